Context: an optimization exercise on an open-source flow, tuned for small area, a short achievable clock period and few clock cycles per item. The choices shown serve that exercise and are no tape-out recipe. At most, simulation tests tie the RTL to the original design; equivalence was not proved. Runs are listed by start time; runs that overlapped did not see each other's results, and the first one shown may already differ from the original design. The series may have gaps, and a smaller design here may also do less where the tests do not look. For run 2, only the layout was checked, not whether the RTL still works.

==> design/flow/design.v <==
package defs_div_sqrt_mvp;
   localparam C_RM                  = 3;
   localparam C_RM_NEAREST          = 3'h0;
   localparam C_RM_TRUNC            = 3'h1;
   localparam C_RM_PLUSINF          = 3'h2;
   localparam C_RM_MINUSINF         = 3'h3;
   localparam C_RM_M                = 3'h4;
   localparam C_PC                  = 6;  
   localparam C_FS                  = 2;  
   localparam C_IUNC                = 2;  
   localparam Iteration_unit_num_S  = 2'b10;
   localparam C_OP_FP64             = 64;
   localparam C_MANT_FP64           = 52;
   localparam C_EXP_FP64            = 11;
   localparam C_BIAS_FP64           = 1023;
   localparam C_BIAS_AONE_FP64      = 11'h400;
   localparam C_HALF_BIAS_FP64      = 511;
   localparam C_EXP_ZERO_FP64       = 11'h000;
   localparam C_EXP_ONE_FP64        = 13'h001;  
   localparam C_EXP_INF_FP64        = 11'h7FF;
   localparam C_MANT_ZERO_FP64      = 52'h0;
   localparam C_MANT_NAN_FP64       = 52'h8_0000_0000_0000;
   localparam C_PZERO_FP64          = 64'h0000_0000_0000_0000;
   localparam C_MZERO_FP64          = 64'h8000_0000_0000_0000;
   localparam C_QNAN_FP64           = 64'h7FF8_0000_0000_0000;
   localparam C_OP_FP32             = 32;
   localparam C_MANT_FP32           = 23;
   localparam C_EXP_FP32            = 8;
   localparam C_BIAS_FP32           = 127;
   localparam C_BIAS_AONE_FP32      = 8'h80;
   localparam C_HALF_BIAS_FP32      = 63;
   localparam C_EXP_ZERO_FP32       = 8'h00;
   localparam C_EXP_INF_FP32        = 8'hFF;
   localparam C_MANT_ZERO_FP32      = 23'h0;
   localparam C_PZERO_FP32          = 32'h0000_0000;
   localparam C_MZERO_FP32          = 32'h8000_0000;
   localparam C_QNAN_FP32           = 32'h7FC0_0000;
   localparam C_OP_FP16             = 16;
   localparam C_MANT_FP16           = 10;
   localparam C_EXP_FP16            = 5;
   localparam C_BIAS_FP16           = 15;
   localparam C_BIAS_AONE_FP16      = 5'h10;
   localparam C_HALF_BIAS_FP16      = 7;
   localparam C_EXP_ZERO_FP16       = 5'h00;
   localparam C_EXP_INF_FP16        = 5'h1F;
   localparam C_MANT_ZERO_FP16      = 10'h0;
   localparam C_PZERO_FP16          = 16'h0000;
   localparam C_MZERO_FP16          = 16'h8000;
   localparam C_QNAN_FP16           = 16'h7E00;
   localparam C_OP_FP16ALT           = 16;
   localparam C_MANT_FP16ALT         = 7;
   localparam C_EXP_FP16ALT          = 8;
   localparam C_BIAS_FP16ALT         = 127;
   localparam C_BIAS_AONE_FP16ALT    = 8'h80;
   localparam C_HALF_BIAS_FP16ALT    = 63;
   localparam C_EXP_ZERO_FP16ALT     = 8'h00;
   localparam C_EXP_INF_FP16ALT      = 8'hFF;
   localparam C_MANT_ZERO_FP16ALT    = 7'h0;
   localparam C_QNAN_FP16ALT         = 16'h7FC0;
endpackage : defs_div_sqrt_mvp
import defs_div_sqrt_mvp::*;
module div_sqrt_top_mvp
  ( 
   input logic                            Clk_CI,
   input logic                            Rst_RBI,
   input logic                            Div_start_SI,
   input logic                            Sqrt_start_SI,
   input logic [C_OP_FP64-1:0]            Operand_a_DI,
   input logic [C_OP_FP64-1:0]            Operand_b_DI,
   input logic [C_RM-1:0]                 RM_SI,     
   input logic [C_FS-1:0]                 Format_sel_SI,   
   input logic                            Kill_SI,
   output logic [C_OP_FP64-1:0]           Result_DO,
   output logic [4:0]                     Fflags_SO,
   output logic                           Ready_SO,
   output logic                           Done_SO
 );
  localparam logic [3:0] S_IDLE = 4'd0,
                         S_PREP = 4'd1,
                         S_NORM = 4'd2,
                         S_ITER = 4'd3,
                         S_DENS = 4'd4,
                         S_N1   = 4'd5,
                         S_N2   = 4'd6,
                         S_DONE = 4'd7;
  localparam int RW = 60;    
  logic [3:0]    State_SP, State_SN;
  logic          Ready_SP, Done_SP;
  logic [RW-1:0] Rem_DP, Rem_DN;       
  logic [53:0]   Div_DP, Div_DN;       
  logic [56:0]   Quo_DP, Quo_DN;       
  logic [11:0]   Exp_a_DP, Exp_a_DN;
  logic [11:0]   Exp_b_DP, Exp_b_DN;
  logic [12:0]   Exp_z_DP, Exp_z_DN;
  logic [5:0]    Cnt_SP, Cnt_SN;
  logic          Div_SP;               
  logic [1:0]    Fmt_SP;
  logic [2:0]    RM_SP;
  logic          Sign_z_DP, Sign_z_DN;
  logic          Nan_SP, Nan_SN;       
  logic          Den_SP, Den_SN;       
  logic          Neg_SP, Neg_SN;       
  logic          Of_SP, Of_SN;
  logic          Lower1_SP, Lower1_SN, Lower0_SP, Lower0_SN, Sticky_SP, Sticky_SN;
  logic [4:0]    Flags_DP, Flags_DN;
  logic          Start_S;
  assign Start_S = (Div_start_SI | Sqrt_start_SI) & Ready_SP;
  logic [51:0]   Frac_a_D, Frac_b_D;
  logic [10:0]   Ex_a_D, Ex_b_D;
  logic          Sg_a_D, Sg_b_D;
  always_comb begin
    case (Format_sel_SI)
      2'b00: begin
        Sg_a_D = Operand_a_DI[31]; Sg_b_D = Operand_b_DI[31];
        Ex_a_D = {3'h0, Operand_a_DI[30:23]}; Ex_b_D = {3'h0, Operand_b_DI[30:23]};
        Frac_a_D = {Operand_a_DI[22:0], 29'h0}; Frac_b_D = {Operand_b_DI[22:0], 29'h0};
      end
      2'b01: begin
        Sg_a_D = Operand_a_DI[63]; Sg_b_D = Operand_b_DI[63];
        Ex_a_D = Operand_a_DI[62:52]; Ex_b_D = Operand_b_DI[62:52];
        Frac_a_D = Operand_a_DI[51:0]; Frac_b_D = Operand_b_DI[51:0];
      end
      2'b10: begin
        Sg_a_D = Operand_a_DI[15]; Sg_b_D = Operand_b_DI[15];
        Ex_a_D = {6'h0, Operand_a_DI[14:10]}; Ex_b_D = {6'h0, Operand_b_DI[14:10]};
        Frac_a_D = {Operand_a_DI[9:0], 42'h0}; Frac_b_D = {Operand_b_DI[9:0], 42'h0};
      end
      default: begin
        Sg_a_D = Operand_a_DI[15]; Sg_b_D = Operand_b_DI[15];
        Ex_a_D = {3'h0, Operand_a_DI[14:7]}; Ex_b_D = {3'h0, Operand_b_DI[14:7]};
        Frac_a_D = {Operand_a_DI[6:0], 45'h0}; Frac_b_D = {Operand_b_DI[6:0], 45'h0};
      end
    endcase
  end
  logic        FP32_S, FP64_S, FP16_S, FP16ALT_S;
  assign FP32_S    = (Fmt_SP == 2'b00);
  assign FP64_S    = (Fmt_SP == 2'b01);
  assign FP16_S    = (Fmt_SP == 2'b10);
  assign FP16ALT_S = (Fmt_SP == 2'b11);
  logic [5:0]  Kbits_S;       
  logic [59:0] Lsb_S;         
  logic [53:0] Rpos_S;        
  logic [12:0] Bias_S, Half_bias_S;
  always_comb begin
    case (Fmt_SP)
      2'b00:   begin Kbits_S = 6'd27; Lsb_S = 60'd1 << 30; Rpos_S = 54'd1 << 29; Bias_S = 13'd127;  Half_bias_S = 13'd63;  end
      2'b01:   begin Kbits_S = 6'd57; Lsb_S = 60'd1;       Rpos_S = 54'd1; Bias_S = 13'd1023; Half_bias_S = 13'd511; end
      2'b10:   begin Kbits_S = 6'd15; Lsb_S = 60'd1 << 42; Rpos_S = 54'd1 << 42; Bias_S = 13'd15;   Half_bias_S = 13'd7;   end
      default: begin Kbits_S = 6'd12; Lsb_S = 60'd1 << 45; Rpos_S = 54'd1 << 45; Bias_S = 13'd127;  Half_bias_S = 13'd63;  end
    endcase
  end
  logic Ea_zero_S, Eb_zero_S, Ea_ones_S, Eb_ones_S, Fa_zero_S, Fb_zero_S;
  assign Ea_zero_S = (Exp_a_DP[10:0] == 11'd0);
  assign Eb_zero_S = (Exp_b_DP[10:0] == 11'd0);
  always_comb begin
    case (Fmt_SP)
      2'b00:   begin Ea_ones_S = &Exp_a_DP[7:0];  Eb_ones_S = &Exp_b_DP[7:0];  end
      2'b01:   begin Ea_ones_S = &Exp_a_DP[10:0]; Eb_ones_S = &Exp_b_DP[10:0]; end
      2'b10:   begin Ea_ones_S = &Exp_a_DP[4:0];  Eb_ones_S = &Exp_b_DP[4:0];  end
      default: begin Ea_ones_S = &Exp_a_DP[7:0];  Eb_ones_S = &Exp_b_DP[7:0];  end
    endcase
  end
  assign Fa_zero_S = (Rem_DP[51:0] == 52'd0);
  assign Fb_zero_S = (Div_DP[52:1] == 52'd0);
  logic Zero_a_S, Zero_b_S, Inf_a_S, Inf_b_S, NaN_a_S, NaN_b_S, SNaN_S;
  assign Zero_a_S = Ea_zero_S & Fa_zero_S;
  assign Zero_b_S = Eb_zero_S & Fb_zero_S;
  assign Inf_a_S  = Ea_ones_S & Fa_zero_S;
  assign Inf_b_S  = Eb_ones_S & Fb_zero_S;
  assign NaN_a_S  = Ea_ones_S & ~Fa_zero_S;
  assign NaN_b_S  = Eb_ones_S & ~Fb_zero_S;
  assign SNaN_S   = (NaN_a_S & ~Rem_DP[51]) | (NaN_b_S & ~Div_DP[52]);
  logic Sp_nan_S, Sp_inf_S, Sp_zero_S, Sp_nv_S, Sp_dz_S, Special_S;
  always_comb begin
    Sp_nan_S = 1'b0; Sp_inf_S = 1'b0; Sp_zero_S = 1'b0; Sp_nv_S = 1'b0; Sp_dz_S = 1'b0;
    if (NaN_a_S | NaN_b_S) begin
      Sp_nan_S = 1'b1; Sp_nv_S = SNaN_S;
    end else if (Inf_a_S) begin
      if ((Div_SP & Inf_b_S) | (~Div_SP & Sign_z_DP)) begin Sp_nan_S = 1'b1; Sp_nv_S = 1'b1; end
      else Sp_inf_S = 1'b1;
    end else if (Div_SP & Inf_b_S) begin
      Sp_zero_S = 1'b1;
    end else if (Zero_a_S) begin
      if (Div_SP & Zero_b_S) begin Sp_nan_S = 1'b1; Sp_nv_S = 1'b1; end
      else Sp_zero_S = 1'b1;
    end else if (Div_SP & Zero_b_S) begin
      Sp_inf_S = 1'b1; Sp_dz_S = 1'b1;
    end else if (~Div_SP & Sign_z_DP) begin
      Sp_nan_S = 1'b1; Sp_nv_S = 1'b1;
    end
  end
  assign Special_S = Sp_nan_S | Sp_inf_S | Sp_zero_S;
  logic          Sub_S;            
  logic [RW-1:0] Add_a_D, Add_b_D, Sum_D;
  logic          Qbit_S;
  assign Sub_S = ~Rem_DP[RW-1];
  always_comb begin
    if (Div_SP) begin
      Add_a_D = {Rem_DP[RW-2:0], 1'b0};
      Add_b_D = {{(RW-54){1'b0}}, Div_DP};
    end else begin
      Add_a_D = {Rem_DP[RW-3:0], 2'b00} | (Div_DP[53] ? (Lsb_S << 1) : '0) | (Div_DP[52] ? Lsb_S : '0);
      Add_b_D = {Quo_DP, 2'b00} | (Sub_S ? Lsb_S : (Lsb_S | (Lsb_S << 1)));
    end
  end
  assign Sum_D  = Add_a_D + (Add_b_D ^ {RW{Sub_S}}) + {{(RW-1){1'b0}}, Sub_S};
  assign Qbit_S = ~Sum_D[RW-1];
  logic [12:0] Exp_calc_D;
  assign Exp_calc_D = Div_SP ? ({Exp_a_DP[11], Exp_a_DP} - {Exp_b_DP[11], Exp_b_DP} + Bias_S)
                             : ({Exp_a_DP[11], Exp_a_DP[11], Exp_a_DP[11:1]} + {12'd0, Exp_a_DP[0]} + Half_bias_S);
  logic Exp_lt1_S, Exp_deep_S;
  assign Exp_lt1_S  = Exp_z_DP[12] | (Exp_z_DP == 13'd0);
  assign Exp_deep_S = Exp_z_DP[12] & (Exp_z_DP[11:0] <= 12'hF92);    
  logic        Ovf_S, Ones_S;
  always_comb begin
    case (Fmt_SP)
      2'b00:   begin Ovf_S = Exp_z_DP[8];  Ones_S = &Exp_z_DP[7:0];  end
      2'b01:   begin Ovf_S = Exp_z_DP[11]; Ones_S = &Exp_z_DP[10:0]; end
      2'b10:   begin Ovf_S = Exp_z_DP[5];  Ones_S = &Exp_z_DP[4:0];  end
      default: begin Ovf_S = Exp_z_DP[8];  Ones_S = &Exp_z_DP[7:0];  end
    endcase
  end
  logic [52:0] Mnorm_D;
  logic [10:0] Enorm_D;
  logic        N_of_S, N_uf_S, N_l1_S, N_l0_S, N_st_S;
  logic [10:0] Exp_m1_D;
  assign Exp_m1_D = Exp_z_DP[10:0] - 11'd1;
  always_comb begin
    N_of_S = 1'b0; N_uf_S = 1'b0;
    if (Den_SP | ((Exp_z_DP == 13'd1) & ~Quo_DP[56])) begin
      Mnorm_D = Quo_DP[56:4]; Enorm_D = 11'd0;
      N_l1_S = Quo_DP[3]; N_l0_S = Quo_DP[2];
      N_st_S = (|Quo_DP[2:0]) | (Den_SP & (|Rem_DP[52:0]));
      N_uf_S = Den_SP & Neg_SP & (Quo_DP[56:33] == 24'd0);
    end else if (Ovf_S) begin
      Mnorm_D = '1; Enorm_D = 11'h7FE; N_of_S = 1'b1;
      N_l1_S = 1'b0; N_l0_S = 1'b0; N_st_S = 1'b0;
    end else if (Ones_S & Quo_DP[56]) begin
      Mnorm_D = '0; Enorm_D = 11'h7FF; N_of_S = 1'b1;
      N_l1_S = 1'b0; N_l0_S = 1'b0; N_st_S = 1'b0;
    end else if (Quo_DP[56]) begin
      Mnorm_D = Quo_DP[56:4]; Enorm_D = Exp_z_DP[10:0];
      N_l1_S = Quo_DP[3]; N_l0_S = Quo_DP[2]; N_st_S = |Quo_DP[2:0];
    end else begin
      Mnorm_D = Quo_DP[55:3]; Enorm_D = Exp_m1_D;
      N_l1_S = Quo_DP[2]; N_l0_S = Quo_DP[1]; N_st_S = |Quo_DP[1:0];
    end
  end
  logic [52:0] Mup_D;
  logic [1:0]  Mlow_D;
  logic        Mst_S, Ulsb_S, Rounded_S, RoundUp_S;
  logic [53:0] Mrnd_D;
  always_comb begin
    case (Fmt_SP)
      2'b00: begin
        Mup_D  = {Quo_DP[52:29], 29'd0};
        Mlow_D = Quo_DP[28:27];
        Mst_S  = |Quo_DP[26:0];
        Ulsb_S = Quo_DP[29];
      end
      2'b01: begin
        Mup_D  = Quo_DP[52:0];
        Mlow_D = {Lower1_SP, Lower0_SP};
        Mst_S  = Sticky_SP;
        Ulsb_S = Quo_DP[0];
      end
      2'b10: begin
        Mup_D  = {Quo_DP[52:42], 42'd0};
        Mlow_D = Quo_DP[41:40];
        Mst_S  = |Quo_DP[39:30];
        Ulsb_S = Quo_DP[42];
      end
      default: begin
        Mup_D  = {Quo_DP[52:45], 45'd0};
        Mlow_D = Quo_DP[44:43];
        Mst_S  = |Quo_DP[42:30];
        Ulsb_S = Quo_DP[45];
      end
    endcase
  end
  assign Rounded_S = (|Mlow_D) | Mst_S;
  always_comb begin
    case (RM_SP)
      C_RM_NEAREST:  RoundUp_S = Mlow_D[1] & (Mlow_D[0] | Mst_S | Ulsb_S);
      C_RM_TRUNC:    RoundUp_S = 1'b0;
      C_RM_PLUSINF:  RoundUp_S = Rounded_S & ~Sign_z_DP;
      C_RM_MINUSINF: RoundUp_S = Rounded_S & Sign_z_DP;
      C_RM_M:        RoundUp_S = Ulsb_S;
      default:       RoundUp_S = 1'b0;
    endcase
  end
  logic RoundUp_en_S;
  assign RoundUp_en_S = RoundUp_S & ~(FP32_S & Of_SP);
  assign Mrnd_D = {1'b0, Mup_D} + (Rpos_S & {54{RoundUp_en_S}});
  logic Div_norm_S;    
  assign Div_norm_S = Rem_DP[52] & Div_DP[53];
  always_comb begin
    State_SN  = State_SP;
    Rem_DN    = Rem_DP;
    Div_DN    = Div_DP;
    Quo_DN    = Quo_DP;
    Exp_a_DN  = Exp_a_DP;
    Exp_b_DN  = Exp_b_DP;
    Exp_z_DN  = Exp_z_DP;
    Cnt_SN    = Cnt_SP;
    Sign_z_DN = Sign_z_DP;
    Nan_SN    = Nan_SP;
    Den_SN    = Den_SP;
    Neg_SN    = Neg_SP;
    Of_SN     = Of_SP;
    Lower1_SN = Lower1_SP;
    Lower0_SN = Lower0_SP;
    Sticky_SN = Sticky_SP;
    Flags_DN  = Flags_DP;
    case (State_SP)
      S_PREP, S_NORM: begin
        Exp_z_DN = Exp_calc_D;
        if ((State_SP == S_PREP) && Special_S) begin
          Quo_DN    = '0;
          Nan_SN    = Sp_nan_S;
          Sign_z_DN = Sign_z_DP & ~Sp_nan_S;
          Exp_z_DN  = (Sp_nan_S | Sp_inf_S) ? 13'h7FF : 13'h0;
          Flags_DN  = {Sp_nv_S, Sp_dz_S, 3'b000};
          State_SN  = S_DONE;
        end else if (Div_SP) begin
          if ((State_SP == S_PREP) ? (~Ea_zero_S & ~Eb_zero_S) : Div_norm_S) begin
            Rem_DN   = Sum_D;
            Quo_DN   = (Quo_DP << 1) | (Qbit_S ? Lsb_S[56:0] : '0);
            Cnt_SN   = Kbits_S - 6'd1;
            State_SN = S_ITER;
          end else begin
            if ((State_SP == S_PREP) ? Ea_zero_S : ~Rem_DP[52]) begin
              Rem_DN[52:0] = {Rem_DP[51:0], 1'b0};
              if (State_SP == S_NORM) Exp_a_DN = Exp_a_DP - 12'd1;
            end
            if ((State_SP == S_PREP) ? Eb_zero_S : ~Div_DP[53]) begin
              Div_DN = {Div_DP[52:0], 1'b0};
              if (State_SP == S_NORM) Exp_b_DN = Exp_b_DP - 12'd1;
            end
            State_SN = S_NORM;
          end
        end else begin
          if ((State_SP == S_PREP) ? ~Ea_zero_S : Rem_DP[52]) begin
            Div_DN   = Exp_a_DP[0] ? {1'b0, Rem_DP[52:0]} : {Rem_DP[52:0], 1'b0};
            Rem_DN   = '0;
            Cnt_SN   = Kbits_S;
            State_SN = S_ITER;
          end else begin
            Rem_DN[52:0] = {Rem_DP[51:0], 1'b0};
            if (State_SP == S_NORM) Exp_a_DN = Exp_a_DP - 12'd1;
            State_SN = S_NORM;
          end
        end
      end
      S_ITER: begin
        Exp_z_DN = Exp_calc_D;
        Rem_DN   = Sum_D;
        Quo_DN   = (Quo_DP << 1) | (Qbit_S ? Lsb_S[56:0] : '0);
        Div_DN   = Div_SP ? Div_DP : {Div_DP[51:0], 2'b00};
        Cnt_SN   = Cnt_SP - 6'd1;
        if (Cnt_SP == 6'd1) begin
          if (Exp_lt1_S) begin
            Rem_DN   = '0;
            Den_SN   = 1'b1;
            Neg_SN   = Exp_z_DP[12];
            State_SN = S_DENS;
          end else begin
            State_SN = S_N1;
          end
        end
      end
      S_DENS: begin
        if (Exp_deep_S) begin
          Quo_DN   = '0;
          Rem_DN   = '0;
          Exp_z_DN = 13'd1;
          State_SN = S_N1;
        end else begin
          Quo_DN       = {1'b0, Quo_DP[56:1]};
          Rem_DN[52:0] = {Quo_DP[0], Rem_DP[52:1]};
          Exp_z_DN     = Exp_z_DP + 13'd1;
          if (Exp_z_DP == 13'd0) State_SN = S_N1;
        end
      end
      S_N1: begin
        Quo_DN    = {4'd0, Mnorm_D};
        Exp_z_DN  = {2'b00, Enorm_D};
        Of_SN     = N_of_S;
        Lower1_SN = N_l1_S;
        Lower0_SN = N_l0_S;
        Sticky_SN = N_st_S;
        Flags_DN  = {2'b00, N_of_S, N_uf_S, 1'b0};
        State_SN  = S_N2;
      end
      S_N2: begin
        Quo_DN      = {5'd0, Mrnd_D[51:0]};
        Exp_z_DN    = {2'b00, Exp_z_DP[10:0] + {10'd0, Mrnd_D[53]}};
        Flags_DN[0] = Rounded_S;
        State_SN    = S_DONE;
      end
      default: ;   
    endcase
    if (Start_S) begin
      Rem_DN    = {{(RW-53){1'b0}}, 1'b1, Frac_a_D};
      Div_DN    = {1'b1, Frac_b_D, 1'b0};
      Quo_DN    = '0;
      Exp_a_DN  = {1'b0, Ex_a_D};
      Exp_b_DN  = {1'b0, Ex_b_D};
      Sign_z_DN = Div_start_SI ? (Sg_a_D ^ Sg_b_D) : Sg_a_D;
      Nan_SN    = 1'b0;
      Den_SN    = 1'b0;
      Neg_SN    = 1'b0;
      State_SN  = S_PREP;
    end else if (State_SP == S_DONE) begin
      State_SN  = S_IDLE;
    end
    if (Kill_SI) State_SN = S_IDLE;
  end
  always_ff @(posedge Clk_CI, negedge Rst_RBI) begin
    if (~Rst_RBI) begin
      State_SP <= S_IDLE;
      Ready_SP <= 1'b1;
      Done_SP  <= 1'b0;
    end else begin
      State_SP <= State_SN;
      Ready_SP <= (State_SN == S_IDLE) | (State_SN == S_DONE);
      Done_SP  <= (State_SN == S_DONE);
    end
  end
  always_ff @(posedge Clk_CI) begin
    Rem_DP    <= Rem_DN;
    Div_DP    <= Div_DN;
    Quo_DP    <= Quo_DN;
    Exp_a_DP  <= Exp_a_DN;
    Exp_b_DP  <= Exp_b_DN;
    Exp_z_DP  <= Exp_z_DN;
    Cnt_SP    <= Cnt_SN;
    Sign_z_DP <= Sign_z_DN;
    Nan_SP    <= Nan_SN;
    Den_SP    <= Den_SN;
    Neg_SP    <= Neg_SN;
    Of_SP     <= Of_SN;
    Lower1_SP <= Lower1_SN;
    Lower0_SP <= Lower0_SN;
    Sticky_SP <= Sticky_SN;
    Flags_DP  <= Flags_DN;
    if (Start_S) begin
      Div_SP <= Div_start_SI;
      Fmt_SP <= Format_sel_SI;
      RM_SP  <= RM_SI;
    end
  end
  logic [51:0] Mout_D;
  assign Mout_D = {Quo_DP[51] | Nan_SP, Quo_DP[50:0]};
  always_comb begin
    case (Fmt_SP)
      2'b00:   Result_DO = {32'hffff_ffff, Sign_z_DP, Exp_z_DP[7:0], Mout_D[51:29]};
      2'b01:   Result_DO = {Sign_z_DP, Exp_z_DP[10:0], Mout_D};
      2'b10:   Result_DO = {48'hffff_ffff_ffff, Sign_z_DP, Exp_z_DP[4:0], Mout_D[51:42]};
      default: Result_DO = {48'hffff_ffff_ffff, Sign_z_DP, Exp_z_DP[7:0], Mout_D[51:45]};
    endcase
  end
  assign Fflags_SO = Flags_DP;
  assign Ready_SO  = Ready_SP;
  assign Done_SO   = Done_SP;
endmodule
==> design/flow/run.sh <==
#!/bin/bash
# synth_recipe.tcl (not shown) runs the flow's synth.tcl, then flattens the netlist and writes it again
# the make line also repeats each setting of config.mk as NAME=value (left out here)
make -C /OpenROAD-flow-scripts/flow DESIGN_CONFIG=/design/flow/config.mk WORK_HOME=/design/flow/orfs CLKGATE_MAP_FILE= SYNTH_SCRIPT=/design/flow/synth_recipe.tcl finish
==> design/flow/config.mk <==
export PLATFORM = sky130hd
export DESIGN_NAME = div_sqrt_top_mvp
export DESIGN_NICKNAME = div_sqrt_top_mvp
export VERILOG_FILES = /design/flow/design.v
export SDC_FILE = /design/flow/constraint.sdc
export NUM_CORES = 4
export LEC_CHECK = 0
export ABC_CLOCK_PERIOD_IN_PS = 4000
export CAP_MARGIN = 20
export CORE_MARGIN = 2
export CORE_UTILIZATION = 30
export SETUP_SLACK_MARGIN = 5
export SLEW_MARGIN = 20
==> design/flow/constraint.sdc <==
create_clock -name core_clock -period 15.0 [get_ports {Clk_CI}]
set_input_delay 3.0000 -clock core_clock [delete_from_list [all_inputs] [get_ports {Clk_CI}]]
set_output_delay 3.0000 -clock core_clock [all_outputs]
set_load 0.01 [all_outputs]
==> results of run 1 <==
[sequential cells by signal (all words and copies together), names as in the netlist]
signal     cells
Div_SP         1
Lower0_SP      1
Flags_DP       5
Exp_b_DP      12
Ready_SP       1
Lower1_SP      1
Exp_a_DP      12
Den_SP         1
Div_DP        54
Sign_z_DP      1
Nan_SP         1
Exp_z_DP      13
Neg_SP         1
Quo_DP        57
Cnt_SP         6
Sticky_SP      1
Done_SP        1
Rem_DP        60
Fmt_SP         2
RM_SP          3
Of_SP          1
State_SP       4
[metrics by stage]
step	cells	setup WS (ps)	area [µm²]	utilization (%)	hold WS (ps)
floorplan	3425	9290	26400	-	425
finish	4590	7200	30300	34.8	476
detailed placement	4527	7500	29200	33.6	456
CTS	4588	7440	30200	34.8	482
global placement	4527	7610	29200	33.6	442
global route	4588	6650	30200	34.8	498
[synthesized netlist by cell type, types with 52 or more instances]
cell type  count  area, µm²
inv_1         84        315
xnor2_1       92        806
mux2_2        55        619
edfxtp_1     161       4830
ha_1         115       1440
o21ai_0      273       1370
dfxtp_1       72       1440
nand3_1       79        395
a221oi_1      58        508
clkbuf_1     257        965
a21oi_1      406       2030
nor3_1        52        260
a222oi_1      60        601
mux2i_1      147       1470
nor2_1       291       1090
nand2_1      399       1500
xor2_1       113        990
[logic make-up (layout without fill, tap and decap cells)]
kind of cell               Yosys count  count (layout)  synth area share (%)
adders and majority gates          124             124                  6.13
other                                0               2                     0
muxes                              226             226                  9.96
AOI/OAI and AO/OA                 1160            1160                  28.2
xor gates and xnor gates           206             206                  6.86
DFF                                239             239                  24.3
and+or+nand+nor                   1059            1059                  18.4
buffers and inverters              411             419                  6.09
[worst max-delay path, delay by kind of cell (launching register included)]
kind	cells	cell delay [ps]
AND/OR/NAND/NOR	14	3150
AO/OA/AOI/OAI	10	2480
adder cells (fa/ha/maj)	4	750
buffers and inverters	2	730
flip-flops	1	410
[worst paths after layout]
check                                    end  slack, ps  depth (start not counted)
min in group asynchronous        State_SP[3]       2660                          1
worst min-delay path              Rem_DP[58]        480                          2
worst max-delay path            Exp_z_DP[10]       7200                         30
max in group asynchronous           Ready_SP      12070                          1
worst min register to register    Rem_DP[58]        480                          2
worst max register to register  Exp_z_DP[10]       7200                         30
[per-layer routing]
layer  vias to the layer above  global-route usage [%]  share of wire [%]
li1                      12700                       -                  -
met1                     13700                    33.2                 39
met2                      1893                    40.5                 44
met3                       388                    4.27                 10
met4                         0                    15.6                7.1
met5                         -                       0                  0
[cell type report]
cell class / instances / area, µm²
Antenna cell: 2 / 5.00
Clock buffer: 44 / 908
Clock inverter: 17 / 128
Sequential cell: 239 / 6430
Fill cell: 9164 / 56800
Inverter: 86 / 325
Multi-Input combinational cell: 2775 / 18400
Tap cell: 1155 / 1450
Timing Repair Buffer: 272 / 2570
==> results.cfg, run 1 <==
[place]
portBuffers = 208
hpwl_um = 88200
gp_congestion = 0.984

[routing]
drt_iter0_drc = 4570
ant_nets = 0
wirelength_um = 122000
vias_per_cell = 6.24
drt_pass1_iterations = 10
via_count = 28600
wl_per_cell_um = 26.5
drc = 0

[sta]
hold_viol = 0
slew_headroom_pct = 21.5
worst_pin_slew_ps = 1180
drv_slew = 0
max_freq_mhz = 128
fin_crit_sh_pct = 52.0
period_needed_ps = 7800
setup_viol = 0
tns_ps = 0
rsz0062_at_grt = no
clock_skew_ps = 22.3

[logic_synthesis]
syn_nets = 3687
synth_edf_count = 161
ys_types = 107
async_flop_share_pct = 2.51
syn_inst = 3425
synth-seq-cells = 239
synth_flop_cell = edfxtp_1
syn_area_mm2 = 0.0264
ys_seq_area_share_pct = 24.3
ys.warnings.count = 1
synth_area_per_cell_um2 = 7.71

[cells_and_area]
drive_above_1_share_pct = 7.34
nets = 3670
area_growth_pct = 14.5
final_common_cell = a21oi_1
final_cell_mix = a21oi_1, nand2_1, nor2_1

[clock_network]
htree_num_levels = 2
insertion_delay_ps = 570
tritoncts = done
clk_pin_slew_ps = 60
post_cts_resized = 0
postCtsSetupBuffers = 0
hold_buffers = 0
clk_path_buf_depth = 3
clock-root-buffer = clkbuf_16
numCtsBuffers = 34
cts.sink_count = 239

[worst_setup_path]
critPathLaunchType = flip-flop
end_kind = flip-flop
worst-path-max-fanout = 23
cp_data_required_time_ps = 15300
crit_start = Fmt_SP[0]
crit_top_cell = nor2_1
slowest_delay_ps = 770
setup.worst_path.class = flip-flop to flip-flop
critPathSlowestCell = nand2_1
critPathArrivalTime_ps = 8100
r2r-start = Fmt_SP[0]

[grt]
grt-ovfl-total = 0
track_usage_pct = 25.8
grt_pass1_wl_um = 178000
antenna_found_initial = 1
grt_pass1_vias = 26100
grt_max_degree = 165

[floorplanning]
die_y_um = 301
rows = 108
start_util_pct = 30.3
coreArea_mm2 = 0.0870
num_io_pins = 209
dieWidth_um = 301
dieArea_mm2 = 0.0904

[status]
outcome = complete, no violations

[run]
max_cap_violations = 0

[hold_path]
hold_class = flip-flop to flip-flop
worstHoldStart = Rem_DP[58]
Testbench counts, summed over its fixed seeds: cycles 1,058,448, ops 32,000.
Power of run 1 is not shown: the default activity estimate is doubtful for this run.
==> inputs of run 2 (changes only) <==
--- a/design/flow/design.v
+++ b/design/flow/design.v
@@ -81,7 +81,6 @@
                          S_ITER = 4'd3,
                          S_DENS = 4'd4,
                          S_N1   = 4'd5,
-                         S_N2   = 4'd6,
                          S_DONE = 4'd7;
   localparam int RW = 60;    
   logic [3:0]    State_SP, State_SN;
@@ -91,17 +90,16 @@
   logic [56:0]   Quo_DP, Quo_DN;       
   logic [11:0]   Exp_a_DP, Exp_a_DN;
   logic [11:0]   Exp_b_DP, Exp_b_DN;
-  logic [12:0]   Exp_z_DP, Exp_z_DN;
+  logic [12:0]   Exp_z_DP, Exp_z_DN;   
   logic [5:0]    Cnt_SP, Cnt_SN;
   logic          Div_SP;               
   logic [1:0]    Fmt_SP;
   logic [2:0]    RM_SP;
   logic          Sign_z_DP, Sign_z_DN;
-  logic          Nan_SP, Nan_SN;       
+  logic          Spc_SP, Spc_SN;       
   logic          Den_SP, Den_SN;       
   logic          Neg_SP, Neg_SN;       
-  logic          Of_SP, Of_SN;
-  logic          Lower1_SP, Lower1_SN, Lower0_SP, Lower0_SN, Sticky_SP, Sticky_SN;
+  logic          Shf_SP, Shf_SN;       
   logic [4:0]    Flags_DP, Flags_DN;
   logic          Start_S;
   assign Start_S = (Div_start_SI | Sqrt_start_SI) & Ready_SP;
@@ -206,7 +204,7 @@
   assign Sum_D  = Add_a_D + (Add_b_D ^ {RW{Sub_S}}) + {{(RW-1){1'b0}}, Sub_S};
   assign Qbit_S = ~Sum_D[RW-1];
   logic [12:0] Exp_calc_D;
-  assign Exp_calc_D = Div_SP ? ({Exp_a_DP[11], Exp_a_DP} - {Exp_b_DP[11], Exp_b_DP} + Bias_S)
+  assign Exp_calc_D = Div_SP ? ({Exp_a_DP[11], Exp_a_DP} - {Exp_b_DP[11], Exp_b_DP} + (Bias_S - {12'd0, Shf_SP}))
                              : ({Exp_a_DP[11], Exp_a_DP[11], Exp_a_DP[11:1]} + {12'd0, Exp_a_DP[0]} + Half_bias_S);
   logic Exp_lt1_S, Exp_deep_S;
   assign Exp_lt1_S  = Exp_z_DP[12] | (Exp_z_DP == 13'd0);
@@ -223,58 +221,52 @@
   logic [52:0] Mnorm_D;
   logic [10:0] Enorm_D;
   logic        N_of_S, N_uf_S, N_l1_S, N_l0_S, N_st_S;
-  logic [10:0] Exp_m1_D;
-  assign Exp_m1_D = Exp_z_DP[10:0] - 11'd1;
   always_comb begin
+    Mnorm_D = Quo_DP[56:4]; Enorm_D = Exp_z_DP[10:0];
     N_of_S = 1'b0; N_uf_S = 1'b0;
-    if (Den_SP | ((Exp_z_DP == 13'd1) & ~Quo_DP[56])) begin
-      Mnorm_D = Quo_DP[56:4]; Enorm_D = 11'd0;
-      N_l1_S = Quo_DP[3]; N_l0_S = Quo_DP[2];
-      N_st_S = (|Quo_DP[2:0]) | (Den_SP & (|Rem_DP[52:0]));
-      N_uf_S = Den_SP & Neg_SP & (Quo_DP[56:33] == 24'd0);
-    end else if (Ovf_S) begin
+    N_l1_S = Quo_DP[3]; N_l0_S = Quo_DP[2];
+    N_st_S = (|Quo_DP[2:0]) | (Den_SP & (|Rem_DP[52:0]));
+    if (Spc_SP) begin
+      N_l1_S = 1'b0; N_l0_S = 1'b0; N_st_S = 1'b0;
+    end else if (Den_SP) begin
+      Enorm_D = 11'd0;
+      N_uf_S  = Neg_SP & (Quo_DP[56:33] == 24'd0);
+    end else if (Ovf_S | (Shf_SP & Ones_S)) begin
       Mnorm_D = '1; Enorm_D = 11'h7FE; N_of_S = 1'b1;
       N_l1_S = 1'b0; N_l0_S = 1'b0; N_st_S = 1'b0;
-    end else if (Ones_S & Quo_DP[56]) begin
+    end else if (Ones_S) begin
       Mnorm_D = '0; Enorm_D = 11'h7FF; N_of_S = 1'b1;
       N_l1_S = 1'b0; N_l0_S = 1'b0; N_st_S = 1'b0;
-    end else if (Quo_DP[56]) begin
-      Mnorm_D = Quo_DP[56:4]; Enorm_D = Exp_z_DP[10:0];
-      N_l1_S = Quo_DP[3]; N_l0_S = Quo_DP[2]; N_st_S = |Quo_DP[2:0];
-    end else begin
-      Mnorm_D = Quo_DP[55:3]; Enorm_D = Exp_m1_D;
-      N_l1_S = Quo_DP[2]; N_l0_S = Quo_DP[1]; N_st_S = |Quo_DP[1:0];
     end
   end
   logic [52:0] Mup_D;
   logic [1:0]  Mlow_D;
   logic        Mst_S, Ulsb_S, Rounded_S, RoundUp_S;
-  logic [53:0] Mrnd_D;
   always_comb begin
     case (Fmt_SP)
       2'b00: begin
-        Mup_D  = {Quo_DP[52:29], 29'd0};
-        Mlow_D = Quo_DP[28:27];
-        Mst_S  = |Quo_DP[26:0];
-        Ulsb_S = Quo_DP[29];
+        Mup_D  = {Mnorm_D[52:29], 29'd0};
+        Mlow_D = Mnorm_D[28:27];
+        Mst_S  = |Mnorm_D[26:0];
+        Ulsb_S = Mnorm_D[29];
       end
       2'b01: begin
-        Mup_D  = Quo_DP[52:0];
-        Mlow_D = {Lower1_SP, Lower0_SP};
-        Mst_S  = Sticky_SP;
-        Ulsb_S = Quo_DP[0];
+        Mup_D  = Mnorm_D[52:0];
+        Mlow_D = {N_l1_S, N_l0_S};
+        Mst_S  = N_st_S;
+        Ulsb_S = Mnorm_D[0];
       end
       2'b10: begin
-        Mup_D  = {Quo_DP[52:42], 42'd0};
-        Mlow_D = Quo_DP[41:40];
-        Mst_S  = |Quo_DP[39:30];
-        Ulsb_S = Quo_DP[42];
+        Mup_D  = {Mnorm_D[52:42], 42'd0};
+        Mlow_D = Mnorm_D[41:40];
+        Mst_S  = |Mnorm_D[39:30];
+        Ulsb_S = Mnorm_D[42];
       end
       default: begin
-        Mup_D  = {Quo_DP[52:45], 45'd0};
-        Mlow_D = Quo_DP[44:43];
-        Mst_S  = |Quo_DP[42:30];
-        Ulsb_S = Quo_DP[45];
+        Mup_D  = {Mnorm_D[52:45], 45'd0};
+        Mlow_D = Mnorm_D[44:43];
+        Mst_S  = |Mnorm_D[42:30];
+        Ulsb_S = Mnorm_D[45];
       end
     endcase
   end
@@ -290,8 +282,29 @@
     endcase
   end
   logic RoundUp_en_S;
-  assign RoundUp_en_S = RoundUp_S & ~(FP32_S & Of_SP);
-  assign Mrnd_D = {1'b0, Mup_D} + (Rpos_S & {54{RoundUp_en_S}});
+  assign RoundUp_en_S = RoundUp_S & ~(FP32_S & N_of_S) & ~Spc_SP;
+  logic [63:0] Pack_D, Expf_D, Res_D;
+  always_comb begin
+    case (Fmt_SP)
+      2'b00: begin
+        Pack_D = {32'hffff_ffff, Sign_z_DP, Enorm_D[7:0], Mnorm_D[51:29]};
+        Expf_D = 64'h0000_0000_7f80_0000;
+      end
+      2'b01: begin
+        Pack_D = {Sign_z_DP, Enorm_D, Mnorm_D[51:0]};
+        Expf_D = 64'h7ff0_0000_0000_0000;
+      end
+      2'b10: begin
+        Pack_D = {48'hffff_ffff_ffff, Sign_z_DP, Enorm_D[4:0], Mnorm_D[51:42]};
+        Expf_D = 64'h0000_0000_0000_7c00;
+      end
+      default: begin
+        Pack_D = {48'hffff_ffff_ffff, Sign_z_DP, Enorm_D[7:0], Mnorm_D[51:45]};
+        Expf_D = 64'h0000_0000_0000_7f80;
+      end
+    endcase
+  end
+  assign Res_D = (Pack_D + {63'd0, RoundUp_en_S}) & ~(Den_SP ? Expf_D : 64'd0);
   logic Div_norm_S;    
   assign Div_norm_S = Rem_DP[52] & Div_DP[53];
   always_comb begin
@@ -304,29 +317,27 @@
     Exp_z_DN  = Exp_z_DP;
     Cnt_SN    = Cnt_SP;
     Sign_z_DN = Sign_z_DP;
-    Nan_SN    = Nan_SP;
+    Spc_SN    = Spc_SP;
     Den_SN    = Den_SP;
     Neg_SN    = Neg_SP;
-    Of_SN     = Of_SP;
-    Lower1_SN = Lower1_SP;
-    Lower0_SN = Lower0_SP;
-    Sticky_SN = Sticky_SP;
+    Shf_SN    = Shf_SP;
     Flags_DN  = Flags_DP;
     case (State_SP)
       S_PREP, S_NORM: begin
         Exp_z_DN = Exp_calc_D;
         if ((State_SP == S_PREP) && Special_S) begin
-          Quo_DN    = '0;
-          Nan_SN    = Sp_nan_S;
+          Quo_DN    = Sp_nan_S ? (57'd1 << 55) : 57'd0;    
+          Spc_SN    = 1'b1;
           Sign_z_DN = Sign_z_DP & ~Sp_nan_S;
           Exp_z_DN  = (Sp_nan_S | Sp_inf_S) ? 13'h7FF : 13'h0;
           Flags_DN  = {Sp_nv_S, Sp_dz_S, 3'b000};
-          State_SN  = S_DONE;
+          State_SN  = S_N1;
         end else if (Div_SP) begin
           if ((State_SP == S_PREP) ? (~Ea_zero_S & ~Eb_zero_S) : Div_norm_S) begin
             Rem_DN   = Sum_D;
-            Quo_DN   = (Quo_DP << 1) | (Qbit_S ? Lsb_S[56:0] : '0);
-            Cnt_SN   = Kbits_S - 6'd1;
+            Quo_DN   = Qbit_S ? Lsb_S[56:0] : '0;
+            Shf_SN   = ~Qbit_S;
+            Cnt_SN   = Qbit_S ? (Kbits_S - 6'd1) : Kbits_S;
             State_SN = S_ITER;
           end else begin
             if ((State_SP == S_PREP) ? Ea_zero_S : ~Rem_DP[52]) begin
@@ -341,9 +352,10 @@
           end
         end else begin
           if ((State_SP == S_PREP) ? ~Ea_zero_S : Rem_DP[52]) begin
-            Div_DN   = Exp_a_DP[0] ? {1'b0, Rem_DP[52:0]} : {Rem_DP[52:0], 1'b0};
-            Rem_DN   = '0;
-            Cnt_SN   = Kbits_S;
+            Div_DN   = Exp_a_DP[0] ? {Rem_DP[51:0], 2'b00} : {Rem_DP[50:0], 3'b000};
+            Rem_DN   = Exp_a_DP[0] ? '0 : (Rem_DP[51] ? (Lsb_S << 1) : Lsb_S);
+            Quo_DN   = Lsb_S[56:0];
+            Cnt_SN   = Kbits_S - 6'd1;
             State_SN = S_ITER;
           end else begin
             Rem_DN[52:0] = {Rem_DP[51:0], 1'b0};
@@ -355,14 +367,14 @@
       S_ITER: begin
         Exp_z_DN = Exp_calc_D;
         Rem_DN   = Sum_D;
-        Quo_DN   = (Quo_DP << 1) | (Qbit_S ? Lsb_S[56:0] : '0);
+        Quo_DN   = (Quo_DP << 1) | ((Qbit_S & ~(Shf_SP & (Cnt_SP == 6'd1))) ? Lsb_S[56:0] : '0);
         Div_DN   = Div_SP ? Div_DP : {Div_DP[51:0], 2'b00};
         Cnt_SN   = Cnt_SP - 6'd1;
         if (Cnt_SP == 6'd1) begin
           if (Exp_lt1_S) begin
             Rem_DN   = '0;
             Den_SN   = 1'b1;
-            Neg_SN   = Exp_z_DP[12];
+            Neg_SN   = Exp_z_DP[12] & ~(Shf_SP & (Exp_z_DP == 13'h1FFF));
             State_SN = S_DENS;
           end else begin
             State_SN = S_N1;
@@ -383,36 +395,25 @@
         end
       end
       S_N1: begin
-        Quo_DN    = {4'd0, Mnorm_D};
-        Exp_z_DN  = {2'b00, Enorm_D};
-        Of_SN     = N_of_S;
-        Lower1_SN = N_l1_S;
-        Lower0_SN = N_l0_S;
-        Sticky_SN = N_st_S;
-        Flags_DN  = {2'b00, N_of_S, N_uf_S, 1'b0};
-        State_SN  = S_N2;
-      end
-      S_N2: begin
-        Quo_DN      = {5'd0, Mrnd_D[51:0]};
-        Exp_z_DN    = {2'b00, Exp_z_DP[10:0] + {10'd0, Mrnd_D[53]}};
-        Flags_DN[0] = Rounded_S;
-        State_SN    = S_DONE;
+        Quo_DN    = {5'd0, Res_D[51:0]};
+        Exp_z_DN  = {1'b0, Res_D[63:52]};
+        if (~Spc_SP) Flags_DN = {2'b00, N_of_S, N_uf_S, Rounded_S};
+        State_SN  = S_DONE;
       end
       default: ;   
     endcase
-    if (Start_S) begin
+    if (Ready_SP) begin
       Rem_DN    = {{(RW-53){1'b0}}, 1'b1, Frac_a_D};
       Div_DN    = {1'b1, Frac_b_D, 1'b0};
       Quo_DN    = '0;
       Exp_a_DN  = {1'b0, Ex_a_D};
       Exp_b_DN  = {1'b0, Ex_b_D};
       Sign_z_DN = Div_start_SI ? (Sg_a_D ^ Sg_b_D) : Sg_a_D;
-      Nan_SN    = 1'b0;
+      Spc_SN    = 1'b0;
       Den_SN    = 1'b0;
       Neg_SN    = 1'b0;
-      State_SN  = S_PREP;
-    end else if (State_SP == S_DONE) begin
-      State_SN  = S_IDLE;
+      Shf_SN    = 1'b0;
+      State_SN  = Start_S ? S_PREP : S_IDLE;
     end
     if (Kill_SI) State_SN = S_IDLE;
   end
@@ -436,30 +437,18 @@
     Exp_z_DP  <= Exp_z_DN;
     Cnt_SP    <= Cnt_SN;
     Sign_z_DP <= Sign_z_DN;
-    Nan_SP    <= Nan_SN;
+    Spc_SP    <= Spc_SN;
     Den_SP    <= Den_SN;
     Neg_SP    <= Neg_SN;
-    Of_SP     <= Of_SN;
-    Lower1_SP <= Lower1_SN;
-    Lower0_SP <= Lower0_SN;
-    Sticky_SP <= Sticky_SN;
+    Shf_SP    <= Shf_SN;
     Flags_DP  <= Flags_DN;
-    if (Start_S) begin
+    if (Ready_SP) begin
       Div_SP <= Div_start_SI;
       Fmt_SP <= Format_sel_SI;
       RM_SP  <= RM_SI;
     end
   end
-  logic [51:0] Mout_D;
-  assign Mout_D = {Quo_DP[51] | Nan_SP, Quo_DP[50:0]};
-  always_comb begin
-    case (Fmt_SP)
-      2'b00:   Result_DO = {32'hffff_ffff, Sign_z_DP, Exp_z_DP[7:0], Mout_D[51:29]};
-      2'b01:   Result_DO = {Sign_z_DP, Exp_z_DP[10:0], Mout_D};
-      2'b10:   Result_DO = {48'hffff_ffff_ffff, Sign_z_DP, Exp_z_DP[4:0], Mout_D[51:42]};
-      default: Result_DO = {48'hffff_ffff_ffff, Sign_z_DP, Exp_z_DP[7:0], Mout_D[51:45]};
-    endcase
-  end
+  assign Result_DO = {Exp_z_DP[11:0], Quo_DP[51:0]};
   assign Fflags_SO = Flags_DP;
   assign Ready_SO  = Ready_SP;
   assign Done_SO   = Done_SP;
==> design/flow/flow/run.sh (new file) <==
#!/bin/bash
# The standard layout (standard.sh, unchanged synthesis), with ORFS's
# timing repair asked for 10.5 ns of setup slack on the 15 ns clock, so that it
# keeps improving paths the 15 ns clock alone would leave as they are.
set -euo pipefail
export SETUP_SLACK_MARGIN=10.5
bash standard.sh > standard.log 2>&1
==> design/flow/standard.sh (new file) <==
#!/bin/bash
# synth_recipe.tcl (not shown) runs the flow's synth.tcl, then flattens the netlist and writes it again
# the make line also repeats each setting of config.mk as NAME=value (left out here)
make -C /OpenROAD-flow-scripts/flow DESIGN_CONFIG=/design/flow/config.mk WORK_HOME=/design/flow/orfs CLKGATE_MAP_FILE= SYNTH_SCRIPT=/design/flow/synth_recipe.tcl "${@:-finish}"
==> design/flow/config.mk (replaced) <==
export PLATFORM = sky130hd
export DESIGN_NAME = div_sqrt_top_mvp
export DESIGN_NICKNAME = div_sqrt_top_mvp
export VERILOG_FILES = /design/flow/design.v
export SDC_FILE = /design/flow/constraint.sdc
export NUM_CORES = 4
export LEC_CHECK = 0
export CAP_MARGIN = 40
export CORE_MARGIN = 2
export CORE_UTILIZATION = 50
export SLEW_MARGIN = 40
removed: design/flow/run.sh
==> results.cfg, run 2 <==
[cells_and_area]
largestRegisters = Rem_DP (60), Quo_DP (57), Div_DP (53)
seq_area_mm2 = 0.00646
final_common_cell = nand2_1
drive_above_1_share_pct = 20.8
fin_cells = 4231
regMostFlops = Rem_DP
nFillCells = 4429
final_cell_mix = nand2_1, a21oi_1, nor2_1
multiInputGateArea_mm2 = 0.0198
area_growth_pct = 26.9
nets = 3783
largest_reg_flops = 60

[sta]
hold_viol = 0
period_needed_ps = 5090
drv_slew = 0
max_freq_mhz = 197
worst_pin_slew_ps = 1010
tns_ps = 0
fin_crit_sh_pct = 33.9
setup_viol = 0
slew_headroom_pct = 32.1
clock_skew_ps = 20.4
rsz0062_at_grt = yes

[worst_setup_path]
cp_data_required_time_ps = 15360
critPathLaunchType = flip-flop
crit_chain = buf_6 -> ha_4 -> a22o_4 -> a21oi_4 -> nand3_4 -> a211oi_4 -> o41ai_2 -> nand4_1 -> a21oi_2 -> nor2_1 -> nor2_1 -> or4_4 -> a221oi_2 -> ha_2 -> a21boi_4 -> o221ai_4 -> nor4_4 -> buf_6 -> nand4_4 -> nor3_2 -> xnor2_1 -> a221o_1
critPathSlowestCell = or4_4
worstReg2RegEnd = Exp_z_DP[11]
r2r-start = Fmt_SP[0]
setup.worst_path.class = flip-flop to flip-flop
slowest_delay_ps = 490
worst-path-max-fanout = 7
reg2reg_depth = 22
critPathArrivalTime_ps = 5440
r2r_slack_ps = 9910
crit_start = Fmt_SP[0]
end_kind = flip-flop

[clock_network]
hold_buffers = 0
clk_pin_slew_ps = 60
cts.sink_count = 235
clock-root-buffer = clkbuf_16
insertion_delay_ps = 620
htree_num_levels = 1
clk_path_buf_depth = 3
tritoncts = done
numCtsBuffers = 31

[routing]
vias_per_cell = 7.22
drc = 0
drt_iter0_drc = 5074
wl_per_cell_um = 31.4
ant_nets = 0
wirelength_um = 133000
drt_pass1_iterations = 12
via_count = 30500

[floorplanning]
start_util_pct = 50.5
dieArea_mm2 = 0.0548
coreArea_mm2 = 0.0524
rows = 84
dieWidth_um = 234
num_io_pins = 209
die_y_um = 234

[logic_synthesis]
synth_area_leaders = edfxtp_1, a21oi_1, ha_1
synth_fa_ha_area_share_pct = 6.42
ys_seq_area_share_pct = 23.8
yosysMostFrequentCell = nand2_1
syn_inst = 3335
synth_top_family_by_area = compound AO/OA/AOI/OAI gates
syn_area_mm2 = 0.0265
ys.warnings.count = 1
ys_types = 103
syn_nets = 3604
synth-simple-area-share_pct = 18.1
synth_top_area_share_pct = 17.8
synth_compound_area_share_pct = 27.5
synth_xor_area_share_pct = 7.15
synth-seq-cells = 235
synth_edf_count = 157
synth_commonest_cells = nand2_1, a21oi_1, o21ai_0, nor2_1, clkbuf_1
synth_area_per_cell_um2 = 7.94
yosysTopAreaCell = edfxtp_1
muxShareOfSynthArea_pct = 9.63
synth_flop_cell = edfxtp_1
async_flop_share_pct = 2.55

[status]
outcome = complete, no violations

[grt]
grt_max_degree = 106
antenna_found_initial = 14
track_usage_pct = 46.1
grt_pass1_vias = 28100
grt-ovfl-total = 0
grt_pass1_wl_um = 187000

[hold_path]
worstHoldStart = Rem_DP[58]
hold_end = Rem_DP[58]
hold_class = flip-flop to flip-flop
hold_depth = 1

[place]
gp_congestion = 1.05
hpwl_um = 88800
dp.cells = 3957
portBuffers = 208

[run]
max_cap_violations = 0
-- run 2: metal layers --
layer / share of wire (%) / vias up / global-route usage [%]
li1: - / 12800 / -
met1: 36 / 14500 / 58.2
met2: 43 / 2586 / 70.0
met3: 14 / 637 / 13.3
met4: 7.6 / 24 / 26.7
met5: 0.18 / - / 2.41
-- run 2: how the worst max path moves through the flow --
stage | endpoint | slack (ps)
final | Exp_z_DP[11] | 9910
after global routing | Exp_z_DP[10] | 9840
after CTS | Exp_z_DP[4] | 10010
after detailed placement | Exp_z_DP[4] | 8820
after global placement | Quo_DP[42] | 8800
after floorplan | Exp_z_DP[11] | 9950
-- run 2: cell families after synthesis --
kind of cell,after synthesis
and+or+nand+nor,981
muxes,217
adders and majority gates,131
buffers and inverters,441
AOI/OAI and AO/OA,1114
xor gates and xnor gates,216
DFF,235
-- run 2: critical path, delay by kind of cell (launching register included) --
kind                       cells  cell delay (ps)
adders and majority gates      2              460
AOI/OAI and AO/OA              9             2020
and+or+nand+nor                8             1510
DFF                            1              420
buffers and inverters          2              330
xor gates and xnor gates       1              100
-- run 2: repair_timing --
| item | 4_1_cts | 5_1_grt |
|---|---|---|
| endpoints found under the setup margin | 356 | 216 |
| cloned | 13 | 2 |
| resized for setup | 383 | 156 |
| pin swaps | 82 | 87 |
| buffers inserted | 143 | 53 |
-- run 2: layout make-up --
cell class / instances / share of cell area, %
antenna: 5 / 0.0372
inverter: 96 / 1.10
clock inverter: 15 / 0.611
clock buffer: 42 / 2.67
tap: 688 / 2.56
multi-input combinational: 2662 / 59.1
sequential: 235 / 19.2
timing repair buffer: 488 / 14.7
-- run 2: metrics by stage --
step | utilization [%] | setup slack [ps] | hold slack [ps] | instance area (µm²)
finish | 64.1 | 9910 | 512 | 33600
floorplan | - | 9950 | 449 | 26900
detailed placement | 54.8 | 8820 | 486 | 28700
global placement | 54.7 | 8800 | 482 | 28700
CTS | 61.8 | 10010 | 499 | 32400
global route | 64.0 | 9840 | 523 | 33600
Power of run 2 is not shown: the default activity estimate is doubtful for this run.
==> inputs of run 3 (changes only) <==
--- a/design/flow/design.v
+++ b/design/flow/design.v
@@ -80,8 +80,7 @@
                          S_NORM = 4'd2,
                          S_ITER = 4'd3,
                          S_DENS = 4'd4,
-                         S_N1   = 4'd5,
-                         S_DONE = 4'd7;
+                         S_N1   = 4'd5;
   localparam int RW = 60;    
   logic [3:0]    State_SP, State_SN;
   logic          Ready_SP, Done_SP;
@@ -93,16 +92,22 @@
   logic [12:0]   Exp_z_DP, Exp_z_DN;   
   logic [5:0]    Cnt_SP, Cnt_SN;
   logic          Div_SP;               
+  logic          DivA_SP, DivB_SP;     
   logic [1:0]    Fmt_SP;
+  logic          F32_SP, F64_SP, F16_SP, FALT_SP;    
+  logic          OfA_SP, OfA_SN, OfB_SP, OfB_SN;     
   logic [2:0]    RM_SP;
   logic          Sign_z_DP, Sign_z_DN;
   logic          Spc_SP, Spc_SN;       
   logic          Den_SP, Den_SN;       
   logic          Neg_SP, Neg_SN;       
   logic          Shf_SP, Shf_SN;       
+  logic          Fst_SP, Fst_SN;       
+  logic          Stk_SP, Stk_SN;       
   logic [4:0]    Flags_DP, Flags_DN;
-  logic          Start_S;
+  logic          Start_S, Ld_S;
   assign Start_S = (Div_start_SI | Sqrt_start_SI) & Ready_SP;
+  assign Ld_S    = (State_SP == S_IDLE) | (State_SP == S_N1);    
   logic [51:0]   Frac_a_D, Frac_b_D;
   logic [10:0]   Ex_a_D, Ex_b_D;
   logic          Sg_a_D, Sg_b_D;
@@ -131,22 +136,19 @@
     endcase
   end
   logic        FP32_S, FP64_S, FP16_S, FP16ALT_S;
-  assign FP32_S    = (Fmt_SP == 2'b00);
-  assign FP64_S    = (Fmt_SP == 2'b01);
-  assign FP16_S    = (Fmt_SP == 2'b10);
-  assign FP16ALT_S = (Fmt_SP == 2'b11);
+  assign FP32_S    = F32_SP;
+  assign FP64_S    = F64_SP;
+  assign FP16_S    = F16_SP;
+  assign FP16ALT_S = FALT_SP;
   logic [5:0]  Kbits_S;       
   logic [59:0] Lsb_S;         
   logic [53:0] Rpos_S;        
   logic [12:0] Bias_S, Half_bias_S;
-  always_comb begin
-    case (Fmt_SP)
-      2'b00:   begin Kbits_S = 6'd27; Lsb_S = 60'd1 << 30; Rpos_S = 54'd1 << 29; Bias_S = 13'd127;  Half_bias_S = 13'd63;  end
-      2'b01:   begin Kbits_S = 6'd57; Lsb_S = 60'd1;       Rpos_S = 54'd1; Bias_S = 13'd1023; Half_bias_S = 13'd511; end
-      2'b10:   begin Kbits_S = 6'd15; Lsb_S = 60'd1 << 42; Rpos_S = 54'd1 << 42; Bias_S = 13'd15;   Half_bias_S = 13'd7;   end
-      default: begin Kbits_S = 6'd12; Lsb_S = 60'd1 << 45; Rpos_S = 54'd1 << 45; Bias_S = 13'd127;  Half_bias_S = 13'd63;  end
-    endcase
-  end
+  assign Kbits_S     = ({6{F32_SP}} & 6'd27) | ({6{F64_SP}} & 6'd57) | ({6{F16_SP}} & 6'd15) | ({6{FALT_SP}} & 6'd12);
+  assign Lsb_S       = {14'd0, FALT_SP, 2'd0, F16_SP, 11'd0, F32_SP, 29'd0, F64_SP};
+  assign Rpos_S      = {8'd0, FALT_SP, 2'd0, F16_SP, 12'd0, F32_SP, 28'd0, F64_SP};
+  assign Bias_S      = ({13{F32_SP}} & 13'd127) | ({13{F64_SP}} & 13'd1023) | ({13{F16_SP}} & 13'd15) | ({13{FALT_SP}} & 13'd127);
+  assign Half_bias_S = ({13{F32_SP}} & 13'd63)  | ({13{F64_SP}} & 13'd511)  | ({13{F16_SP}} & 13'd7)  | ({13{FALT_SP}} & 13'd63);
   logic Ea_zero_S, Eb_zero_S, Ea_ones_S, Eb_ones_S, Fa_zero_S, Fb_zero_S;
   assign Ea_zero_S = (Exp_a_DP[10:0] == 11'd0);
   assign Eb_zero_S = (Exp_b_DP[10:0] == 11'd0);
@@ -193,13 +195,10 @@
   logic          Qbit_S;
   assign Sub_S = ~Rem_DP[RW-1];
   always_comb begin
-    if (Div_SP) begin
-      Add_a_D = {Rem_DP[RW-2:0], 1'b0};
-      Add_b_D = {{(RW-54){1'b0}}, Div_DP};
-    end else begin
-      Add_a_D = {Rem_DP[RW-3:0], 2'b00} | (Div_DP[53] ? (Lsb_S << 1) : '0) | (Div_DP[52] ? Lsb_S : '0);
-      Add_b_D = {Quo_DP, 2'b00} | (Sub_S ? Lsb_S : (Lsb_S | (Lsb_S << 1)));
-    end
+    if (DivA_SP) Add_a_D = {Rem_DP[RW-2:0], 1'b0};
+    else         Add_a_D = {Rem_DP[RW-3:0], 2'b00} | (Div_DP[53] ? (Lsb_S << 1) : '0) | (Div_DP[52] ? Lsb_S : '0);
+    if (DivB_SP) Add_b_D = {{(RW-54){1'b0}}, Div_DP};
+    else         Add_b_D = {Quo_DP, 2'b00} | (Sub_S ? Lsb_S : (Lsb_S | (Lsb_S << 1)));
   end
   assign Sum_D  = Add_a_D + (Add_b_D ^ {RW{Sub_S}}) + {{(RW-1){1'b0}}, Sub_S};
   assign Qbit_S = ~Sum_D[RW-1];
@@ -225,51 +224,28 @@
     Mnorm_D = Quo_DP[56:4]; Enorm_D = Exp_z_DP[10:0];
     N_of_S = 1'b0; N_uf_S = 1'b0;
     N_l1_S = Quo_DP[3]; N_l0_S = Quo_DP[2];
-    N_st_S = (|Quo_DP[2:0]) | (Den_SP & (|Rem_DP[52:0]));
+    N_st_S = (|Quo_DP[2:0]) | (Den_SP & Stk_SP);
     if (Spc_SP) begin
       N_l1_S = 1'b0; N_l0_S = 1'b0; N_st_S = 1'b0;
     end else if (Den_SP) begin
       Enorm_D = 11'd0;
       N_uf_S  = Neg_SP & (Quo_DP[56:33] == 24'd0);
-    end else if (Ovf_S | (Shf_SP & Ones_S)) begin
+    end else if (OfA_SP) begin
       Mnorm_D = '1; Enorm_D = 11'h7FE; N_of_S = 1'b1;
       N_l1_S = 1'b0; N_l0_S = 1'b0; N_st_S = 1'b0;
-    end else if (Ones_S) begin
+    end else if (OfB_SP) begin
       Mnorm_D = '0; Enorm_D = 11'h7FF; N_of_S = 1'b1;
       N_l1_S = 1'b0; N_l0_S = 1'b0; N_st_S = 1'b0;
     end
   end
-  logic [52:0] Mup_D;
   logic [1:0]  Mlow_D;
   logic        Mst_S, Ulsb_S, Rounded_S, RoundUp_S;
-  always_comb begin
-    case (Fmt_SP)
-      2'b00: begin
-        Mup_D  = {Mnorm_D[52:29], 29'd0};
-        Mlow_D = Mnorm_D[28:27];
-        Mst_S  = |Mnorm_D[26:0];
-        Ulsb_S = Mnorm_D[29];
-      end
-      2'b01: begin
-        Mup_D  = Mnorm_D[52:0];
-        Mlow_D = {N_l1_S, N_l0_S};
-        Mst_S  = N_st_S;
-        Ulsb_S = Mnorm_D[0];
-      end
-      2'b10: begin
-        Mup_D  = {Mnorm_D[52:42], 42'd0};
-        Mlow_D = Mnorm_D[41:40];
-        Mst_S  = |Mnorm_D[39:30];
-        Ulsb_S = Mnorm_D[42];
-      end
-      default: begin
-        Mup_D  = {Mnorm_D[52:45], 45'd0};
-        Mlow_D = Mnorm_D[44:43];
-        Mst_S  = |Mnorm_D[42:30];
-        Ulsb_S = Mnorm_D[45];
-      end
-    endcase
-  end
+  assign Mlow_D = ({2{F32_SP}} & Mnorm_D[28:27]) | ({2{F64_SP}} & {N_l1_S, N_l0_S})
+                | ({2{F16_SP}} & Mnorm_D[41:40]) | ({2{FALT_SP}} & Mnorm_D[44:43]);
+  assign Mst_S  = (F32_SP & (|Mnorm_D[26:0])) | (F64_SP & N_st_S)
+                | (F16_SP & (|Mnorm_D[39:30])) | (FALT_SP & (|Mnorm_D[42:30]));
+  assign Ulsb_S = (F32_SP & Mnorm_D[29]) | (F64_SP & Mnorm_D[0])
+                | (F16_SP & Mnorm_D[42]) | (FALT_SP & Mnorm_D[45]);
   assign Rounded_S = (|Mlow_D) | Mst_S;
   always_comb begin
     case (RM_SP)
@@ -284,26 +260,14 @@
   logic RoundUp_en_S;
   assign RoundUp_en_S = RoundUp_S & ~(FP32_S & N_of_S) & ~Spc_SP;
   logic [63:0] Pack_D, Expf_D, Res_D;
-  always_comb begin
-    case (Fmt_SP)
-      2'b00: begin
-        Pack_D = {32'hffff_ffff, Sign_z_DP, Enorm_D[7:0], Mnorm_D[51:29]};
-        Expf_D = 64'h0000_0000_7f80_0000;
-      end
-      2'b01: begin
-        Pack_D = {Sign_z_DP, Enorm_D, Mnorm_D[51:0]};
-        Expf_D = 64'h7ff0_0000_0000_0000;
-      end
-      2'b10: begin
-        Pack_D = {48'hffff_ffff_ffff, Sign_z_DP, Enorm_D[4:0], Mnorm_D[51:42]};
-        Expf_D = 64'h0000_0000_0000_7c00;
-      end
-      default: begin
-        Pack_D = {48'hffff_ffff_ffff, Sign_z_DP, Enorm_D[7:0], Mnorm_D[51:45]};
-        Expf_D = 64'h0000_0000_0000_7f80;
-      end
-    endcase
-  end
+  assign Pack_D = ({64{F32_SP}}  & {32'hffff_ffff, Sign_z_DP, Enorm_D[7:0], Mnorm_D[51:29]})
+                | ({64{F64_SP}}  & {Sign_z_DP, Enorm_D, Mnorm_D[51:0]})
+                | ({64{F16_SP}}  & {48'hffff_ffff_ffff, Sign_z_DP, Enorm_D[4:0], Mnorm_D[51:42]})
+                | ({64{FALT_SP}} & {48'hffff_ffff_ffff, Sign_z_DP, Enorm_D[7:0], Mnorm_D[51:45]});
+  assign Expf_D = ({64{F32_SP}}  & 64'h0000_0000_7f80_0000)
+                | ({64{F64_SP}}  & 64'h7ff0_0000_0000_0000)
+                | ({64{F16_SP}}  & 64'h0000_0000_0000_7c00)
+                | ({64{FALT_SP}} & 64'h0000_0000_0000_7f80);
   assign Res_D = (Pack_D + {63'd0, RoundUp_en_S}) & ~(Den_SP ? Expf_D : 64'd0);
   logic Div_norm_S;    
   assign Div_norm_S = Rem_DP[52] & Div_DP[53];
@@ -321,13 +285,19 @@
     Den_SN    = Den_SP;
     Neg_SN    = Neg_SP;
     Shf_SN    = Shf_SP;
+    Fst_SN    = Fst_SP;
+    Stk_SN    = Stk_SP;
+    OfA_SN    = OfA_SP;
+    OfB_SN    = OfB_SP;
     Flags_DN  = Flags_DP;
     case (State_SP)
       S_PREP, S_NORM: begin
-        Exp_z_DN = Exp_calc_D;
+        Fst_SN = 1'b1;
         if ((State_SP == S_PREP) && Special_S) begin
           Quo_DN    = Sp_nan_S ? (57'd1 << 55) : 57'd0;    
           Spc_SN    = 1'b1;
+          OfA_SN    = 1'b0;
+          OfB_SN    = 1'b0;
           Sign_z_DN = Sign_z_DP & ~Sp_nan_S;
           Exp_z_DN  = (Sp_nan_S | Sp_inf_S) ? 13'h7FF : 13'h0;
           Flags_DN  = {Sp_nv_S, Sp_dz_S, 3'b000};
@@ -337,7 +307,7 @@
             Rem_DN   = Sum_D;
             Quo_DN   = Qbit_S ? Lsb_S[56:0] : '0;
             Shf_SN   = ~Qbit_S;
-            Cnt_SN   = Qbit_S ? (Kbits_S - 6'd1) : Kbits_S;
+            Cnt_SN   = Kbits_S - 6'd1;    
             State_SN = S_ITER;
           end else begin
             if ((State_SP == S_PREP) ? Ea_zero_S : ~Rem_DP[52]) begin
@@ -367,12 +337,15 @@
       S_ITER: begin
         Exp_z_DN = Exp_calc_D;
         Rem_DN   = Sum_D;
+        Fst_SN   = 1'b0;
         Quo_DN   = (Quo_DP << 1) | ((Qbit_S & ~(Shf_SP & (Cnt_SP == 6'd1))) ? Lsb_S[56:0] : '0);
         Div_DN   = Div_SP ? Div_DP : {Div_DP[51:0], 2'b00};
-        Cnt_SN   = Cnt_SP - 6'd1;
+        if (~(Fst_SP & Shf_SP)) Cnt_SN = Cnt_SP - 6'd1;
+        OfA_SN   = ~Exp_lt1_S & (Ovf_S | (Shf_SP & Ones_S));
+        OfB_SN   = ~Exp_lt1_S & ~(Ovf_S | (Shf_SP & Ones_S)) & Ones_S;
         if (Cnt_SP == 6'd1) begin
           if (Exp_lt1_S) begin
-            Rem_DN   = '0;
+            Stk_SN   = 1'b0;
             Den_SN   = 1'b1;
             Neg_SN   = Exp_z_DP[12] & ~(Shf_SP & (Exp_z_DP == 13'h1FFF));
             State_SN = S_DENS;
@@ -384,12 +357,12 @@
       S_DENS: begin
         if (Exp_deep_S) begin
           Quo_DN   = '0;
-          Rem_DN   = '0;
+          Stk_SN   = 1'b0;
           Exp_z_DN = 13'd1;
           State_SN = S_N1;
         end else begin
           Quo_DN       = {1'b0, Quo_DP[56:1]};
-          Rem_DN[52:0] = {Quo_DP[0], Rem_DP[52:1]};
+          Stk_SN       = Stk_SP | (Quo_DP[0] & (~Exp_z_DP[12] | (Exp_z_DP[11:0] >= 12'hFCC)));    
           Exp_z_DN     = Exp_z_DP + 13'd1;
           if (Exp_z_DP == 13'd0) State_SN = S_N1;
         end
@@ -398,14 +371,12 @@
         Quo_DN    = {5'd0, Res_D[51:0]};
         Exp_z_DN  = {1'b0, Res_D[63:52]};
         if (~Spc_SP) Flags_DN = {2'b00, N_of_S, N_uf_S, Rounded_S};
-        State_SN  = S_DONE;
       end
       default: ;   
     endcase
-    if (Ready_SP) begin
+    if (Ld_S) begin
       Rem_DN    = {{(RW-53){1'b0}}, 1'b1, Frac_a_D};
       Div_DN    = {1'b1, Frac_b_D, 1'b0};
-      Quo_DN    = '0;
       Exp_a_DN  = {1'b0, Ex_a_D};
       Exp_b_DN  = {1'b0, Ex_b_D};
       Sign_z_DN = Div_start_SI ? (Sg_a_D ^ Sg_b_D) : Sg_a_D;
@@ -424,8 +395,8 @@
       Done_SP  <= 1'b0;
     end else begin
       State_SP <= State_SN;
-      Ready_SP <= (State_SN == S_IDLE) | (State_SN == S_DONE);
-      Done_SP  <= (State_SN == S_DONE);
+      Ready_SP <= (State_SN == S_IDLE) | (State_SN == S_N1);
+      Done_SP  <= (State_SP == S_N1) & ~Kill_SI;
     end
   end
   always_ff @(posedge Clk_CI) begin
@@ -441,10 +412,20 @@
     Den_SP    <= Den_SN;
     Neg_SP    <= Neg_SN;
     Shf_SP    <= Shf_SN;
+    Fst_SP    <= Fst_SN;
+    Stk_SP    <= Stk_SN;
+    OfA_SP    <= OfA_SN;
+    OfB_SP    <= OfB_SN;
     Flags_DP  <= Flags_DN;
-    if (Ready_SP) begin
-      Div_SP <= Div_start_SI;
-      Fmt_SP <= Format_sel_SI;
+    if (Ld_S) begin
+      Div_SP  <= Div_start_SI;
+      DivA_SP <= ~Sqrt_start_SI;                   
+      DivB_SP <= Div_start_SI | ~Sqrt_start_SI;    
+      Fmt_SP  <= Format_sel_SI;
+      F32_SP  <= (Format_sel_SI == 2'b00);
+      F64_SP  <= (Format_sel_SI == 2'b01);
+      F16_SP  <= (Format_sel_SI == 2'b10);
+      FALT_SP <= (Format_sel_SI == 2'b11);
       RM_SP  <= RM_SI;
     end
   end
==> design/flow/run.sh (new file) <==
#!/bin/bash
# synth_recipe.tcl (not shown) runs the flow's synth.tcl, then flattens the netlist and writes it again
# the make line also repeats each setting of config.mk as NAME=value (left out here)
make -C /OpenROAD-flow-scripts/flow DESIGN_CONFIG=/design/flow/config.mk WORK_HOME=/design/flow/orfs CLKGATE_MAP_FILE= SYNTH_SCRIPT=/design/flow/synth_recipe.tcl finish
==> design/flow/config.mk (replaced) <==
export PLATFORM = sky130hd
export DESIGN_NAME = div_sqrt_top_mvp
export DESIGN_NICKNAME = div_sqrt_top_mvp
export VERILOG_FILES = /design/flow/design.v
export SDC_FILE = /design/flow/constraint.sdc
export NUM_CORES = 4
export LEC_CHECK = 0
export ABC_AREA = 1
export CAP_MARGIN = 50
export CORE_MARGIN = 2
export CORE_UTILIZATION = 45
export SLEW_MARGIN = 80
removed: design/flow/flow/run.sh
removed: design/flow/standard.sh
==> results.cfg, run 3 <==
[sta]
slew_headroom_pct = 75.6
drv_slew = 0
setup_viol = 0
tns_ps = 0
rsz0062_at_grt = no
period_needed_ps = 4950
max_freq_mhz = 202
clock_skew_ps = 25.5
fin_crit_sh_pct = 33.0
hold_viol = 0
worst_pin_slew_ps = 363

[clock_network]
insertion_delay_ps = 590
clk_path_buf_depth = 3
tritoncts = done
cts.sink_count = 245
numCtsBuffers = 35
clock-root-buffer = clkbuf_16
post_cts_resized = 0
clk_pin_slew_ps = 60
hold_buffers = 0
postCtsSetupBuffers = 0
htree_num_levels = 2

[logic_synthesis]
synth-seq-cells = 245
ys_types = 78
yosysMostFrequentCell = nand2_1
syn_nets = 4290
synth_area_per_cell_um2 = 6.66
synth_area_leaders = edfxtp_1, nand2_1, o21ai_0
syn_area_mm2 = 0.0269
synth_flop_cell = edfxtp_1
ys.warnings.count = 1
syn_inst = 4040
yosysTopAreaCell = edfxtp_1
synth_edf_count = 224
ys_seq_area_share_pct = 26.7
async_flop_share_pct = 2.45
synth_top_area_share_pct = 25.0
synth_commonest_cells = nand2_1, inv_1, nor2_1, o21ai_0, a21oi_1

[floorplanning]
num_io_pins = 209
die_y_um = 248
rows = 89
start_util_pct = 45.6
coreArea_mm2 = 0.0590
dieWidth_um = 248
dieArea_mm2 = 0.0617

[worst_setup_path]
critPathArrivalTime_ps = 1950
worst-path-max-fanout = 3
r2r_slack_ps = 10320
setup.worst_path.class = flip-flop to output port
cp_data_required_time_ps = 12000
end_kind = output port
worstReg2RegEnd = Quo_DP[24]
critPathLaunchType = flip-flop
reg2reg_depth = 26
r2r-start = Den_SP

[cells_and_area]
largest_reg_flops = 60
largestRegisters = Rem_DP (60), Quo_DP (57), Div_DP (53)
nFillCells = 5773
drive_above_1_share_pct = 15.6
area_growth_pct = 25.6
final_cell_mix = nand2_1, inv_1, nor2_1
regMostFlops = Rem_DP
nets = 4490
final_common_cell = nand2_1

[place]
portBuffers = 208
hpwl_um = 111000
gp_congestion = 1.05

[grt]
grt_pass1_wl_um = 197000
grt_max_degree = 48
track_usage_pct = 42.9
grt_pass1_vias = 29000
grt-ovfl-total = 0
antenna_found_initial = 8

[routing]
drt_pass1_iterations = 8
drc = 0
ant_nets = 0
via_count = 31400
vias_per_cell = 6.23
wl_per_cell_um = 27.4
drt_iter0_drc = 4319
wirelength_um = 138000

[hold_path]
hold_class = flip-flop to flip-flop
hold_depth = 2
hold_end = Rem_DP[58]
worstHoldStart = Rem_DP[58]

[run]
max_cap_violations = 0

[status]
outcome = complete, no violations
## run 3: worst max-delay path by stage
stage	slack (ps)	endpoint	startpoint
global placement	9130	Rem_DP[44]	Format_sel_SI[1]
global route	10060	Result_DO[32]	Quo_DP[32]
finish	10050	Result_DO[32]	Quo_DP[32]
CTS	10090	Result_DO[32]	Quo_DP[32]
floorplan	8080	Div_DP[10]	Exp_a_DP[0]
detailed placement	10060	Exp_a_DP[5]	Format_sel_SI[1]
## run 3: cells by family (layout without fill, tap and decap cells)
kind of cell	count (synthesis)	after routing	share of synthesized area (%)
xor gates and xnor gates	119	119	3.88
adders and majority gates	112	112	5.63
muxes	1	1	0.0372
and+or+nand+nor	1731	1731	27.9
buffers and inverters	765	992	12.0
AOI/OAI and AO/OA	1067	1067	23.9
DFF	245	245	26.7
other	0	4	0
## run 3: final cells by class
| cell class | count | area [µm²] | area share [%] |
|---|---|---|---|
| clock buffer | 42 | 932 | 2.76 |
| inverter | 523 | 2030 | 6.00 |
| antenna | 4 | 10.0 | 0.0296 |
| multi-input combinational | 3030 | 18100 | 53.7 |
| clock inverter | 22 | 249 | 0.737 |
| sequential | 245 | 7190 | 21.3 |
| timing repair buffer | 405 | 4270 | 12.6 |
| tap | 773 | 967 | 2.86 |
## run 3: layer usage
metal / up-vias / routed length (µm) / share of wire, % / global-route usage, %
li1: 14100 / - / - / -
met1: 14600 / 51300 / 37 / 53.1
met2: 2104 / 60400 / 44 / 67.3
met3: 542 / 14600 / 11 / 8.77
met4: 6 / 11900 / 8.6 / 29.3
met5: - / 34 / 0.025 / 0
## run 3: critical path, stage by stage, from the launching register on
cell and delay, ps:
edfxtp_1 390, buf_2 180, buf_2 230, clkdlybuf4s50_1 570
## run 3: stage by stage
| step | instances | setup slack (ps) | utilization, % | instance area [µm²] | hold WS [ps] |
|---|---|---|---|---|---|
| final | 5044 | 10050 | 57.3 | 33800 | 466 |
| after global routing | 5041 | 10060 | 57.2 | 33800 | 513 |
| after CTS | 5024 | 10090 | 56.5 | 33300 | 469 |
| after detailed placement | 4960 | 10060 | 54.5 | 32200 | 459 |
| after global placement | 4816 | 9130 | 49.2 | 29000 | 456 |
| after floorplan | 4040 | 8080 | - | 26900 | 440 |
Testbench counts for the RTL of run 3, summed over its fixed seeds: cycles 997,238, ops 32,000.
Power of run 3 is left out: the tool's default activity adds up to more than one toggle a clock period on the data nets, which glitch-free logic cannot reach.
==> inputs of run 4 (changes only) <==
--- a/design/flow/design.v
+++ b/design/flow/design.v
@@ -275,10 +275,10 @@
     State_SN  = State_SP;
     Rem_DN    = Rem_DP;
     Div_DN    = Div_DP;
-    Quo_DN    = Quo_DP;
+    Quo_DN    = (Quo_DP << 1) | ((Qbit_S & ~(Shf_SP & (Cnt_SP == 6'd1))) ? Lsb_S[56:0] : '0);
     Exp_a_DN  = Exp_a_DP;
     Exp_b_DN  = Exp_b_DP;
-    Exp_z_DN  = Exp_z_DP;
+    Exp_z_DN  = Exp_calc_D;
     Cnt_SN    = Cnt_SP;
     Sign_z_DN = Sign_z_DP;
     Spc_SN    = Spc_SP;
@@ -335,10 +335,8 @@
         end
       end
       S_ITER: begin
-        Exp_z_DN = Exp_calc_D;
         Rem_DN   = Sum_D;
         Fst_SN   = 1'b0;
-        Quo_DN   = (Quo_DP << 1) | ((Qbit_S & ~(Shf_SP & (Cnt_SP == 6'd1))) ? Lsb_S[56:0] : '0);
         Div_DN   = Div_SP ? Div_DP : {Div_DP[51:0], 2'b00};
         if (~(Fst_SP & Shf_SP)) Cnt_SN = Cnt_SP - 6'd1;
         OfA_SN   = ~Exp_lt1_S & (Ovf_S | (Shf_SP & Ones_S));
==> results.cfg, run 4 <==
[status]
outcome = complete, no violations

[logic_synthesis]
synth_top_area_share_pct = 17.6
synth_area_leaders = edfxtp_1, nand2_1, o21ai_0
synth_commonest_cells = nand2_1, inv_1, nor2_1, o21ai_0, a21oi_1
synth_compound_area_share_pct = 24.1
muxShareOfSynthArea_pct = 0.0761
synth-simple-area-share_pct = 29.0
synth_area_per_cell_um2 = 6.31
syn_area_mm2 = 0.0263
synth_top_family_by_area = simple AND/OR/NAND/NOR gates
synth_fa_ha_area_share_pct = 5.76
synth_edf_count = 154
yosysMostFrequentCell = nand2_1
syn_nets = 4420
ys_types = 69
yosysTopAreaCell = edfxtp_1
ys_seq_area_share_pct = 24.6
async_flop_share_pct = 2.45
synth_xor_area_share_pct = 3.90
syn_inst = 4170
synth-seq-cells = 245
synth_flop_cell = edfxtp_1
ys.warnings.count = 1

[worst_setup_path]
worst-path-buf-inv = 1
critPathArrivalTime_ps = 1690
setup.worst_path.class = flip-flop to output port
crit_cells = 1
end_kind = output port
crit_chain = clkdlybuf4s50_1
critPathLaunchType = flip-flop
worstReg2RegEnd = Quo_DP[46]
worst-path-max-fanout = 7
critPathCapture = Result_DO[33]
slowest_delay_ps = 610
crit_start = Quo_DP[33]
cp_data_required_time_ps = 12000
r2r-start = Spc_SP
r2r_slack_ps = 10370
crit_family = buffers and inverters
critPathSlowestCell = clkdlybuf4s50_1
reg2reg_depth = 26

[grt]
grt_max_degree = 58
grt_pass1_wl_um = 197000
grt.met3_usage_pct = 10.8
track_usage_pct = 44.7
grt-ovfl-total = 0
grt_use_met1_pct = 54.7
grt_busiest_layer = met2
grt_util_met2_pct = 68.8
antenna_found_initial = 7
grt_pass1_vias = 29400

[sta]
setup_viol = 0
hold_viol = 0
period_needed_ps = 4690
fin_crit_sh_pct = 31.3
rsz0062_at_grt = no
max_freq_mhz = 213
holdWs_ps = 462
tns_ps = 0
worst_pin_slew_ps = 362
drv_slew = 0
clock_skew_ps = 20.8
slew_headroom_pct = 75.8

[routing]
via_count = 31500
wl_per_cell_um = 26.9
vias_per_cell = 6.16
wirelength_um = 138000
drt_pass1_iterations = 9
drc = 0
ant_nets = 0
drt_iter0_drc = 4039

[cells_and_area]
nets = 4576
largest_reg_flops = 60
final_cell_mix = nand2_1, inv_1, nor2_1
fin_cells = 5121
largestRegisters = Rem_DP (60), Quo_DP (57), Div_DP (53)
area_growth_pct = 24.7
fin_util_pct = 56.8
regMostFlops = Rem_DP
drive_above_1_share_pct = 14.2
final_common_cell = nand2_1

[place]
portBuffers = 208
hpwl_um = 110000
gp_congestion = 1.06
dp.cells = 5032

[floorplanning]
dieArea_mm2 = 0.0604
die_y_um = 246
dieWidth_um = 246
rows = 88
coreArea_mm2 = 0.0577
num_io_pins = 209
start_util_pct = 45.6

[clock_network]
tritoncts = done
clk_path_buf_depth = 3
post_cts_resized = 0
numCtsBuffers = 35
insertion_delay_ps = 580
htree_num_levels = 2
cts.sink_count = 245
postCtsSetupBuffers = 0
hold_buffers = 0
clk_pin_slew_ps = 60
clock-root-buffer = clkbuf_16

[hold_path]
hold_class = flip-flop to flip-flop
worstHoldStart = Rem_DP[58]

[run]
max_cap_violations = 0
==> run 4: cell count changes in the layout (fill, tap and decap cells not counted), moves of 9 or more <==
cell,change
nand2_1,+106
nor2_1,-14
dfxtp_2,+9
edfxtp_1,-70
nand4_1,+17
clkdlybuf4s50_1,-12
dfxtp_1,+61
o2111ai_1,+9
nor2_4,-9
buf_2,-11
nor3_1,+11
o21ai_0,+29
xor2_1,-9
inv_1,+16
==> run 4: layout make-up <==
cell class | instances | area [µm²]
antenna | 4 | 10.0
tap | 765 | 957
clock buffer | 49 | 1020
timing repair buffer | 367 | 3890
inverter | 545 | 2100
fill | 5728 | 24900
sequential | 245 | 6500
clock inverter | 14 | 116
multi-input combinational | 3132 | 18200
==> run 4: metrics by stage <==
step,worst slack (ps),cell area (µm²)
after floorplan,10400,26300
after global placement,9010,28400
after detailed placement,10180,31000
after CTS,10320,32200
after global routing,10080,32800
final,10310,32800
==> run 4: worst min path at each step <==
stage,to,slack (ps),cells after the start
6_report,Rem_DP[58],460,2
5_1_grt,Rem_DP[56],500,2
4_1_cts,Rem_DP[58],460,2
3_5_place_dp,Rem_DP[58],450,2
3_3_place_gp,Rem_DP[58],450,2
2_1_floorplan,Neg_SP,440,2
==> run 4: per-layer routing <==
layer / vias up / part of all wire [%]
met5: - / 0.020
li1: 14400 / -
met2: 2053 / 43
met4: 4 / 9.3
met3: 532 / 11
met1: 14500 / 37
==> run 4: cells by family after synthesis <==
family                   after synthesis
buffers and inverters                793
XOR/XNOR                             117
AO/OA/AOI/OAI                       1077
AND/OR/NAND/NOR                     1824
multiplexers                           2
adder cells (fa/ha/maj)              112
flip-flops                           245
==> run 4: worst reg2reg max path: cells and delay by family (launching register included) <==
| family | cells | cell delay [ps] |
|---|---|---|
| AOI/OAI and AO/OA | 5 | 560 |
| DFF | 1 | 360 |
| adders and majority gates | 2 | 520 |
| buffers and inverters | 7 | 990 |
| and+or+nand+nor | 12 | 2090 |
Testbench counts for the RTL of run 4, summed over its fixed seeds: cycles 997,238, ops 32,000.
Power of run 4 is left out for the same reason.
==> inputs of run 5 (changes only) <==
==> design/flow/flow/run.sh (new file) <==
#!/bin/bash
# The standard layout (standard.sh, unchanged synthesis), with ORFS's
# timing repair asked for 10.7 ns of setup slack on the 15 ns clock, so that it
# keeps improving paths the 15 ns clock alone would leave as they are.
set -euo pipefail
export SETUP_SLACK_MARGIN=10.7
bash standard.sh > standard.log 2>&1
==> design/flow/standard.sh (new file) <==
#!/bin/bash
# synth_recipe.tcl (not shown) runs the flow's synth.tcl, then flattens the netlist and writes it again
# the make line also repeats each setting of config.mk as NAME=value (left out here)
make -C /OpenROAD-flow-scripts/flow DESIGN_CONFIG=/design/flow/config.mk WORK_HOME=/design/flow/orfs CLKGATE_MAP_FILE= SYNTH_SCRIPT=/design/flow/synth_recipe.tcl "${@:-finish}"
--- a/design/flow/config.mk
+++ b/design/flow/config.mk
@@ -6,7 +6,7 @@
 export NUM_CORES = 4
 export LEC_CHECK = 0
 export ABC_AREA = 1
-export CAP_MARGIN = 50
+export CAP_MARGIN = 30
 export CORE_MARGIN = 2
-export CORE_UTILIZATION = 45
-export SLEW_MARGIN = 80
+export CORE_UTILIZATION = 40
+export SLEW_MARGIN = 40
removed: design/flow/run.sh
==> results.cfg, run 5 <==
[status]
outcome = complete, no violations

[sta]
hold_viol = 0
clock_skew_ps = 35.0
period_needed_ps = 4290
fin_crit_sh_pct = 28.6
worst_pin_slew_ps = 955
tns_ps = 0
max_freq_mhz = 233
slew_headroom_pct = 35.7
drv_slew = 0
setup_viol = 0
rsz0062_at_grt = yes

[floorplanning]
rows = 94
die_y_um = 260
start_util_pct = 40.2
num_io_pins = 209
dieWidth_um = 260
dieArea_mm2 = 0.0678
coreArea_mm2 = 0.0654

[grt]
grt_pass1_wl_um = 195000
grt-ovfl-total = 0
antenna_found_initial = 6
grt_max_degree = 100
track_usage_pct = 39.1
grt_pass1_vias = 29200

[place]
gp_congestion = 1.02
portBuffers = 208
hpwl_um = 105000

[cells_and_area]
largestRegisters = Rem_DP (60), Quo_DP (57), Div_DP (53)
area_growth_pct = 15.2
nets = 4491
nFillCells = 7160
final_cell_mix = nand2_1, inv_1, nor2_1
regMostFlops = Rem_DP
drive_above_1_share_pct = 7.10
largest_reg_flops = 60
final_common_cell = nand2_1

[logic_synthesis]
syn_inst = 4170
synth_commonest_cells = nand2_1, inv_1, nor2_1, o21ai_0, a21oi_1
synth_area_leaders = edfxtp_1, nand2_1, o21ai_0
syn_nets = 4420
synth_flop_cell = edfxtp_1
synth_area_per_cell_um2 = 6.31
ys_types = 69
synth-seq-cells = 245
async_flop_share_pct = 2.45
yosysMostFrequentCell = nand2_1
yosysTopAreaCell = edfxtp_1
synth_edf_count = 154
syn_area_mm2 = 0.0263
ys_seq_area_share_pct = 24.6
ys.warnings.count = 1
synth_top_area_share_pct = 17.6

[clock_network]
numCtsBuffers = 34
clk_path_buf_depth = 3
hold_buffers = 0
clock-root-buffer = clkbuf_16
tritoncts = done
clk_pin_slew_ps = 60
cts.sink_count = 245
insertion_delay_ps = 580
htree_num_levels = 2

[worst_setup_path]
worst-path-buf-inv = 1
crit_cells = 1
cp_data_required_time_ps = 12000
slowest_delay_ps = 420
critPathSlowestCell = dfxtp_2
reg2reg_depth = 19
setup.worst_path.class = flip-flop to output port
critPathLaunchType = flip-flop
critPathArrivalTime_ps = 1290
crit_family = flip-flops
end_kind = output port
worst-path-max-fanout = 4
crit_chain = dlygate4sd2_1

[routing]
drt_iter0_drc = 4037
vias_per_cell = 6.08
wl_per_cell_um = 26.5
ant_nets = 0
dr.max_layer_used = met5
via_count = 31200
wl_met2_um = 59700
drc = 0
drt-met1-wl_um = 51000
drt_pass1_iterations = 7
wl_met3_um = 13800
wirelength_um = 136000

[hold_path]
hold_class = flip-flop to flip-flop
hold_depth = 2

[run]
max_cap_violations = 0
[run 5: cell counts after synthesis]
No cell type changed its count.
[run 5: cells by family after synthesis]
kind of cell               count (synthesis)  share of synthesized area [%]
DFF                                      245                           24.6
adders and majority gates                112                           5.76
AOI/OAI and AO/OA                       1077                           24.1
buffers and inverters                    793                           12.5
and+or+nand+nor                         1824                           29.0
xor gates and xnor gates                 117                           3.90
muxes                                      2                         0.0761
[run 5: per-layer routing]
layer | track usage, % | vias up
met2 | 61.0 | 1977
met3 | 7.38 | 476
met5 | 0 | -
li1 | - | 14200
met4 | 28.6 | 8
met1 | 48.2 | 14500
[run 5: what timing repair did]
item | in CTS | in global routing
endpoints found under the setup margin | 372 | 249
gates resized for setup | 170 | 73
pin swaps | 4 | 6
gates cloned | 8 | 4
buffers inserted | 14 | 11
[run 5: cell type report]
type                       instances  area [µm²]  area share [%]
multi-input combinational       3136       16800            55.5
sequential                       245        6540            21.6
timing repair buffer             274        2650            8.73
inverter                         545        2080            6.87
tap                              864        1080            3.57
clock buffer                      48         965            3.18
clock inverter                    12         118           0.388
timing repair inverter             5        37.5           0.124
antenna                            4        10.0          0.0330
[run 5: final timing paths]
check	slack (ps)	startpoint	endpoint
worst max-delay path	10710	Quo_DP[44]	Result_DO[44]
worst min-delay path	460	Rem_DP[57]	Rem_DP[57]
worst max register to register	10880	DivB_SP	Rem_DP[51]
worst min register to register	460	Rem_DP[57]	Rem_DP[57]
max in group asynchronous	11980	Rst_RBI	Ready_SP
min in group asynchronous	2710	Rst_RBI	State_SP[2]
[run 5: stage by stage]
stage	cells	setup slack [ps]	hold WS, ps	cell area [µm²]	util [%]
floorplan	4170	10710	439	26300	-
global placement	5032	8830	457	28600	43.7
detailed placement	5032	8730	457	28600	43.7
CTS	5114	10710	465	30000	45.9
global route	5130	10680	499	30300	46.3
finish	5133	10710	462	30300	46.3
Power of run 5 is left out for the same reason.
==> inputs of run 6 (changes only) <==
--- a/design/flow/config.mk
+++ b/design/flow/config.mk
@@ -8,5 +8,5 @@
 export ABC_AREA = 1
 export CAP_MARGIN = 30
 export CORE_MARGIN = 2
-export CORE_UTILIZATION = 40
+export CORE_UTILIZATION = 48
 export SLEW_MARGIN = 40
==> results.cfg, run 6 <==
[worst_setup_path]
crit_family = flip-flops
critPathArrivalTime_ps = 1310
slowest_delay_ps = 430
crit_chain = dlygate4sd2_1
end_kind = output port
critPathLaunchType = flip-flop
critPathSlowestCell = dfxtp_2
worst-path-max-fanout = 4
cp_data_required_time_ps = 12000
setup.worst_path.class = flip-flop to output port
worst-path-buf-inv = 1

[place]
gp_congestion = 1.06
portBuffers = 208
hpwl_um = 103000
dp_slack_ps = 8700
dpl_cell_area_mm2 = 0.0283

[cells_and_area]
final_common_cell = nand2_1
nets = 4492
fin_util_pct = 56.0
regMostFlops = Rem_DP
fin_area_mm2 = 0.0303
largestRegisters = Rem_DP (60), Quo_DP (57), Div_DP (53)
final_cell_mix = nand2_1, inv_1, nor2_1
area_growth_pct = 15.1
largest_reg_flops = 60
drive_above_1_share_pct = 7.27

[grt]
grt_pass1_wl_um = 191000
grt-ovfl-total = 0
antenna_found_initial = 7
track_usage_pct = 45.9
grt_pass1_vias = 28600
grt_max_degree = 83

[sta]
max_freq_mhz = 232
hold_viol = 0
tns_ps = 0
setup_viol = 0
clock_skew_ps = 25.3
drv_slew = 0
worst_pin_slew_ps = 877
period_needed_ps = 4310
slew_headroom_pct = 40.9
rsz0062_at_grt = yes
fin_ws_ps = 10690
fin_crit_sh_pct = 28.8

[routing]
wl_per_cell_um = 27.1
vias_per_cell = 6.37
drt_iter0_drc = 4823
via_count = 31700
drt_pass1_iterations = 9
wirelength_um = 135000
drc = 0
ant_nets = 0

[floorplanning]
num_io_pins = 209
dieArea_mm2 = 0.0567
die_y_um = 238
rows = 85
dieWidth_um = 238
coreArea_mm2 = 0.0540
start_util_pct = 48.7

[clock_network]
insertion_delay_ps = 590
clk_pin_slew_ps = 70
cts.sink_count = 245
clk_path_buf_depth = 3
htree_num_levels = 2
clock-root-buffer = clkbuf_16
tritoncts = done
numCtsBuffers = 34

[logic_synthesis]
yosysMostFrequentCell = nand2_1
syn_area_mm2 = 0.0263
synth_edf_count = 154
syn_nets = 4420
synth_top_area_share_pct = 17.6
syn_inst = 4170
synth_area_per_cell_um2 = 6.31
yosysTopAreaCell = edfxtp_1
synth_flop_cell = edfxtp_1
synth_commonest_cells = nand2_1, inv_1, nor2_1, o21ai_0, a21oi_1
async_flop_share_pct = 2.45
synth-seq-cells = 245
ys.warnings.count = 1
ys_seq_area_share_pct = 24.6
synth_area_leaders = edfxtp_1, nand2_1, o21ai_0
ys_types = 69

[hold_path]
hold_class = flip-flop to flip-flop

[status]
outcome = complete, no violations

[run]
max_cap_violations = 0
-- run 6: logic make-up (layout without fill, tap and decap cells) --
family | after synthesis | count (layout) | synth area share [%]
xor gates and xnor gates | 117 | 117 | 3.90
and+or+nand+nor | 1824 | 1828 | 29.0
AOI/OAI and AO/OA | 1077 | 1077 | 24.1
other | 0 | 5 | 0
muxes | 2 | 2 | 0.0761
adders and majority gates | 112 | 112 | 5.76
buffers and inverters | 793 | 886 | 12.5
DFF | 245 | 245 | 24.6
-- run 6: layer usage --
layer / track usage [%] / up-vias / share of wire (%)
met5: 0 / - / 0.017
met4: 35.2 / 4 / 10
met3: 10.8 / 640 / 12
met2: 69.5 / 2322 / 42
met1: 56.7 / 14500 / 36
li1: - / 14200 / -
-- run 6: layout make-up --
class / count / area (µm²)
fillers: 5623 / 23800
multi-input cells: 3136 / 16800
flip-flops and latches: 245 / 6540
repair buffers: 278 / 2810
inverters: 545 / 2120
clock buffers: 44 / 918
well taps: 696 / 871
clock inverters: 17 / 138
repair inverters: 2 / 15.0
diodes: 5 / 12.5
-- run 6: what timing repair did --
item | CTS | global route
hold buffers | 0 | 0
setup buffers | 15 | 16
resized for setup | 173 | 88
gates cloned | 6 | 6
pin swaps | 6 | 9
endpoints found under the setup margin | 374 | 274
-- run 6: worst paths after layout --
path	from	endpoint	slack (ps)	depth (start not counted)
worst max-delay path	Quo_DP[31]	Result_DO[31]	10690	1
worst min-delay path	Rem_DP[57]	Rem_DP[57]	470	2
worst max register to register	Rem_DP[59]	Rem_DP[49]	10760	18
worst min register to register	Rem_DP[57]	Rem_DP[57]	470	2
max in group asynchronous	Rst_RBI	Ready_SP	12010	1
min in group asynchronous	Rst_RBI	State_SP[0]	2680	1
-- run 6: metrics by stage --
| step | hold WS (ps) | std cells |
|---|---|---|
| finish | 471 | 4968 |
| global route | 487 | 4963 |
| CTS | 471 | 4941 |
| detailed placement | 463 | 4859 |
| global placement | 459 | 4859 |
| floorplan | 439 | 4170 |
Power of run 6 is left out for the same reason.
==> inputs of run 7 (changes only) <==
--- a/design/flow/design.v
+++ b/design/flow/design.v
@@ -268,7 +268,19 @@
                 | ({64{F64_SP}}  & 64'h7ff0_0000_0000_0000)
                 | ({64{F16_SP}}  & 64'h0000_0000_0000_7c00)
                 | ({64{FALT_SP}} & 64'h0000_0000_0000_7f80);
-  assign Res_D = (Pack_D + {63'd0, RoundUp_en_S}) & ~(Den_SP ? Expf_D : 64'd0);
+  logic [63:0] Allones_D;    
+  always_comb begin
+    logic [63:0] g;
+    g = Pack_D;
+    for (int d = 1; d < 64; d = d * 2)              
+      for (int i = 2 * d - 1; i < 64; i += 2 * d)
+        g[i] = g[i] & g[i - d];
+    for (int d = 16; d >= 1; d = d / 2)             
+      for (int i = 3 * d - 1; i < 64; i += 2 * d)
+        g[i] = g[i] & g[i - d];
+    Allones_D = g;
+  end
+  assign Res_D = (Pack_D ^ ({Allones_D[62:0], 1'b1} & {64{RoundUp_en_S}})) & ~(Den_SP ? Expf_D : 64'd0);
   logic Div_norm_S;    
   assign Div_norm_S = Rem_DP[52] & Div_DP[53];
   always_comb begin
--- a/design/flow/config.mk
+++ b/design/flow/config.mk
@@ -8,5 +8,5 @@
 export ABC_AREA = 1
 export CAP_MARGIN = 30
 export CORE_MARGIN = 2
-export CORE_UTILIZATION = 48
+export CORE_UTILIZATION = 40
 export SLEW_MARGIN = 40
==> results.cfg, run 7 <==
[status]
outcome = complete, no violations

[floorplanning]
dieArea_mm2 = 0.0671
coreArea_mm2 = 0.0643
die_y_um = 259
num_io_pins = 209
start_util_pct = 40.4
rows = 93
dieWidth_um = 259

[sta]
rsz0062_at_grt = yes
slew_headroom_pct = 43.0
hold_viol = 0
clock_skew_ps = 37.3
fin_crit_sh_pct = 28.6
setup_viol = 0
max_freq_mhz = 233
tns_ps = 0
period_needed_ps = 4280
drv_slew = 0
worst_pin_slew_ps = 855

[grt]
grt_pass1_vias = 28100
grt_max_degree = 79
grt_pass1_wl_um = 185000
grt-ovfl-total = 0
track_usage_pct = 37.2
antenna_found_initial = 6

[worst_setup_path]
critPathSlowestCell = dfxtp_2
crit_family = flip-flops
worst-path-buf-inv = 1
cp_data_required_time_ps = 12000
setup.worst_path.class = flip-flop to output port
critPathLaunchType = flip-flop
reg2reg_depth = 16
worstReg2RegEnd = Rem_DP[51]
worst-path-max-fanout = 4
crit_chain = dlygate4sd2_1
critPathArrivalTime_ps = 1280
r2r_slack_ps = 10770
r2r-start = DivB_SP
slowest_delay_ps = 410
end_kind = output port

[cells_and_area]
final_cell_mix = nand2_1, inv_1, o21ai_0
regMostFlops = Rem_DP
area_growth_pct = 15.9
nets = 4434
largest_reg_flops = 60
final_common_cell = nand2_1
drive_above_1_share_pct = 7.50
largestRegisters = Rem_DP (60), Quo_DP (57), Div_DP (53)

[clock_network]
numCtsBuffers = 35
clk_pin_slew_ps = 60
clock-root-buffer = clkbuf_16
hold_buffers = 0
clk_path_buf_depth = 3
tritoncts = done
cts.sink_count = 245
htree_num_levels = 2
insertion_delay_ps = 600

[logic_synthesis]
ys_seq_area_share_pct = 24.9
synth_edf_count = 154
synth_area_leaders = edfxtp_1, nand2_1, o21ai_0
syn_area_mm2 = 0.0260
synth_top_area_share_pct = 17.8
yosysMostFrequentCell = nand2_1
async_flop_share_pct = 2.45
synth_flop_cell = edfxtp_1
syn_inst = 4126
ys.warnings.count = 1
synth_area_per_cell_um2 = 6.30
yosysTopAreaCell = edfxtp_1
synth-seq-cells = 245
ys_types = 62
syn_nets = 4375
synth_commonest_cells = nand2_1, inv_1, o21ai_0, nor2_1, nand3_1

[routing]
via_count = 30500
vias_per_cell = 6.01
wirelength_um = 129000
drt_pass1_iterations = 8
ant_nets = 0
wl_per_cell_um = 25.5
drt_iter0_drc = 4184
drc = 0

[place]
portBuffers = 208
hpwl_um = 98300
gp_congestion = 1.03

[hold_path]
worstHoldStart = Rem_DP[58]
hold_end = Rem_DP[58]
hold_class = flip-flop to flip-flop
hold_depth = 2

[run]
max_cap_violations = 0
run 7: changes by cell type in the layout (fill, tap and decap cells not counted), sizes merged, moves of 28 or more:
cell | previous run | this run
nand3 | 202 | 279
nand2 | 1011 | 1075
inv | 535 | 477
o21ai | 477 | 438
nor2 | 446 | 412
o221ai | 48 | 20
run 7: final cells by class:
class / count / area [µm²]
Timing Repair Buffer: 283 / 2760
Multi-Input combinational cell: 3132 / 16600
Sequential cell: 245 / 6630
Clock inverter: 20 / 273
Tap cell: 855 / 1070
Inverter: 485 / 1850
Antenna cell: 6 / 15.0
Fill cell: 6817 / 34200
Clock buffer: 44 / 940
Timing Repair inverter: 3 / 20.0
run 7: kinds of logic (layout without fill, tap and decap cells):
group,Yosys count,after routing,share of synthesized area [%]
xor gates and xnor gates,110,110,3.70
AOI/OAI and AO/OA,977,977,22.2
adders and majority gates,111,111,5.77
and+or+nand+nor,1932,1932,31.2
other,0,6,0
buffers and inverters,749,835,12.1
DFF,245,245,24.9
muxes,2,2,0.0770
run 7: how the worst max path moves through the flow:
stage                      from       endpoint  cells after the start
2_1_floorplan  Format_sel_SI[0]     Rem_DP[35]                      8
3_3_place_gp   Format_sel_SI[0]     Rem_DP[22]                      8
3_5_place_dp   Format_sel_SI[0]     Rem_DP[21]                      8
4_1_cts              Quo_DP[20]  Result_DO[20]                      1
5_1_grt                  F16_SP   Exp_z_DP[12]                     26
6_report              Quo_DP[2]   Result_DO[2]                      1
run 7: timing repair:
action	in CTS	in global routing
gates cloned	5	3
gates resized for setup	209	71
setup buffers	14	12
setup endpoints to repair	345	189
pin swaps	2	4
run 7: layer usage:
layer | vias to the layer above | part of all wire (%) | global-route usage [%] | wire length (µm)
met1 | 14200 | 39 | 47.6 | 49800
met3 | 385 | 10 | 5.94 | 12900
met4 | 4 | 7.9 | 24.9 | 10200
met5 | - | 0.024 | 0 | 31
met2 | 1836 | 43 | 57.9 | 56200
li1 | 14100 | - | - | -
run 7: stage by stage:
step	area, µm²	setup WS, ps	cells	hold slack, ps	util [%]
after floorplan	26000	10680	4126	439	-
after global placement	28200	9000	4969	456	43.9
after detailed placement	28200	8920	4969	455	43.9
after CTS	29800	10700	5052	464	46.3
after global routing	30100	10690	5067	481	46.8
final	30100	10720	5073	463	46.8
Testbench counts for the RTL of run 7, summed over its fixed seeds: cycles 997,238, ops 32,000.
Power of run 7 is not shown: the default activity estimate is doubtful for this run.
==> inputs of run 8 (changes only) <==
--- a/design/flow/config.mk
+++ b/design/flow/config.mk
@@ -6,7 +6,7 @@
 export NUM_CORES = 4
 export LEC_CHECK = 0
 export ABC_AREA = 1
-export CAP_MARGIN = 30
+export CAP_MARGIN = 20
 export CORE_MARGIN = 2
 export CORE_UTILIZATION = 40
-export SLEW_MARGIN = 40
+export SLEW_MARGIN = 20
==> results.cfg, run 8 <==
[status]
outcome = complete, no violations

[floorplanning]
dieArea_mm2 = 0.0671
die_y_um = 259
coreArea_mm2 = 0.0643
rows = 93
start_util_pct = 40.4
num_io_pins = 209
dieWidth_um = 259

[worst_setup_path]
worst-path-max-fanout = 6
cp_data_required_time_ps = 12000
r2r_slack_ps = 10730
worst-path-buf-inv = 1
r2r-start = DivB_SP
slowest_delay_ps = 420
critPathLaunchType = flip-flop
end_kind = output port
critPathArrivalTime_ps = 1290
setup.worst_path.class = flip-flop to output port
crit_start = Quo_DP[28]
crit_family = flip-flops
crit_chain = dlygate4sd2_1
critPathSlowestCell = dfxtp_2

[logic_synthesis]
ys_types = 62
synth_area_leaders = edfxtp_1, nand2_1, o21ai_0
synth-seq-cells = 245
synth_commonest_cells = nand2_1, inv_1, o21ai_0, nor2_1, nand3_1
yosysTopAreaCell = edfxtp_1
synth_edf_count = 154
async_flop_share_pct = 2.45
syn_inst = 4126
syn_nets = 4375
ys.warnings.count = 1
yosysMostFrequentCell = nand2_1
synth_top_area_share_pct = 17.8
syn_area_mm2 = 0.0260
ys_seq_area_share_pct = 24.9
synth_area_per_cell_um2 = 6.30
synth_flop_cell = edfxtp_1

[clock_network]
hold_buffers = 0
clk_pin_slew_ps = 60
numCtsBuffers = 34
clock-root-buffer = clkbuf_16
htree_num_levels = 2
clk_path_buf_depth = 3
insertion_delay_ps = 580
tritoncts = done
cts.sink_count = 245

[sta]
period_needed_ps = 4290
clock_skew_ps = 27.9
tns_ps = 0
worst_pin_slew_ps = 1190
setup_viol = 0
rsz0062_at_grt = yes
drv_slew = 0
slew_headroom_pct = 20.0
max_freq_mhz = 233
fin_crit_sh_pct = 28.6
hold_viol = 0

[routing]
vias_per_cell = 6.03
via_count = 30600
drt_pass1_iterations = 8
ant_nets = 0
drc = 0
wl_per_cell_um = 25.5
wirelength_um = 129000
drt_iter0_drc = 4044

[cells_and_area]
final_common_cell = nand2_1
area_growth_pct = 15.3
drive_above_1_share_pct = 7.22
largestRegisters = Rem_DP (60), Quo_DP (57), Div_DP (53)
n_antenna_cell = 0
nFillCells = 6843
largest_reg_flops = 60
regMostFlops = Rem_DP
final_cell_mix = nand2_1, inv_1, o21ai_0
nets = 4435

[run]
max_cap_violations = 0

[place]
hpwl_um = 98300
gp_congestion = 1.03
portBuffers = 208

[grt]
antenna_found_initial = 9
grt_pass1_wl_um = 184000
grt-ovfl-total = 0
track_usage_pct = 37.1
grt_pass1_vias = 28000
grt_max_degree = 79

[hold_path]
hold_class = flip-flop to flip-flop
worstHoldStart = Rem_DP[57]
run 8: cell types whose count changed in the layout (fill, tap and decap cells not counted), sizes merged, moves of 2 or more:
cell,before,now
clkinv,16,20
clkbuf,49,45
diode,6,0
bufinv,5,3
dlygate4sd2,61,66
clkdlybuf4s15,8,4
run 8: final timing paths:
| check | to | cells after the start |
|---|---|---|
| max | Result_DO[28] | 1 |
| max in group asynchronous | Ready_SP | 1 |
| min in group asynchronous | Done_SP | 1 |
| min | Rem_DP[57] | 2 |
| max reg2reg | Rem_DP[48] | 20 |
| min reg2reg | Rem_DP[57] | 2 |
run 8: routing by layer:
metal	wire [µm]	vias up	global-route usage, %
met4	10900	6	25.9
met2	55300	1929	57.5
li1	-	14000	-
met1	49200	14200	47.2
met3	13600	436	5.88
met5	45	-	0
run 8: timing repair:
item	in CTS	in global routing
cloned	5	3
endpoints found under the setup margin	345	212
resized for setup	197	63
pin swaps	3	5
setup buffers	17	11
run 8: final cells by class:
| cell class | instances | area, µm² | area share, % |
|---|---|---|---|
| repair inverters | 3 | 20.0 | 0.0668 |
| inverters | 485 | 1850 | 6.17 |
| multi-input cells | 3132 | 16600 | 55.3 |
| clock inverters | 22 | 200 | 0.668 |
| well taps | 855 | 1070 | 3.57 |
| clock buffers | 40 | 883 | 2.95 |
| flip-flops and latches | 245 | 6600 | 22.0 |
| repair buffers | 285 | 2760 | 9.21 |
run 8: stage by stage:
step	instances	hold WS, ps	instance area [µm²]	util (%)	setup slack (ps)
3_5_place_dp	4969	455	28200	43.9	8920
2_1_floorplan	4126	439	26000	-	10680
4_1_cts	5053	464	29600	46.0	10700
5_1_grt	5067	481	30000	46.6	10600
6_report	5067	466	30000	46.6	10710
3_3_place_gp	4969	456	28200	43.9	9000
run 8: kinds of logic after synthesis:
| logic type | Yosys count | share of synthesized area [%] |
|---|---|---|
| buffers and inverters | 749 | 12.1 |
| adders and majority gates | 111 | 5.77 |
| xor gates and xnor gates | 110 | 3.70 |
| DFF | 245 | 24.9 |
| muxes | 2 | 0.0770 |
| AOI/OAI and AO/OA | 977 | 22.2 |
| and+or+nand+nor | 1932 | 31.2 |
Power of run 8 is not shown: the default activity estimate is doubtful for this run.

==> port drivers added, routing unchanged <==
No port has a modelled driver above. Below, the same layouts with a new extraction and two added sets of constraints. Step 1: set_driving_cell puts a clkbuf_16 on Clk_CI and a buf_2 on each other input, an assumption about the parent block. Step 2, shift: input delay + t, output delay - t, t = (earliest + latest rising clock arrival at the registers) / 2. This alone moves slack from input paths to output paths. Slacks: no drivers / after step 1 / after step 2; pairs: no drivers / after step 1.
run | shift t [ns] | slack for setup (ns) | hold slack, ns | worst slew at a driven data input, ns
run 1 | 0.630 | 7.205 / 7.205 / 7.205 | 0.476 / 0.476 / 0.476 | 0.06
run 2 | 0.674 | 9.914 / 9.914 / 9.873 | 0.512 / 0.512 / 0.512 | 0.09
run 3 | 0.646 | 10.052 / 9.983 / 9.979 | 0.466 / 0.466 / 0.466 | 0.10
run 4 | 0.641 | 10.307 / 10.240 / 10.128 | 0.462 / 0.462 / 0.462 | 0.06
run 5 | 0.625 | 10.710 / 10.647 / 10.165 | 0.462 / 0.462 / 0.462 | 0.06
run 6 | 0.652 | 10.685 / 10.615 / 10.117 | 0.471 / 0.471 / 0.471 | 0.05
run 7 | 0.647 | 10.717 / 10.651 / 10.193 | 0.463 / 0.463 / 0.463 | 0.06
run 8 | 0.627 | 10.714 / 10.649 / 10.188 | 0.466 / 0.466 / 0.466 | 0.07
After both steps setup and hold are still met in every run listed. The setup slack of run 6, which loses most, moves by -0.070 ns with the drivers and by -0.568 ns with both steps.
